Background: an optimization exercise with open tools, aiming at a short achievable clock period and few clock cycles per item. Do not read the settings as production practice.
In this exercise RTL edits were held to simulation tests only and were not proved equivalent to the original.
Order is by start time. A run may have started before the one above it ended, and the first run may already hold edits.
Some runs may be left out. An edit can pass the tests and still lose a function that they never use.
Power figures rest on the tool's default switching activity, not on a simulated workload.

## flow/config.mk

```make
export PLATFORM = sky130hd
export DESIGN_NAME = core
export DESIGN_NICKNAME = core
export VERILOG_FILES = /design/flow/design.v
export SDC_FILE = /design/flow/constraint.sdc
export NUM_CORES = 4
export LEC_CHECK = 0
export CAP_MARGIN = 20
export CORE_MARGIN = 2
export CORE_UTILIZATION = 40
export SLEW_MARGIN = 20
```

## flow/constraint.sdc

```tcl
create_clock -name core_clock -period 6.5 [get_ports {clk}]
set_input_delay 1.3000 -clock core_clock [delete_from_list [all_inputs] [get_ports {clk}]]
set_output_delay 1.3000 -clock core_clock [all_outputs]
set_load 0.01 [all_outputs]
```

## flow/design.v

```verilog
`timescale 1ns/1ps
module core (
  input  wire        clk,         
  input  wire        rst,         
  output wire [7:0]  imem_addr,   
  input  wire [15:0] imem_rdata,  
  output reg  [7:0]  out_port,    
  output reg         out_valid,   
  output wire        halted       
);
  reg [7:0] data_mem [0:255];
  reg [7:0] pc;      
  reg [7:0] acc;     
  reg [7:0] ir;      
  reg       fetch;   
  reg       halt;    
  wire [7:0] inst_byte = imem_rdata[7:0];
  assign imem_addr = pc;
  assign halted    = halt;
  always @(posedge clk) begin
    if (!halt && !fetch && ir == 8'h12)
      data_mem[inst_byte] <= acc;
  end
  always @(posedge clk or posedge rst) begin
    if (rst) begin
      pc    <= 8'h00;
      acc   <= 8'h00;
      fetch <= 1'b1;
      halt  <= 1'b0;
      out_port  <= 8'h00;
      out_valid <= 1'b0;
    end
    else begin
      out_valid <= 1'b0;
      if (!halt) begin
      if (fetch) begin
        ir    <= inst_byte;
        pc    <= pc + 1;
        fetch <= 1'b0;
      end
      else begin
        case (ir)
          8'h00: begin
          end
          8'h10: begin
            acc <= inst_byte;
            pc  <= pc + 1;
          end
          8'h11: begin
            acc <= data_mem[inst_byte];
            pc  <= pc + 1;
          end
          8'h12: begin
            pc <= pc + 1;
          end
          8'h20: begin
            acc <= acc + inst_byte;
            pc  <= pc + 1;
          end
          8'h21: begin
            acc <= acc + data_mem[inst_byte];
            pc  <= pc + 1;
          end
          8'h22: begin
            acc <= acc - inst_byte;
            pc  <= pc + 1;
          end
          8'h23: begin
            acc <= acc - data_mem[inst_byte];
            pc  <= pc + 1;
          end
          8'h24: begin
            acc <= acc & inst_byte;
            pc  <= pc + 1;
          end
          8'h25: begin
            acc <= acc & data_mem[inst_byte];
            pc  <= pc + 1;
          end
          8'h26: begin
            acc <= acc | inst_byte;
            pc  <= pc + 1;
          end
          8'h27: begin
            acc <= acc | data_mem[inst_byte];
            pc  <= pc + 1;
          end
          8'h30: begin
            pc <= inst_byte;
          end
          8'h31: begin
            if (acc == 8'h00)
              pc <= inst_byte;
            else
              pc <= pc + 1;
          end
          8'h32: begin
            if (acc != 8'h00)
              pc <= inst_byte;
            else
              pc <= pc + 1;
          end
          8'h40: begin
            out_port  <= acc;
            out_valid <= 1'b1;
          end
          8'hFF: begin
            halt <= 1'b1;
          end
          default: begin
          end
        endcase
        fetch <= 1'b1;
      end
      end
    end
  end
endmodule
```

## flow/run.sh

```bash
#!/bin/bash
# synth_recipe.tcl (not shown) runs the flow's synth.tcl, then flattens the netlist and writes it again
# the make line also repeats each setting of config.mk as NAME=value (left out here)
make -C /OpenROAD-flow-scripts/flow DESIGN_CONFIG=/design/flow/config.mk WORK_HOME=/design/flow/orfs CLKGATE_MAP_FILE= SYNTH_SCRIPT=/design/flow/synth_recipe.tcl finish
```

==> results of run 1 <==
==> cell families (layout without fill, tap and decap cells) <==
group | after synthesis | count (layout) | share of synthesized area
buffers and inverters | 273 | 966 | 0.0169
and+or+nand+nor | 630 | 630 | 0.0356
DFF | 2083 | 2083 | 0.759
AOI/OAI and AO/OA | 410 | 410 | 0.0342
xor gates and xnor gates | 11 | 11 | 0.00117
muxes | 638 | 638 | 0.151
other | 0 | 2 | 0
adders and majority gates | 14 | 14 | 0.00222
==> per-layer routing <==
layer	GRT usage	part of all wire
met1	0.314	0.40
met4	0.0888	0.042
met3	0.0495	0.096
met5	0	0.000034
met2	0.340	0.46
==> power breakdown <==
part / internal [mW] / switching, mW
sequential: 16.7 / 0.464
clock: 6.69 / 5.25
combinational: 0.972 / 2.67
total: 24.4 / 8.39
==> cells in the mapped netlist, types with 6 or more instances <==
| cell type | n |
|---|---|
| and3_1 | 7 |
| buf_2 | 61 |
| nor4b_1 | 6 |
| mux2_2 | 11 |
| a22o_1 | 15 |
| buf_1 | 27 |
| a221oi_1 | 10 |
| nand4b_1 | 8 |
| and4b_1 | 6 |
| buf_4 | 19 |
| o32ai_1 | 8 |
| o31ai_1 | 6 |
| nor2_1 | 302 |
| a21oi_1 | 88 |
| mux2i_1 | 146 |
| nand2b_1 | 21 |
| buf_6 | 22 |
| o21ai_0 | 51 |
| a32oi_1 | 6 |
| and2_1 | 7 |
| nor4bb_1 | 6 |
| dfrtp_1 | 26 |
| clkbuf_1 | 120 |
| inv_1 | 19 |
| nor2b_1 | 15 |
| nor4_1 | 12 |
| o22ai_1 | 17 |
| ha_1 | 13 |
| a31oi_1 | 9 |
| nor3_1 | 21 |
| edfxtp_1 | 2056 |
| or3_1 | 6 |
| a211oi_1 | 14 |
| nand3_1 | 47 |
| nand2_1 | 124 |
| o2111ai_1 | 7 |
| nand4_1 | 19 |
| o211ai_1 | 17 |
| xnor2_1 | 7 |
| mux4_2 | 480 |
| a22oi_1 | 127 |
==> repair_timing <==
action / CTS / global route
endpoints found under the setup margin: 1 / 1
gates cloned: 0 / 1
pin swaps: 0 / 6
setup buffers: 0 / 14
resized for setup: 6 / 19
==> state kept, by name (all words and copies together) (netlist names) <==
name       count
data_mem    2048
acc            8
ir             8
out_port       8
pc             8
fetch          1
halt           1
out_valid      1
==> stage by stage <==
step           hold slack, ps  utilization  power (mW)  cells
2_1_floorplan             478            -        19.4   4059
3_3_place_gp              463        0.435        20.9   7036
3_5_place_dp              470        0.435        21.0   7036
4_1_cts                   485        0.469        32.8   7423
5_1_grt                   504        0.470        33.7   7440
6_report                  478        0.470        32.7   7442
==> worst paths after layout <==
path,startpoint,endpoint,cells past startpoint
setup / recovery,imem_rdata[0],acc[7],23
hold / removal,out_port[2],out_port[2],2
setup reg to reg,data_mem[114][1],acc[7],25
hold reg to reg,out_port[2],out_port[2],2
max in group asynchronous,rst,acc[2],2
min in group asynchronous,rst,pc[5],2
==> tightest hold or removal path, cell delays in order (launching register included) <==
cell	delay [ps]
dfrtp_1	340
nand2_1	40
o21ai_0	60
==> final cells by class <==
class	instances	area, um^2
clock buffer	245	5430
fill	16885	108000
sequential	2083	62400
timing repair buffer	559	4940
multi-input combinational	1703	18600
clock inverter	142	1380
antenna	2	5.00
tap	2688	3360
inverter	20	75.1
==> layout by cell type (no fill, tap or decap), types with 10 or more instances in the layout <==
master,instances
clkbuf_1,32
edfxtp_1,2056
a22o_1,15
buf_12,45
nor4_1,11
nor3_1,20
o22ai_1,17
clkdlybuf4s50_1,19
bufinv_16,17
buf_4,479
inv_1,18
clkinv_1,54
mux2i_1,146
a211oi_1,14
nor2_1,300
mux2_2,11
dfrtp_1,18
a22oi_1,126
o211ai_1,17
nand2b_1,21
nor2b_1,12
mux4_2,480
a21oi_1,87
nand2_1,124
nand3_1,46
clkbuf_16,212
clkinv_2,42
nand4_1,19
o21ai_0,47
a221oi_1,10
ha_1,13
==> results.py, run 1 <==
metrics = {
    "outcome": {
        "status": "finished clean",
    },
    "floorplanning": {
        "start_util": 0.402,
        "die-height_um": 457,
        "fp.coreArea_mm2": 0.205,
        "dieArea_mm2": 0.209,
        "io_pins": 36,
        "num_rows": 166,
        "die_w_um": 457,
    },
    "global_route": {
        "antenna_found_initial": 4,
        "grt_overflow": 0,
        "grt_max_degree": 218,
        "grt_pass1_wl_um": 333000,
        "track_usage": 0.224,
        "grt_pass1_vias": 43460,
    },
    "clock_tree": {
        "tritoncts": "built",
        "cts_inserted_buffers": 209,
        "clockBufferDepth": 3,
        "cts_sinks": 2083,
        "cts_root_buf": "clkbuf_16",
        "cts_hold_buffers": 0,
        "htreeDepth": 4,
        "cts.clk_slew.worst_paths_ps": 70,
        "insertion_delay_ps": 860,
    },
    "setup_path": {
        "crit_type": "primary input to flop",
        "crit_slowest_cell": "or4_1",
        "crit_family": "compound AO/OA/AOI/OAI gates",
        "max_stage_delay_ps": 600,
        "cp-end-kind": "flop",
        "worst-path-buf-inv": 4,
        "path_cells": "buf_16, buf_4, buf_6, mux4_2, mux2_2, a211oi_1, o221ai_2, buf_4, or4_1, nand3_1, a21oi_1, o21ai_0, o31ai_1, ha_1, a21boi_1, o21ai_1, a21oi_1, o21ai_2, and4b_1, nor3b_1, or3b_1, a311o_1, mux2_4",
        "r2r_slack_ps": 860,
        "critPathRequiredTime_ps": 7250,
        "critPathLaunchType": "primary input",
        "crit_fanout": 19,
        "crit_arrival_ps": 7090,
    },
    "finish": {
        "finalInstanceArea_mm2": 0.0962,
        "drive_gt1_frac": 0.290,
        "area_delta_synth_final_pct": 17.0,
        "final_nets": 4608,
    },
    "synth": {
        "postSynthAreaPerCell_um2": 20.3,
        "syn_area_mm2": 0.0822,
        "async_flop_share": 0.0130,
        "synth_cells": 4059,
        "synth_edf_count": 2056,
        "synth_top_cell_by_area": "edfxtp_1",
        "ys_ff_latch": 2083,
        "yosys_warnings": 1,
        "ys_types": 82,
        "synth_ff_type": "edfxtp_1",
        "synth.top_cells.by_area": "edfxtp_1 (75%), mux4_2 (13%), mux2i_1 (1.8%)",
        "yosysTopAreaCellShare": 0.751,
        "syn_nets": 4091,
        "seq_area_frac_synth": 0.759,
    },
    "sta": {
        "worst_pin_slew_ps": 1090,
        "drv_slew": 0,
        "setup_violations": 0,
        "tns_ps": 0,
        "fin_skew_ps": 32.0,
        "layout_setup_ws_ps": 159,
        "finalHoldViolCount": 0,
        "fmax_ghz": 0.158,
        "period_share": 0.976,
        "period_needed_ps": 6340,
        "slew_headroom": 0.272,
    },
    "routing": {
        "viasPerCell": 5.89,
        "drc": 0,
        "drt_iter0_markers": 5797,
        "ant_nets": 0,
        "wirelength_um": 235000,
        "vias": 43863,
        "routedWlPerCell_um": 31.6,
        "dr.pass1.iters": 7,
    },
    "placed_design": {
        "place_ws_ps": -1290,
        "place_hpwl_um": 154000,
        "gp_congestion": 0.945,
        "port_buffers": 27,
        "place_area_mm2": 0.0891,
    },
    "pwr": {
        "ir_worst_vdd_mv": 0.255,
        "power.leakage_nw": 30.8,
        "power_density_mw_per_mm2": 340,
    },
    "run": {
        "cap_violations": 0,
    },
    "worst_hold_path": {
        "hp-class": "flop to flop",
    },
}
Testbench counts, summed over its fixed seeds: cycles 173,938, instructions 86,873.
==> inputs of run 2 (changes only) <==
==> flow/design.v (replaced) <==
`timescale 1ns/1ps
module core (
  input  wire        clk,         
  input  wire        rst,         
  output wire [7:0]  imem_addr,   
  input  wire [15:0] imem_rdata,  
  output reg  [7:0]  out_port,    
  output reg         out_valid,   
  output wire        halted       
);
  reg [7:0] data_mem [0:255];
  reg [7:0] pc;        
  reg [7:0] acc;
  reg       halt;
  reg       m_valid;
  reg [7:0] m_op;
  reg [7:0] m_arg;
  reg [7:0] m_pc2;     
  reg       x_valid;
  reg [7:0] x_arg;
  reg [7:0] x_b;       
  reg [7:0] x_pc2;
  reg       x_ld, x_add, x_sub, x_and, x_or, x_st, x_out, x_hlt, x_jz, x_jnz;
  assign imem_addr = pc;
  assign halted    = halt;
  wire [7:0] f_op  = imem_rdata[7:0];
  wire [7:0] f_arg = imem_rdata[15:8];
  wire f_two = (f_op == 8'h10) | (f_op == 8'h11) | (f_op == 8'h12) |
               (f_op[7:3] == 5'b00100) |
               (f_op == 8'h30) | (f_op == 8'h31) | (f_op == 8'h32);
  wire f_jump = (f_op == 8'h30) | (f_op == 8'h32);    
  wire [7:0] pc1 = pc + 8'd1;
  wire [7:0] pc2 = pc + 8'd2;
  wire [7:0] f_npc = f_jump ? f_arg : (f_two ? pc2 : pc1);
  wire x_run  = x_valid & ~halt;
  wire acc_z  = (acc == 8'h00);
  wire x_miss = x_run & ((x_jz & acc_z) | (x_jnz & acc_z));
  wire [7:0] x_tgt = x_jz ? x_arg : x_pc2;
  wire m_mem = (m_op == 8'h11) | (m_op == 8'h21) | (m_op == 8'h23) |
               (m_op == 8'h25) | (m_op == 8'h27);
  wire m_fwd = x_run & x_st & (x_arg == m_arg);
  wire [7:0] m_rd = m_fwd ? acc : data_mem[m_arg];
  wire [7:0] m_b  = m_mem ? m_rd : m_arg;
  always @(posedge clk) begin
    if (x_run && x_st)
      data_mem[x_arg] <= acc;
  end
  always @(posedge clk) begin
    m_op  <= f_op;
    m_arg <= f_arg;
    m_pc2 <= pc2;
    x_arg <= m_arg;
    x_b   <= m_b;
    x_pc2 <= m_pc2;
    x_ld  <= (m_op == 8'h10) | (m_op == 8'h11);
    x_add <= (m_op == 8'h20) | (m_op == 8'h21);
    x_sub <= (m_op == 8'h22) | (m_op == 8'h23);
    x_and <= (m_op == 8'h24) | (m_op == 8'h25);
    x_or  <= (m_op == 8'h26) | (m_op == 8'h27);
    x_st  <= (m_op == 8'h12);
    x_out <= (m_op == 8'h40);
    x_hlt <= (m_op == 8'hFF);
    x_jz  <= (m_op == 8'h31);
    x_jnz <= (m_op == 8'h32);
  end
  always @(posedge clk or posedge rst) begin
    if (rst) begin
      pc        <= 8'h00;
      acc       <= 8'h00;
      halt      <= 1'b0;
      m_valid   <= 1'b0;
      x_valid   <= 1'b0;
      out_port  <= 8'h00;
      out_valid <= 1'b0;
    end
    else begin
      out_valid <= 1'b0;
      if (x_miss) begin
        pc      <= x_tgt;
        m_valid <= 1'b0;
        x_valid <= 1'b0;
      end
      else begin
        pc      <= f_npc;
        m_valid <= 1'b1;
        x_valid <= m_valid;
      end
      if (x_run) begin
        if (x_ld)  acc <= x_b;
        if (x_add) acc <= acc + x_b;
        if (x_sub) acc <= acc - x_b;
        if (x_and) acc <= acc & x_b;
        if (x_or)  acc <= acc | x_b;
        if (x_out) begin
          out_port  <= acc;
          out_valid <= 1'b1;
        end
        if (x_hlt) halt <= 1'b1;
      end
    end
  end
endmodule
==> run 2 against run 1 <==
Synthesized area is 1.9% higher. Wire length fell by 11%. Critical endpoint is now x_b[0]. Count of clock-buffer cells in the layout increased by 18. Register-to-register slack better by 1300 ps.
==> results.py, run 2 <==
metrics = {
    "floorplanning": {
        "die-height_um": 462,
        "start_util": 0.401,
        "dieArea_mm2": 0.213,
        "fp.coreArea_mm2": 0.209,
        "die_w_um": 462,
        "num_rows": 168,
        "io_pins": 36,
    },
    "setup_path": {
        "crit_arrival_ps": 4980,
        "crit_slowest_cell": "dfxtp_4",
        "r2r-end": "x_b[0]",
        "r2r_slack_ps": 2200,
        "path_cells": "buf_12, mux4_2, mux2i_1, o22a_1, a21oi_1, nor3_1, a31o_2, o21ai_0",
        "crit_fanout": 85,
        "reg2reg_depth": 8,
        "critPathLaunch": "m_arg[1]",
        "max_stage_delay_ps": 980,
        "critPathLaunchType": "flop",
        "critPathRequiredTime_ps": 7180,
        "rr_startpoint": "m_arg[1]",
        "crit_type": "flop to flop",
        "cp-end-kind": "flop",
    },
    "routing": {
        "drc": 0,
        "routedWlPerCell_um": 29.3,
        "drt-met1-wl_um": 88100,
        "viasPerCell": 5.74,
        "drt_iter0_markers": 5280,
        "wirelength_um": 209000,
        "wl_met2_um": 101000,
        "highest_layer": "met5",
        "dr.pass1.iters": 8,
        "vias": 40838,
        "wl_met3_um": 14100,
        "ant_nets": 0,
    },
    "finish": {
        "finish.utilization": 0.451,
        "nFillCells": 17647,
        "finalInstanceArea_mm2": 0.0943,
        "largest_reg_flops": 2048,
        "drive_gt1_frac": 0.228,
        "stdcell_count": 7115,
        "layout_commonest_cell": "edfxtp_1",
        "multi_input_area_mm2": 0.0190,
        "regMostFlops": "data_mem",
        "regArea_mm2": 0.0634,
        "layout_common_cells": "edfxtp_1 (2,048), mux4_2 (539), nor2_1 (280), clkbuf_16 (212), mux2i_1 (134)",
        "final_nets": 4174,
        "area_delta_synth_final_pct": 12.5,
    },
    "clock_tree": {
        "htreeDepth": 4,
        "cts_sinks": 2134,
        "cts_inserted_buffers": 211,
        "tritoncts": "built",
        "cts_root_buf": "clkbuf_16",
        "postCtsSetupRepairBufs": 0,
        "insertion_delay_ps": 840,
        "cts_hold_buffers": 0,
        "clockBufferDepth": 3,
        "postCtsResizedCells": 0,
        "cts.clk_slew.worst_paths_ps": 60,
    },
    "outcome": {
        "status": "finished clean",
    },
    "synth": {
        "syn_nets": 4079,
        "seq_area_frac_synth": 0.756,
        "synth_top_cell_by_area": "edfxtp_1",
        "synth_edf_count": 2048,
        "yosys_warnings": 1,
        "yosys-top-cells-count": "edfxtp_1 (2,048), mux4_2 (539), nor2_1 (288)",
        "synth_ff_type": "edfxtp_1",
        "postSynthAreaPerCell_um2": 20.8,
        "synth_cells": 4034,
        "syn_area_mm2": 0.0838,
        "synth.top_cells.by_area": "edfxtp_1 (73%), mux4_2 (14%), mux2i_1 (1.6%)",
        "async_flop_share": 0.0131,
        "synth_most_common_cell": "edfxtp_1",
        "ys_ff_latch": 2134,
        "yosysTopAreaCellShare": 0.734,
        "ys_types": 75,
    },
    "global_route": {
        "grt_pass1_wl_um": 301000,
        "grt_pass1_vias": 40830,
        "grt_max_degree": 221,
        "track_usage": 0.195,
        "grt_overflow": 0,
        "antenna_found_initial": 6,
    },
    "sta": {
        "fmax_ghz": 0.233,
        "fin_skew_ps": 38.3,
        "drv_slew": 0,
        "rsz0062_at_grt": "no",
        "worst_pin_slew_ps": 1270,
        "period_share": 0.662,
        "tns_ps": 0,
        "period_needed_ps": 4300,
        "finalHoldViolCount": 0,
        "slew_headroom": 0.154,
        "setup_violations": 0,
    },
    "worst_hold_path": {
        "min_path_cells": 0,
        "holdPathEnd": "x_pc2[1]",
        "hp-class": "flop to flop",
        "hp-start": "m_pc2[1]",
    },
    "placed_design": {
        "gp_congestion": 0.825,
        "port_buffers": 35,
        "dp_cells": 6717,
        "place_hpwl_um": 125000,
        "place_area_mm2": 0.0872,
    },
    "pwr": {
        "power_density_mw_per_mm2": 335,
        "ir_worst_vdd_mv": 0.269,
        "power.leakage_nw": 29.3,
    },
    "run": {
        "cap_violations": 0,
    },
}
[run 2: cell types whose count changed in the layout (fill, tap and decap cells not counted), moves of 23 or more]
cell / previous run / this run
nor2b_1: 12 / 35
buf_12: 45 / 15
o22ai_1: 17 / 40
buf_4: 479 / 59
mux4_2: 480 / 539
dfxtp_1: 0 / 51
nand2_1: 124 / 93
a22oi_1: 126 / 13
a211oi_1: 14 / 37
a21oi_1: 87 / 28
[run 2: worst max-delay path: cells and delay by family, from the launching register on]
kind / cells / cell delay (ps)
buffers and inverters: 1 / 550
DFF: 1 / 980
and+or+nand+nor: 1 / 890
AOI/OAI and AO/OA: 4 / 650
muxes: 2 / 900
[run 2: power breakdown]
part	internal [mW]	switching, mW	total [mW]
Clock	6.96	5.25	12.2
Sequential	16.4	0.444	16.8
Combinational	0.733	1.80	2.54
[run 2: area by class of cell]
| class | instances | area share |
|---|---|---|
| flip-flops and latches | 2134 | 0.673 |
| well taps | 2805 | 0.0372 |
| inverters | 37 | 0.00147 |
| diodes | 3 | 0.0000797 |
| clock inverters | 128 | 0.0149 |
| multi-input cells | 1629 | 0.202 |
| clock buffers | 263 | 0.0589 |
| repair buffers | 116 | 0.0129 |
[run 2: cell families (layout without fill, tap and decap cells)]
logic type / Yosys count / in the layout / synth area share
AND/OR/NAND/NOR: 598 / 598 / 0.0327
XOR/XNOR: 22 / 22 / 0.00230
AO/OA/AOI/OAI: 289 / 289 / 0.0232
multiplexers: 693 / 693 / 0.164
flip-flops: 2134 / 2134 / 0.756
other: 0 / 3 / 0
buffers and inverters: 271 / 544 / 0.0178
adder cells (fa/ha/maj): 27 / 27 / 0.00421
[run 2: layer usage]
metal	vias to the layer above	GRT usage
li1	16932	-
met2	1569	0.313
met5	-	0
met1	22057	0.278
met3	278	0.0318
met4	2	0.0536
[run 2: through the flow]
step	power [mW]	setup WS, ps	hold slack (ps)
final	31.6	2200	326
after global routing	32.5	2050	336
after CTS	31.8	2010	327
after detailed placement	19.7	2020	312
after global placement	19.6	1970	310
after floorplan	18.6	578	310
[run 2: worst max path at each step]
stage / slack [ps] / end
6_report: 2200 / x_b[0]
5_1_grt: 2050 / x_b[0]
4_1_cts: 2010 / x_b[4]
3_5_place_dp: 2020 / x_b[4]
3_3_place_gp: 1970 / x_b[4]
2_1_floorplan: 580 / acc[7]
Testbench counts for the RTL of run 2, summed over its fixed seeds: cycles 92,013, instructions 86,873.
==> inputs of run 3 (changes only) <==
--- a/flow/config.mk
+++ b/flow/config.mk
@@ -6,6 +6,9 @@
 export NUM_CORES = 4
 export LEC_CHECK = 0
+export ABC_CLOCK_PERIOD_IN_PS = 2500
 export CAP_MARGIN = 20
 export CORE_MARGIN = 2
-export CORE_UTILIZATION = 40
+export CORE_UTILIZATION = 50
+export SETUP_SLACK_MARGIN = 4.0
 export SLEW_MARGIN = 20
+export TNS_END_PERCENT = 100
==> run 3 against run 2 <==
Still clean on timing, DRC and antenna. Power is 2.4% higher. Die area fell by 20%. Sequential share of layout area shrank 3.1 points.
==> results.py, run 3 <==
metrics = {
    "routing": {
        "dr.pass1.iters": 5,
        "routedWlPerCell_um": 33.7,
        "ant_nets": 0,
        "viasPerCell": 6.32,
        "wirelength_um": 226000,
        "drt_iter0_markers": 5292,
        "vias": 42508,
        "drc": 0,
    },
    "clock_tree": {
        "cts_root_buf": "clkbuf_16",
        "cts_sinks": 2134,
        "cts_inserted_buffers": 215,
        "cts.clk_slew.worst_paths_ps": 60,
        "tritoncts": "built",
        "insertion_delay_ps": 860,
        "clockBufferDepth": 3,
        "htreeDepth": 4,
    },
    "finish": {
        "nFillCells": 11865,
        "layout_common_cells": "edfxtp_1 (2,048), mux4_2 (539), clkbuf_16 (223), nor2_4 (202), buf_4 (144)",
        "layout_commonest_cell": "edfxtp_1",
        "drive_gt1_frac": 0.349,
        "finalInstanceArea_mm2": 0.0988,
        "largest_reg_flops": 2048,
        "stdcell_count": 6723,
        "final_nets": 4376,
        "regMostFlops": "data_mem",
        "area_delta_synth_final_pct": 17.9,
    },
    "setup_path": {
        "rr_startpoint": "m_arg[0]",
        "crit_family": "compound AO/OA/AOI/OAI gates",
        "crit_fanout": 5,
        "crit_type": "flop to flop",
        "cp-end-kind": "flop",
        "critPathRequiredTime_ps": 7220,
        "crit_arrival_ps": 3940,
        "critPathLaunchType": "flop",
        "path_cells": "buf_12, buf_6, buf_6, buf_12, buf_4, buf_8, mux4_2, mux4_2, o211ai_1, a31o_2, o21ai_1",
        "crit_slowest_cell": "o211ai_1",
        "worst-path-buf-inv": 6,
        "max_stage_delay_ps": 670,
        "critPathLaunch": "m_arg[0]",
    },
    "pwr": {
        "p_int_mw": 24.4,
        "switching_share": 0.246,
        "power.leakage_nw": 31.1,
        "power_frac_comb": 0.111,
        "p_total_mw": 32.3,
        "switchingPower_mw": 7.94,
        "ir_worst_vdd_mv": 0.250,
        "power_density_mw_per_mm2": 327,
        "clockPowerShare": 0.376,
        "power_frac_seq": 0.513,
    },
    "floorplanning": {
        "start_util": 0.502,
        "dieArea_mm2": 0.171,
        "fp.coreArea_mm2": 0.167,
        "num_rows": 150,
        "die_w_um": 413,
        "io_pins": 36,
        "die-height_um": 413,
    },
    "synth": {
        "ys_ff_latch": 2134,
        "yosys_warnings": 1,
        "yosysTopAreaCellShare": 0.734,
        "synth.top_cells.by_area": "edfxtp_1 (73%), mux4_2 (14%), mux2i_1 (1.6%)",
        "syn_nets": 4079,
        "syn_area_mm2": 0.0838,
        "ys_types": 75,
        "synth_edf_count": 2048,
        "synth_ff_type": "edfxtp_1",
        "seq_area_frac_synth": 0.756,
        "synth_cells": 4034,
        "async_flop_share": 0.0131,
        "synth_most_common_cell": "edfxtp_1",
        "yosys-top-cells-count": "edfxtp_1 (2,048), mux4_2 (539), nor2_1 (288)",
        "postSynthAreaPerCell_um2": 20.8,
        "synth_top_cell_by_area": "edfxtp_1",
    },
    "sta": {
        "holdWs_ps": 329,
        "setup_violations": 0,
        "fin_skew_ps": 42.2,
        "finalHoldViolCount": 0,
        "tns_ps": 0,
        "fmax_ghz": 0.310,
        "drv_slew": 0,
        "slew_headroom": 0.233,
        "period_share": 0.496,
        "rsz0062_at_grt": "yes",
        "worst_pin_slew_ps": 1150,
        "period_needed_ps": 3220,
    },
    "global_route": {
        "use_met2": 0.413,
        "grt_pass1_wl_um": 318000,
        "use_met3": 0.0476,
        "antenna_found_initial": 7,
        "grt_pass1_vias": 41986,
        "met1_usage": 0.383,
        "track_usage": 0.265,
        "grt_max_degree": 195,
        "grt_overflow": 0,
        "busiest_layer": "met2",
    },
    "placed_design": {
        "gp_congestion": 0.835,
        "place_area_mm2": 0.0867,
        "place_hpwl_um": 126000,
        "dp_cells": 6132,
        "port_buffers": 35,
    },
    "worst_hold_path": {
        "hp-class": "flop to flop",
        "hp-start": "m_pc2[4]",
    },
    "outcome": {
        "status": "finished clean",
    },
    "run": {
        "cap_violations": 0,
    },
}
==> run 3: routing by layer <==
layer	vias up	part of all wire
met5	-	0.000035
li1	17394	-
met1	22848	0.41
met2	1911	0.48
met4	2	0.033
met3	353	0.080
==> run 3: final cells by class <==
class / count / area [um^2] / share of cell area
flip-flops and latches: 2134 / 63400 / 0.642
multi-input cells: 1629 / 21400 / 0.217
clock buffers: 264 / 5680 / 0.0575
repair buffers: 314 / 4130 / 0.0418
well taps: 2204 / 2760 / 0.0279
clock inverters: 139 / 1230 / 0.0124
inverters: 37 / 146 / 0.00148
diodes: 2 / 5.00 / 0.0000507
==> run 3: metrics by stage <==
| stage | setup WS [ps] | utilization |
|---|---|---|
| after CTS | 3220 | 0.584 |
| after detailed placement | 2290 | 0.519 |
| after global placement | 1850 | 0.519 |
| after global routing | 3280 | 0.592 |
| after floorplan | 3430 | - |
| final | 3280 | 0.592 |
==> run 3: kinds of logic (layout without fill, tap and decap cells) <==
logic type | after synthesis | count (layout) | synth area share
fa+ha+maj | 27 | 27 | 0.00421
simple gates | 598 | 598 | 0.0327
mux | 693 | 693 | 0.164
buf+inv | 271 | 754 | 0.0178
flops | 2134 | 2134 | 0.756
other cells | 0 | 2 | 0
xor+xnor | 22 | 22 | 0.00230
compound gates | 289 | 289 | 0.0232
==> run 3: final timing paths <==
| kind | slack, ps | cells after the start | to |
|---|---|---|---|
| max | 3280 | 11 | x_b[0] |
| min | 330 | 0 | x_pc2[4] |
| max reg2reg | 3280 | 11 | x_b[0] |
| min reg2reg | 330 | 0 | x_pc2[4] |
| max in group asynchronous | 5040 | 3 | acc[4] |
| min in group asynchronous | 770 | 2 | m_valid |
==> run 3: power groups by stage <==
stage	registers [mW]	logic (mW)	clock network, mW
2_1_floorplan	17.4	1.04	0
3_3_place_gp	17.1	2.51	0
3_5_place_dp	17.2	2.56	0
4_1_cts	16.6	3.34	12.3
5_1_grt	16.6	3.80	12.8
6_report	16.6	3.59	12.1
==> run 3: repair_timing <==
action / 4_1_cts / 5_1_grt
resized for setup: 659 / 151
setup endpoints to repair: 2394 / 1905
endpoints found under the hold margin: 0 / 0
pin swaps: 36 / 40
buffers inserted: 113 / 51
hold buffers: 0 / 0
gates cloned: 16 / 5
==> inputs of run 4 (changes only) <==
--- a/flow/design.v
+++ b/flow/design.v
@@ -13,15 +13,24 @@
   reg [7:0] acc;
   reg       halt;
-  reg       m_valid;
-  reg [7:0] m_op;
-  reg [7:0] m_arg;
-  reg [7:0] m_pc2;     
+  reg         m_valid;
+  reg [7:0]   m_op;
+  reg [7:0]   m_arg;
+  reg [127:0] m_part;  
+  reg [15:0]  m_hi;    
+  reg         m_fw;    
+  reg [7:0]   m_fwd;   
+  reg [7:0]   m_pc2;   
   reg       x_valid;
   reg [7:0] x_arg;
   reg [7:0] x_b;       
+  reg       x_fx;      
   reg [7:0] x_pc2;
   reg       x_ld, x_add, x_sub, x_and, x_or, x_st, x_out, x_hlt, x_jz, x_jnz;
+  reg         w_en;
+  reg [7:0]   w_addr, w_data;
+  reg [255:0] w_oh;    
   assign imem_addr = pc;
   assign halted    = halt;
+  integer k;
   wire [7:0] f_op  = imem_rdata[7:0];
   wire [7:0] f_arg = imem_rdata[15:8];
@@ -35,21 +44,43 @@
   wire x_run  = x_valid & ~halt;
   wire acc_z  = (acc == 8'h00);
-  wire x_miss = x_run & ((x_jz & acc_z) | (x_jnz & acc_z));
+  wire x_miss = x_run & (x_jz | x_jnz) & acc_z;
   wire [7:0] x_tgt = x_jz ? x_arg : x_pc2;
+  wire [7:0] x_opnd = x_fx ? w_data : x_b;
   wire m_mem = (m_op == 8'h11) | (m_op == 8'h21) | (m_op == 8'h23) |
                (m_op == 8'h25) | (m_op == 8'h27);
-  wire m_fwd = x_run & x_st & (x_arg == m_arg);
-  wire [7:0] m_rd = m_fwd ? acc : data_mem[m_arg];
-  wire [7:0] m_b  = m_mem ? m_rd : m_arg;
+  reg [7:0] m_rd;
+  always @* begin
+    m_rd = 8'h00;
+    for (k = 0; k < 16; k = k + 1)
+      m_rd = m_rd | ({8{m_hi[k]}} & m_part[8*k +: 8]);
+  end
+  wire [7:0] m_b = ~m_mem ? m_arg :
+                   (w_en && w_addr == m_arg) ? w_data :
+                   m_fw ? m_fwd : m_rd;
+  wire [15:0] f_lo = 16'd1 << f_arg[3:0];
+  reg [127:0] f_part;
+  integer g, l;
+  always @* begin
+    f_part = 128'd0;
+    for (g = 0; g < 16; g = g + 1)
+      for (l = 0; l < 16; l = l + 1)
+        f_part[8*g +: 8] = f_part[8*g +: 8] | ({8{f_lo[l]}} & data_mem[16*g + l]);
+  end
   always @(posedge clk) begin
-    if (x_run && x_st)
-      data_mem[x_arg] <= acc;
+    for (k = 0; k < 256; k = k + 1)
+      if (w_oh[k])
+        data_mem[k] <= w_data;
   end
   always @(posedge clk) begin
     m_op  <= f_op;
     m_arg <= f_arg;
+    m_part <= f_part;
+    m_hi  <= 16'd1 << f_arg[7:4];
+    m_fw  <= w_en & (w_addr == f_arg);
+    m_fwd <= w_data;
     m_pc2 <= pc2;
     x_arg <= m_arg;
     x_b   <= m_b;
+    x_fx  <= m_mem & x_run & x_st & (x_arg == m_arg);
     x_pc2 <= m_pc2;
     x_ld  <= (m_op == 8'h10) | (m_op == 8'h11);
@@ -63,4 +94,6 @@
     x_jz  <= (m_op == 8'h31);
     x_jnz <= (m_op == 8'h32);
+    w_addr <= x_arg;
+    w_data <= acc;
   end
   always @(posedge clk or posedge rst) begin
@@ -71,4 +104,6 @@
       m_valid   <= 1'b0;
       x_valid   <= 1'b0;
+      w_en      <= 1'b0;
+      w_oh      <= 256'd0;
       out_port  <= 8'h00;
       out_valid <= 1'b0;
@@ -86,10 +121,12 @@
         x_valid <= m_valid;
       end
+      w_en <= x_run & x_st;
+      w_oh <= (x_run & x_st) ? (256'd1 << x_arg) : 256'd0;
       if (x_run) begin
-        if (x_ld)  acc <= x_b;
-        if (x_add) acc <= acc + x_b;
-        if (x_sub) acc <= acc - x_b;
-        if (x_and) acc <= acc & x_b;
-        if (x_or)  acc <= acc | x_b;
+        if (x_ld)  acc <= x_opnd;
+        if (x_add) acc <= acc + x_opnd;
+        if (x_sub) acc <= acc - x_opnd;
+        if (x_and) acc <= acc & x_opnd;
+        if (x_or)  acc <= acc | x_opnd;
         if (x_out) begin
           out_port  <= acc;
--- a/flow/config.mk
+++ b/flow/config.mk
@@ -9,5 +9,5 @@
 export CAP_MARGIN = 20
 export CORE_MARGIN = 2
-export CORE_UTILIZATION = 50
+export CORE_UTILIZATION = 45
 export SETUP_SLACK_MARGIN = 4.0
 export SLEW_MARGIN = 20
==> run 4 against run 3 <==
Sequential cell count up 427. Non-clock buffer count down 35. Synthesized area up 8.2%. Global-route usage up 5.1 points. Sequential share of layout area up 5.5 points. Cell count up 24%. Wire length up 47%. Critical path type is now flop to output port. Highest routed layer unchanged.
==> results.py, run 4 <==
metrics = {
    "routing": {
        "vias": 56224,
        "drt_iter0_markers": 10437,
        "wirelength_um": 333000,
        "drc": 0,
        "dr.pass1.iters": 8,
        "ant_nets": 0,
        "viasPerCell": 6.76,
        "routedWlPerCell_um": 40.1,
    },
    "sta": {
        "finalHoldViolCount": 0,
        "rsz0062_at_grt": "yes",
        "fin_skew_ps": 42.2,
        "slew_headroom": 0.262,
        "worst_pin_slew_ps": 1110,
        "tns_ps": 0,
        "period_share": 0.425,
        "fmax_ghz": 0.362,
        "setup_violations": 0,
        "drv_slew": 0,
        "period_needed_ps": 2760,
    },
    "finish": {
        "regArea_mm2": 0.0732,
        "largest_reg_flops": 2048,
        "stdcell_count": 8315,
        "layout_commonest_cell": "edfxtp_1",
        "final_nets": 5459,
        "nFillCells": 15788,
        "area_delta_synth_final_pct": 15.8,
        "drive_gt1_frac": 0.149,
        "largest_registers": "data_mem x2048, w_oh x256, m_part x128",
        "regMostFlops": "data_mem",
        "layout_common_cells": "edfxtp_1 (2,048), a22oi_1 (556), nor2_1 (322), dfrtp_1 (277), clkbuf_16 (252)",
        "multi_input_area_mm2": 0.0166,
    },
    "global_route": {
        "antenna_found_initial": 20,
        "grt_overflow": 0,
        "met1_usage": 0.433,
        "busiest_layer": "met2",
        "grt_pass1_wl_um": 442000,
        "grt_max_degree": 136,
        "track_usage": 0.315,
        "use_met2": 0.442,
        "grt_pass1_vias": 51178,
        "use_met3": 0.100,
    },
    "setup_path": {
        "crit_family": "flip-flops",
        "r2r_slack_ps": 3820,
        "max_stage_delay_ps": 400,
        "critPathRequiredTime_ps": 5200,
        "worst-path-buf-inv": 1,
        "crit_fanout": 3,
        "path_cells": "buf_2",
        "crit_slowest_cell": "dfrtp_1",
        "crit_arrival_ps": 1460,
        "cp-end-kind": "output port",
        "crit_type": "flop to output port",
        "critPathLaunchType": "flop",
    },
    "clock_tree": {
        "clockBufferDepth": 3,
        "tritoncts": "built",
        "insertion_delay_ps": 930,
        "cts_sinks": 2561,
        "cts.clk_slew.worst_paths_ps": 70,
        "cts_inserted_buffers": 241,
        "htreeDepth": 4,
        "cts_root_buf": "clkbuf_16",
        "cts_hold_buffers": 0,
    },
    "synth": {
        "syn_nets": 5229,
        "yosysTopAreaCellShare": 0.678,
        "yosys_warnings": 2,
        "synth_cells": 5184,
        "postSynthAreaPerCell_um2": 17.5,
        "async_flop_share": 0.111,
        "yosys-top-cells-count": "edfxtp_1 (2,048), a22oi_1 (557), nor2_1 (326)",
        "seq_area_frac_synth": 0.807,
        "ys_ff_latch": 2561,
        "synth_top_cell_by_area": "edfxtp_1",
        "synth.top_cells.by_area": "edfxtp_1 (68%), dfrtp_1 (7.9%), dfxtp_1 (5.0%)",
        "ys_types": 82,
        "synth_edf_count": 2048,
        "synth_most_common_cell": "edfxtp_1",
        "syn_area_mm2": 0.0907,
        "synth_ff_type": "edfxtp_1",
    },
    "outcome": {
        "status": "finished clean",
    },
    "placed_design": {
        "place_hpwl_um": 184000,
        "dp_cells": 7695,
        "gp_congestion": 0.985,
        "port_buffers": 35,
    },
    "floorplanning": {
        "start_util": 0.453,
        "die-height_um": 453,
        "dieArea_mm2": 0.205,
        "die_w_um": 453,
        "io_pins": 36,
        "fp.coreArea_mm2": 0.200,
        "num_rows": 164,
    },
    "pwr": {
        "power.leakage_nw": 34.8,
        "power_density_mw_per_mm2": 355,
        "ir_worst_vdd_mv": 0.247,
        "p_total_mw": 37.3,
    },
    "worst_hold_path": {
        "hp-class": "flop to flop",
    },
    "run": {
        "cap_violations": 0,
    },
}
[run 4: cell types whose count changed after synthesis, sizes merged, moves of 119 or more]
| cell | change |
|---|---|
| a22oi | +544 |
| mux4 | -540 |
| dfrtp | +257 |
| a22o | +199 |
| dfxtp | +170 |
| a221oi | +155 |
| nand4 | +119 |
[run 4: kinds of logic after synthesis]
family / synth area share
buf+inv: 0.0171
flops: 0.807
xor+xnor: 0.00328
mux: 0.0104
compound gates: 0.109
simple gates: 0.0488
fa+ha+maj: 0.00389
[run 4: final cells by class]
type | instances | area share
Antenna cell | 24 | 0.000572
Clock buffer | 326 | 0.0638
Clock inverter | 138 | 0.0138
Inverter | 32 | 0.00120
Multi-Input combinational cell | 2299 | 0.159
Sequential cell | 2561 | 0.698
Tap cell | 2656 | 0.0317
Timing Repair Buffer | 279 | 0.0328
[run 4: final timing paths]
check,from,to,cells after the start
setup / recovery,pc[7],imem_addr[7],1
setup reg to reg,m_hi[12],x_b[4],5
hold / removal,m_pc2[7],x_pc2[7],0
hold reg to reg,m_pc2[7],x_pc2[7],0
max in group asynchronous,rst,w_oh[253],3
min in group asynchronous,rst,pc[1],2
[run 4: worst register-to-register path, delay by kind of cell (launching register included)]
kind	cells	cell delay, ps
AOI/OAI and AO/OA	3	1150
DFF	1	490
muxes	1	350
and+or+nand+nor	1	550
[run 4: where the power goes]
group          total, mW  internal, mW  switching (mW)
Clock               14.4          8.04            6.34
Combinational       3.26         0.800            2.46
Sequential          19.7          19.2           0.469
[run 4: layer usage]
metal  wire length, um  vias to the layer above
met5               322                        -
met4             22700                       14
met3             49300                      968
met2            140000                     4834
met1            121000                    28869
li1                  -                    21539
[run 4: metrics by stage]
step | hold WS, ps | area, um^2 | util | setup WS, ps
global route | 328 | 105000 | 0.524 | 3710
detailed placement | 314 | 94400 | 0.472 | 2100
global placement | 312 | 94400 | 0.472 | 2120
CTS | 329 | 104000 | 0.521 | 3680
floorplan | 310 | 90800 | - | 1420
finish | 324 | 105000 | 0.525 | 3740
[run 4: what timing repair did]
item	in CTS	in global routing
endpoints found under the setup margin	761	561
gates resized for setup	195	46
pin swaps	15	13
setup buffers	66	34
gates cloned	22	10
Testbench counts for the RTL of run 4, summed over its fixed seeds: cycles 92,013, instructions 86,873.
==> inputs of run 5 (changes only) <==
--- a/flow/design.v
+++ b/flow/design.v
@@ -25,6 +25,5 @@
   reg [7:0] x_b;       
   reg       x_fx;      
-  reg [7:0] x_pc2;
-  reg       x_ld, x_add, x_sub, x_and, x_or, x_st, x_out, x_hlt, x_jz, x_jnz;
+  reg       x_ld, x_add, x_sub, x_and, x_or, x_st, x_out, x_hlt;
   reg         w_en;
   reg [7:0]   w_addr, w_data;
@@ -43,8 +42,18 @@
   wire [7:0] f_npc = f_jump ? f_arg : (f_two ? pc2 : pc1);
   wire x_run  = x_valid & ~halt;
-  wire acc_z  = (acc == 8'h00);
-  wire x_miss = x_run & (x_jz | x_jnz) & acc_z;
-  wire [7:0] x_tgt = x_jz ? x_arg : x_pc2;
   wire [7:0] x_opnd = x_fx ? w_data : x_b;
+  wire [7:0] sxor = acc ^ x_opnd;
+  wire [7:0] sor  = acc | x_opnd;
+  wire add_z = ~sxor[0] & (sxor[7:1] == sor[6:0]);
+  wire x_z = ~x_run ? (acc == 8'h00) :
+             x_ld  ? (x_opnd == 8'h00) :
+             x_add ? add_z :
+             x_sub ? (acc == x_opnd) :
+             x_and ? ((acc & x_opnd) == 8'h00) :
+             x_or  ? (sor == 8'h00) :
+                     (acc == 8'h00);
+  wire m_jz   = (m_op == 8'h31);
+  wire m_miss = m_valid & (m_jz | (m_op == 8'h32)) & x_z;
+  wire [7:0] m_tgt = m_jz ? m_arg : m_pc2;
   wire m_mem = (m_op == 8'h11) | (m_op == 8'h21) | (m_op == 8'h23) |
                (m_op == 8'h25) | (m_op == 8'h27);
@@ -83,5 +92,4 @@
     x_b   <= m_b;
     x_fx  <= m_mem & x_run & x_st & (x_arg == m_arg);
-    x_pc2 <= m_pc2;
     x_ld  <= (m_op == 8'h10) | (m_op == 8'h11);
     x_add <= (m_op == 8'h20) | (m_op == 8'h21);
@@ -92,6 +100,4 @@
     x_out <= (m_op == 8'h40);
     x_hlt <= (m_op == 8'hFF);
-    x_jz  <= (m_op == 8'h31);
-    x_jnz <= (m_op == 8'h32);
     w_addr <= x_arg;
     w_data <= acc;
@@ -111,13 +117,12 @@
     else begin
       out_valid <= 1'b0;
-      if (x_miss) begin
-        pc      <= x_tgt;
+      x_valid <= m_valid;
+      if (m_miss) begin
+        pc      <= m_tgt;
         m_valid <= 1'b0;
-        x_valid <= 1'b0;
       end
       else begin
         pc      <= f_npc;
         m_valid <= 1'b1;
-        x_valid <= m_valid;
       end
       w_en <= x_run & x_st;
==> run 5 against run 4 <==
Via count shrank 2.4%. Sequential power shrank 2%. Cell count grew 0.30%. Largest power group unchanged. Highest routed layer unchanged. Clock skew shrank 9.6 ps. Critical path depth grew 10. Maximum frequency shrank 7.1%. Setup slack lost 210 ps. Power shrank 1.3%. Count of clock-buffer cells in the layout grew 30. Worst hold slack gained 100 ps. First-iteration DRC count shrank 15%.
==> results.py, run 5 <==
metrics = {
    "outcome": {
        "status": "finished clean",
    },
    "synth": {
        "yosys-top-cells-count": "edfxtp_1 (2,048), a22oi_1 (503), nor2_1 (374)",
        "ys_types": 69,
        "synth_ff_type": "edfxtp_1",
        "syn_area_mm2": 0.0902,
        "synth_edf_count": 2048,
        "synth_most_common_cell": "edfxtp_1",
        "synth.top_cells.by_area": "edfxtp_1 (68%), dfrtp_1 (7.9%), dfxtp_1 (4.8%)",
        "postSynthAreaPerCell_um2": 17.2,
        "synth_top_cell_by_area": "edfxtp_1",
        "syn_nets": 5281,
        "seq_area_frac_synth": 0.809,
        "synth_cells": 5235,
        "yosys_warnings": 2,
        "async_flop_share": 0.112,
        "ys_ff_latch": 2551,
        "yosysTopAreaCellShare": 0.682,
    },
    "routing": {
        "wl_met3_um": 42200,
        "viasPerCell": 6.58,
        "wl_met2_um": 142000,
        "drt_iter0_markers": 8845,
        "vias": 54898,
        "dr.pass1.iters": 6,
        "routedWlPerCell_um": 38.4,
        "drc": 0,
        "ant_nets": 0,
        "highest_layer": "met5",
        "drt-met1-wl_um": 116000,
        "wirelength_um": 320000,
    },
    "finish": {
        "finish.utilization": 0.528,
        "largest_reg_flops": 2048,
        "final_nets": 5506,
        "regMostFlops": "data_mem",
        "drive_gt1_frac": 0.155,
        "multi_input_area_mm2": 0.0170,
        "finalInstanceArea_mm2": 0.105,
        "area_delta_synth_final_pct": 16.6,
        "layout_commonest_cell": "edfxtp_1",
        "regArea_mm2": 0.0730,
        "nFillCells": 15756,
        "largest_registers": "data_mem x2048, w_oh x256, m_part x128",
        "layout_common_cells": "edfxtp_1 (2,048), a22oi_1 (501), nor2_1 (345), dfrtp_1 (282), clkbuf_16 (250)",
    },
    "setup_path": {
        "cp-end-kind": "flop",
        "crit_slowest_cell": "or4_4",
        "crit_fanout": 8,
        "critPathRequiredTime_ps": 7310,
        "r2r-end": "pc[4]",
        "worst-path-buf-inv": 2,
        "crit_family": "simple AND/OR/NAND/NOR gates",
        "path_cells": "buf_12, mux2_4, inv_4, ha_4, nor4_4, a41oi_2, a311oi_4, a311oi_4, or4_4, nor2_1, a21o_1",
        "crit_type": "flop to flop",
        "reg2reg_depth": 11,
        "critPathLaunchType": "flop",
        "max_stage_delay_ps": 610,
        "worst_path_most_repeated_cell": "a311oi_4",
        "crit_arrival_ps": 3780,
        "r2r_slack_ps": 3530,
        "rr_startpoint": "x_fx",
    },
    "floorplanning": {
        "start_util": 0.452,
        "io_pins": 36,
        "dieArea_mm2": 0.204,
        "die-height_um": 452,
        "die_w_um": 452,
        "num_rows": 164,
        "fp.coreArea_mm2": 0.199,
    },
    "placed_design": {
        "port_buffers": 35,
        "place_hpwl_um": 178000,
        "place_area_mm2": 0.0942,
        "gp_congestion": 0.935,
    },
    "sta": {
        "finalHoldViolCount": 0,
        "period_share": 0.457,
        "worst_pin_slew_ps": 1180,
        "fmax_ghz": 0.337,
        "slew_headroom": 0.217,
        "period_needed_ps": 2970,
        "drv_slew": 0,
        "tns_ps": 0,
        "rsz0062_at_grt": "yes",
        "fin_skew_ps": 32.6,
        "setup_violations": 0,
        "holdWs_ps": 426,
    },
    "clock_tree": {
        "htreeDepth": 4,
        "insertion_delay_ps": 900,
        "cts_hold_buffers": 0,
        "cts.clk_slew.worst_paths_ps": 60,
        "tritoncts": "built",
        "cts_sinks": 2551,
        "cts_root_buf": "clkbuf_16",
        "clockBufferDepth": 3,
        "cts_inserted_buffers": 240,
    },
    "pwr": {
        "power_density_mw_per_mm2": 350,
        "power.leakage_nw": 35.0,
        "ir_worst_vdd_mv": 0.284,
    },
    "global_route": {
        "grt_overflow": 0,
        "antenna_found_initial": 20,
        "grt_max_degree": 130,
        "track_usage": 0.307,
        "grt_pass1_wl_um": 432000,
        "grt_pass1_vias": 51724,
    },
    "run": {
        "cap_violations": 0,
    },
    "worst_hold_path": {
        "min_path_cells": 0,
        "hp-start": "m_valid",
        "hp-class": "flop to flop",
        "holdPathEnd": "x_valid",
    },
}
==> run 5: logic make-up after synthesis <==
| family | count (synthesis) | share of synthesized area |
|---|---|---|
| simple gates | 882 | 0.0446 |
| fa+ha+maj | 28 | 0.00405 |
| xor+xnor | 48 | 0.00466 |
| flops | 2551 | 0.809 |
| compound gates | 1251 | 0.108 |
| mux | 130 | 0.0152 |
| buf+inv | 345 | 0.0146 |
==> run 5: area by class of cell <==
class                   count  share of cell area
diodes                      5            0.000119
clock buffers             356              0.0668
clock inverters           105              0.0110
inverters                  31             0.00119
multi-input cells        2344               0.162
flip-flops and latches   2551               0.694
well taps                2656              0.0316
repair buffers            292              0.0334
==> run 5: worst max-delay path by stage <==
stage	startpoint	end	cells past startpoint
3_3_place_gp	imem_rdata[8]	m_part[118]	8
3_5_place_dp	imem_rdata[8]	m_part[118]	8
4_1_cts	x_fx	pc[1]	10
6_report	x_fx	pc[4]	11
2_1_floorplan	rst	acc[0]	1
5_1_grt	x_fx	pc[1]	11
==> run 5: layer usage <==
layer | up-vias | global-route usage
met5 | - | 0.000466
met4 | 16 | 0.163
met3 | 841 | 0.0806
met2 | 4165 | 0.461
met1 | 28345 | 0.412
li1 | 21531 | -
==> run 5: where the power goes <==
part | internal [mW] | switching (mW)
clock network | 8.18 | 6.21
registers | 18.8 | 0.419
logic | 0.846 | 2.31
==> run 5: what timing repair did <==
| action | CTS | global route |
|---|---|---|
| buffers inserted | 88 | 27 |
| cloned | 21 | 4 |
| setup endpoints to repair | 650 | 476 |
| pin swaps | 37 | 29 |
| gates resized for setup | 222 | 90 |
| hold endpoints to repair | 0 | 0 |
==> run 5: per-stage QoR <==
step | setup slack, ps | total power, mW | cells
after detailed placement | 1570 | 22.2 | 7733
after CTS | 3560 | 36.7 | 8303
final | 3530 | 36.8 | 8340
after floorplan | 1420 | 20.7 | 5235
after global placement | 1550 | 22.2 | 7733
after global routing | 3460 | 37.6 | 8335
Testbench counts for the RTL of run 5, summed over its fixed seeds: cycles 89,731, instructions 86,873.
==> inputs of run 6 (changes only) <==
==> flow/design.v (replaced) <==
`timescale 1ns/1ps
module core (
  input  wire        clk,         
  input  wire        rst,         
  output wire [7:0]  imem_addr,   
  input  wire [15:0] imem_rdata,  
  output reg  [7:0]  out_port,    
  output reg         out_valid,   
  output wire        halted       
);
  function automatic f_len2(input [7:0] op);      
    f_len2 = (op == 8'h10) | (op == 8'h11) | (op == 8'h12) |
             (op[7:3] == 5'b00100) |
             (op == 8'h30) | (op == 8'h31) | (op == 8'h32);
  endfunction
  function automatic f_ctl(input [7:0] op);       
    f_ctl = (op == 8'h30) | (op == 8'h31) | (op == 8'h32);
  endfunction
  function automatic f_take(input [7:0] op);      
    f_take = (op == 8'h30) | (op == 8'h32);
  endfunction
  function automatic f_alu(input [7:0] op);       
    f_alu = (op[7:3] == 5'b00100);
  endfunction
  function automatic f_mem(input [7:0] op);       
    f_mem = (op == 8'h11) | (op == 8'h21) | (op == 8'h23) |
            (op == 8'h25) | (op == 8'h27);
  endfunction
  reg [7:0]   data_mem [0:255];
  reg [7:0]   c_d [0:63];
  reg [1:0]   c_t [0:63];
  reg [63:0]  c_v;
  reg [7:0]   pc;                  
  reg [7:0]   ia;                  
  reg [7:0]   q2, q3;              
  reg         qv2, qv3;            
  reg [7:0]   acc;
  reg         halt;
  assign imem_addr = ia;
  assign halted    = halt;
  integer k, g, l;
  reg         mA_v, mB_v;
  reg [7:0]   mA_op, mA_arg, mB_op, mB_arg, m_alt;
  reg [127:0] mA_part, mB_part;    
  reg [15:0]  mA_hi, mB_hi;        
  reg         mA_fw, mB_fw;        
  reg [7:0]   m_fwd;               
  reg       xA_v, xB_v;
  reg [7:0] xA_arg, xB_arg, xA_b, xB_b, x_alt;
  reg       xA_fx, xB_fx, xB_fp;
  reg       xA_ld, xA_add, xA_sub, xA_and, xA_or, xA_st, xA_out, xA_hlt, xA_br;
  reg       xB_ld, xB_add, xB_sub, xB_and, xB_or, xB_st, xB_out, xB_br;
  reg         w_en;
  reg [7:0]   w_addr, w_data;
  reg [255:0] w_oh;                
  wire runA = xA_v & ~halt;
  wire runB = xB_v & ~halt;
  wire [7:0] opndA = xA_fx ? w_data : xA_b;
  reg  [7:0] accA;
  always @* begin
    accA = acc;
    if (runA) begin
      if (xA_ld)  accA = opndA;
      if (xA_add) accA = acc + opndA;
      if (xA_sub) accA = acc - opndA;
      if (xA_and) accA = acc & opndA;
      if (xA_or)  accA = acc | opndA;
    end
  end
  wire [7:0] sxor = acc ^ opndA;
  wire [7:0] sor  = acc | opndA;
  wire add_z = ~sxor[0] & (sxor[7:1] == sor[6:0]);
  wire zA = ~runA ? (acc == 8'h00) :
            xA_ld  ? (opndA == 8'h00) :
            xA_add ? add_z :
            xA_sub ? (acc == opndA) :
            xA_and ? ((acc & opndA) == 8'h00) :
            xA_or  ? (sor == 8'h00) :
                     (acc == 8'h00);
  wire [7:0] opndB = xB_fp ? acc : (xB_fx ? w_data : xB_b);
  wire [7:0] baseB = (runA & xA_ld) ? opndA : acc;
  reg  [7:0] accB;
  always @* begin
    accB = accA;
    if (runB) begin
      if (xB_ld)  accB = opndB;
      if (xB_add) accB = baseB + opndB;
      if (xB_sub) accB = baseB - opndB;
      if (xB_and) accB = baseB & opndB;
      if (xB_or)  accB = baseB | opndB;
    end
  end
  wire x_miss = (runA & xA_br & (acc == 8'h00)) | (runB & xB_br & zA);
  wire       x_st     = (runA & xA_st) | (runB & xB_st);
  wire [7:0] x_staddr = xA_st ? xA_arg : xB_arg;
  wire [7:0] b0 = imem_rdata[7:0];
  wire [7:0] b1 = imem_rdata[15:8];
  wire a_two = f_len2(b0);
  wire [7:0] opB  = a_two ? q2 : b1;
  wire [7:0] argB = a_two ? q3 : q2;
  wire b_two  = a_two ? f_len2(q2) : f_len2(b1);
  wire b_take = a_two ? f_take(q2) : f_take(b1);
  wire b_alu  = a_two ? f_alu(q2)  : f_alu(b1);
  wire b_ok   = a_two ? (qv2 & (~b_two | qv3)) : (~b_two | qv2);
  wire pair = b_ok & ~f_ctl(b0) & (b0 != 8'hFF) & (opB != 8'hFF) &
              ~((b0 == 8'h40) & (opB == 8'h40)) &
              ~((b0 == 8'h12) & (opB == 8'h12)) &
              ~(f_alu(b0) & b_alu);
  wire [7:0] pc1 = pc + 8'd1;
  wire [7:0] pc2 = pc + 8'd2;
  wire [7:0] pc3 = pc + 8'd3;
  wire [7:0] pc4 = pc + 8'd4;
  wire a_take = f_take(b0);
  wire s_b1   = ~pair & a_take;
  wire s_q2   = pair & b_take & ~a_two;
  wire s_q3   = pair & b_take & a_two;
  wire s_seq1 = ~pair & ~a_take & ~a_two;
  wire s_seq2 = (~pair & ~a_take & a_two) | (pair & ~b_take & ~a_two & ~b_two);
  wire s_seq3 = pair & ~b_take & (a_two ^ b_two);
  wire s_seq4 = pair & ~b_take & a_two & b_two;
  function automatic [8:0] c_rdo(input [7:0] a, input integer off);
    reg [10:0] w;
    reg [1:0]  et;
    integer    i;
    begin
      w = 11'd0;
      for (i = 0; i < 64; i = i + 1)
        w = w | ({11{a[5:0] == i}} &
                 {c_v[(i + off) % 64], c_t[(i + off) % 64], c_d[(i + off) % 64]});
      et = a[7:6] + (({26'd0, a[5:0]} + off) > 63);
      c_rdo = {w[10] & (w[9:8] == et), w[7:0]};
    end
  endfunction
  wire [8:0] p3 = c_rdo(pc, 3);
  wire [8:0] p4 = c_rdo(pc, 4);
  wire [8:0] p5 = c_rdo(pc, 5);
  wire [8:0] p6 = c_rdo(pc, 6);
  wire [8:0] p7 = c_rdo(pc, 7);
  wire [8:0] tb_2 = c_rdo(b1, 2);
  wire [8:0] tb_3 = c_rdo(b1, 3);
  wire [8:0] t2_2 = c_rdo(q2, 2);
  wire [8:0] t2_3 = c_rdo(q2, 3);
  wire [8:0] t3_2 = c_rdo(q3, 2);
  wire [8:0] t3_3 = c_rdo(q3, 3);
  reg [7:0]  n_pc;
  reg [17:0] n_q;                  
  always @* begin
    n_pc = pc; n_q = 18'd0;
    if (x_miss) begin
      n_pc = x_alt;                
    end else begin
      case (1'b1)
        s_b1:   begin n_pc = b1;  n_q = {tb_3, tb_2}; end
        s_q2:   begin n_pc = q2;  n_q = {t2_3, t2_2}; end
        s_q3:   begin n_pc = q3;  n_q = {t3_3, t3_2}; end
        s_seq1: begin n_pc = pc1; n_q = {p4, p3}; end
        s_seq2: begin n_pc = pc2; n_q = {p5, p4}; end
        s_seq3: begin n_pc = pc3; n_q = {p6, p5}; end
        s_seq4: begin n_pc = pc4; n_q = {p7, p6}; end
        default: ;
      endcase
    end
  end
  wire [7:0] f_alt = pair ? ((opB == 8'h31) ? argB : (a_two ? pc4 : pc3))
                          : ((b0 == 8'h31) ? b1 : pc2);
  always @(posedge clk) begin
    c_d[pc[5:0]]  <= b0;
    c_t[pc[5:0]]  <= pc[7:6];
    c_d[pc1[5:0]] <= b1;
    c_t[pc1[5:0]] <= pc1[7:6];
  end
  always @(posedge clk) begin
    if (rst) ia <= 8'h00;
    else     ia <= n_pc;
  end
  wire mA_mem = f_mem(mA_op);
  wire mB_mem = f_mem(mB_op);
  reg [7:0] memA, memB;
  always @* begin
    memA = 8'h00; memB = 8'h00;
    for (k = 0; k < 16; k = k + 1) begin
      memA = memA | ({8{mA_hi[k]}} & mA_part[8*k +: 8]);
      memB = memB | ({8{mB_hi[k]}} & mB_part[8*k +: 8]);
    end
  end
  wire [7:0] rdA = (w_en && w_addr == mA_arg) ? w_data : mA_fw ? m_fwd : memA;
  wire [7:0] rdB = (w_en && w_addr == mB_arg) ? w_data : mB_fw ? m_fwd : memB;
  wire [15:0] loA = 16'd1 << b1[3:0];
  wire [15:0] loB = 16'd1 << argB[3:0];
  reg [127:0] partA, partB;
  always @* begin
    partA = 128'd0; partB = 128'd0;
    for (g = 0; g < 16; g = g + 1)
      for (l = 0; l < 16; l = l + 1) begin
        partA[8*g +: 8] = partA[8*g +: 8] | ({8{loA[l]}} & data_mem[16*g + l]);
        partB[8*g +: 8] = partB[8*g +: 8] | ({8{loB[l]}} & data_mem[16*g + l]);
      end
  end
  always @(posedge clk) begin
    for (k = 0; k < 256; k = k + 1)
      if (w_oh[k])
        data_mem[k] <= w_data;
  end
  always @(posedge clk) begin
    q2      <= n_q[7:0];
    q3      <= n_q[16:9];
    mA_op   <= b0;
    mA_arg  <= b1;
    mA_part <= partA;
    mA_hi   <= 16'd1 << b1[7:4];
    mA_fw   <= w_en & (w_addr == b1);
    m_fwd   <= w_data;
    mB_op   <= opB;
    mB_arg  <= argB;
    mB_part <= partB;
    mB_hi   <= 16'd1 << argB[7:4];
    mB_fw   <= w_en & (w_addr == argB);
    m_alt   <= f_alt;
    xA_arg <= mA_arg;
    xB_arg <= mB_arg;
    xA_b   <= mA_mem ? rdA : mA_arg;
    xB_b   <= mB_mem ? rdB : mB_arg;
    xA_fx  <= mA_mem & x_st & (x_staddr == mA_arg);
    xB_fx  <= mB_mem & x_st & (x_staddr == mB_arg);
    xB_fp  <= mB_mem & (mA_op == 8'h12) & (mA_arg == mB_arg);
    x_alt  <= m_alt;
    xA_ld  <= (mA_op == 8'h10) | (mA_op == 8'h11);
    xA_add <= (mA_op == 8'h20) | (mA_op == 8'h21);
    xA_sub <= (mA_op == 8'h22) | (mA_op == 8'h23);
    xA_and <= (mA_op == 8'h24) | (mA_op == 8'h25);
    xA_or  <= (mA_op == 8'h26) | (mA_op == 8'h27);
    xA_st  <= (mA_op == 8'h12);
    xA_out <= (mA_op == 8'h40);
    xA_hlt <= (mA_op == 8'hFF);
    xA_br  <= (mA_op == 8'h31) | (mA_op == 8'h32);
    xB_ld  <= (mB_op == 8'h10) | (mB_op == 8'h11);
    xB_add <= (mB_op == 8'h20) | (mB_op == 8'h21);
    xB_sub <= (mB_op == 8'h22) | (mB_op == 8'h23);
    xB_and <= (mB_op == 8'h24) | (mB_op == 8'h25);
    xB_or  <= (mB_op == 8'h26) | (mB_op == 8'h27);
    xB_st  <= (mB_op == 8'h12);
    xB_out <= (mB_op == 8'h40);
    xB_br  <= (mB_op == 8'h31) | (mB_op == 8'h32);
    w_addr <= x_staddr;
    w_data <= xA_st ? acc : accA;
  end
  always @(posedge clk or posedge rst) begin
    if (rst) begin
      pc        <= 8'h00;
      qv2       <= 1'b0;
      qv3       <= 1'b0;
      c_v       <= 64'd0;
      acc       <= 8'h00;
      halt      <= 1'b0;
      mA_v      <= 1'b0;
      mB_v      <= 1'b0;
      xA_v      <= 1'b0;
      xB_v      <= 1'b0;
      w_en      <= 1'b0;
      w_oh      <= 256'd0;
      out_port  <= 8'h00;
      out_valid <= 1'b0;
    end
    else begin
      c_v[pc[5:0]]  <= 1'b1;
      c_v[pc1[5:0]] <= 1'b1;
      pc   <= n_pc;
      qv2  <= n_q[8];
      qv3  <= n_q[17];
      if (x_miss) begin
        mA_v <= 1'b0;
        mB_v <= 1'b0;
        xA_v <= 1'b0;
        xB_v <= 1'b0;
      end
      else begin
        mA_v <= 1'b1;
        mB_v <= pair;
        xA_v <= mA_v;
        xB_v <= mB_v;
      end
      acc       <= accB;
      w_en      <= x_st;
      w_oh      <= x_st ? (256'd1 << x_staddr) : 256'd0;
      out_valid <= 1'b0;
      if (runA & xA_out) begin
        out_port  <= acc;
        out_valid <= 1'b1;
      end
      if (runB & xB_out) begin
        out_port  <= accA;
        out_valid <= 1'b1;
      end
      if (runA & xA_hlt) halt <= 1'b1;
    end
  end
endmodule
--- a/flow/config.mk
+++ b/flow/config.mk
@@ -10,5 +10,5 @@
 export CORE_MARGIN = 2
 export CORE_UTILIZATION = 45
-export SETUP_SLACK_MARGIN = 4.0
+export SETUP_SLACK_MARGIN = 3.3
 export SLEW_MARGIN = 20
-export TNS_END_PERCENT = 100
+export TNS_END_PERCENT = 20
==> run 6 against run 5 <==
The run now fails in global routing (5_1_grt). Synthesized cell count rose to 3.3 times the previous value. Synthesized area increased by 110%.
==> results.py, run 6 <==
metrics = {
    "floorplanning": {
        "die-height_um": 652,
        "num_rows": 237,
        "io_pins": 36,
        "die_w_um": 652,
        "start_util": 0.453,
    },
    "clock_tree": {
        "cts_sinks": 3479,
        "cts_inserted_buffers": 362,
        "cts_hold_buffers": 0,
        "htreeDepth": 5,
        "clockBufferDepth": 4,
        "cts_root_buf": "clkbuf_16",
    },
    "outcome": {
        "status": "stopped before the end",
        "error_line": "[ERROR GRT-0116] Global routing finished with congestion. Check the congestion regions in the DRC Viewer.",
        "lastStage": "global routing (5_1_grt)",
    },
    "synth": {
        "async_flop_share": 0.101,
        "synth_cells": 17113,
        "yosys_warnings": 2,
        "syn_nets": 17231,
        "synth_ff_type": "edfxtp_1",
        "syn_area_mm2": 0.189,
        "seq_area_frac_synth": 0.521,
        "synth.top_cells.by_area": "edfxtp_1 (43%), a221oi_1 (8.6%), a22o_1 (8.5%)",
        "ys_types": 100,
        "synth_simple_gate_area_frac": 0.102,
        "ys_ff_latch": 3479,
        "synth-adder-area-share": 0.00689,
        "synth_top_cell_by_area": "edfxtp_1",
        "synth_edf_count": 2688,
        "yosysTopAreaCellShare": 0.428,
        "synth_most_common_cell": "edfxtp_1",
        "postSynthAreaPerCell_um2": 11.0,
        "yosys-top-cells-count": "edfxtp_1 (2,688), clkbuf_1 (2,083), a22oi_1 (2,041)",
        "synth_xor_area_frac": 0.00858,
        "synth_compound_area_frac": 0.282,
        "synth.area.mux_share": 0.0277,
        "synth_top_family_by_area": "compound AO/OA/AOI/OAI gates",
    },
    "global_route": {
        "grt_pass1_wl_um": 2470000,
        "grt_max_degree": 208,
        "grt_pass1_vias": 226970,
        "track_usage": 0.859,
        "grt_overflow": 4149,
    },
    "placed_design": {
        "place_area_mm2": 0.201,
        "gp_congestion": 1.25,
        "dp_cells": 21476,
        "place_hpwl_um": 974000,
        "port_buffers": 35,
    },
}
[run 6: cell types whose count changed after synthesis, sizes merged, moves of 640 or more]
cell    delta
clkbuf  +1821
nand2    +799
edfxtp   +640
a22oi   +1538
a22o    +1632
a221oi  +1712
[run 6: logic make-up after synthesis]
group,count (synthesis)
buf+inv,2531
compound gates,6565
simple gates,3779
fa+ha+maj,102
mux,472
xor+xnor,185
flops,3479
[run 6: per-layer routing]
layer  GRT usage  GRT overflow
met1       0.877           804
met2       0.946          1499
met3       0.784           884
met4       0.796           831
met5       0.641           131
[run 6: through the flow]
| stage | setup slack, ps | hold slack [ps] | power [mW] |
|---|---|---|---|
| 4_1_cts | 2420 | 322 | 94.7 |
| 3_5_place_dp | 717 | 312 | 68.7 |
| 3_3_place_gp | 623 | 311 | 68.8 |
| 2_1_floorplan | -870 | 310 | 46.6 |
[run 6: repair_timing]
| action | in CTS |
|---|---|
| setup buffers | 435 |
| gates cloned | 40 |
| setup endpoints to repair | 1919 |
| resized for setup | 745 |
| pin swaps | 200 |
[run 6: power by group through the flow]
stage / Clock, mW / Combinational (mW) / Sequential [mW]
4_1_cts: 22.4 / 39.3 / 33.0
3_5_place_dp: 0 / 35.1 / 33.7
3_3_place_gp: 0 / 35.1 / 33.7
2_1_floorplan: 0 / 16.6 / 30.0
[run 6: how the worst max path moves through the flow]
stage	from	endpoint	slack [ps]	cells after the start
after detailed placement	q3[1]	qv3	720	14
after CTS	q3[0]	qv3	2420	13
after global placement	q3[1]	qv2	620	13
after floorplan	rst	ia[2]	-870	3
Testbench counts for the RTL of run 6, summed over its fixed seeds: cycles 62,744, instructions 86,873.
==> inputs of run 7 (changes only) <==
--- a/flow/design.v
+++ b/flow/design.v
@@ -120,14 +120,18 @@
   wire s_seq4 = pair & ~b_take & a_two & b_two;
   function automatic [8:0] c_rdo(input [7:0] a, input integer off);
-    reg [10:0] w;
-    reg [1:0]  et;
-    integer    i;
+    reg [8:0] w;
+    reg [1:0] t0, t1;
+    reg       hit;
+    integer   i, e;
     begin
-      w = 11'd0;
-      for (i = 0; i < 64; i = i + 1)
-        w = w | ({11{a[5:0] == i}} &
-                 {c_v[(i + off) % 64], c_t[(i + off) % 64], c_d[(i + off) % 64]});
-      et = a[7:6] + (({26'd0, a[5:0]} + off) > 63);
-      c_rdo = {w[10] & (w[9:8] == et), w[7:0]};
+      w = 9'd0;
+      t0 = a[7:6];
+      t1 = a[7:6] + 2'd1;
+      for (i = 0; i < 64; i = i + 1) begin
+        e = (i + off) % 64;
+        hit = c_v[e] & (c_t[e] == ((i + off >= 64) ? t1 : t0));
+        w = w | ({9{a[5:0] == i}} & {hit, c_d[e]});
+      end
+      c_rdo = w;
     end
   endfunction
@@ -187,14 +191,17 @@
   wire [7:0] rdB = (w_en && w_addr == mB_arg) ? w_data : mB_fw ? m_fwd : memB;
   wire [15:0] loA = 16'd1 << b1[3:0];
-  wire [15:0] loB = 16'd1 << argB[3:0];
-  reg [127:0] partA, partB;
+  wire [15:0] lo2 = 16'd1 << q2[3:0];
+  wire [15:0] lo3 = 16'd1 << q3[3:0];
+  reg [127:0] partA, part2, part3;
   always @* begin
-    partA = 128'd0; partB = 128'd0;
+    partA = 128'd0; part2 = 128'd0; part3 = 128'd0;
     for (g = 0; g < 16; g = g + 1)
       for (l = 0; l < 16; l = l + 1) begin
         partA[8*g +: 8] = partA[8*g +: 8] | ({8{loA[l]}} & data_mem[16*g + l]);
-        partB[8*g +: 8] = partB[8*g +: 8] | ({8{loB[l]}} & data_mem[16*g + l]);
+        part2[8*g +: 8] = part2[8*g +: 8] | ({8{lo2[l]}} & data_mem[16*g + l]);
+        part3[8*g +: 8] = part3[8*g +: 8] | ({8{lo3[l]}} & data_mem[16*g + l]);
       end
   end
+  wire [127:0] partB = a_two ? part3 : part2;
   always @(posedge clk) begin
     for (k = 0; k < 256; k = k + 1)
--- a/flow/config.mk
+++ b/flow/config.mk
@@ -9,5 +9,5 @@
 export CAP_MARGIN = 20
 export CORE_MARGIN = 2
-export CORE_UTILIZATION = 45
+export CORE_UTILIZATION = 30
 export SETUP_SLACK_MARGIN = 3.3
 export SLEW_MARGIN = 20
==> run 7 against run 6 <==
The run again fails in global routing (5_1_grt). Synthesized area grew 4.4%. Synthesized cell count increased by 8.4%.
==> results.py, run 7 <==
metrics = {
    "outcome": {
        "status": "stopped before the end",
        "lastStage": "global routing (5_1_grt)",
        "error_line": "[ERROR GRT-0232] Routing congestion too high. Check the congestion heatmap in the GUI.",
    },
    "synth": {
        "synth_top_cell_by_area": "edfxtp_1",
        "synth_edf_count": 2688,
        "synth_most_common_cell": "a22oi_1",
        "synth.top_cells.by_area": "edfxtp_1 (41%), a22oi_1 (12%), a221oi_1 (6.0%)",
        "syn_nets": 18643,
        "synth_ff_type": "edfxtp_1",
        "syn_area_mm2": 0.197,
        "async_flop_share": 0.101,
        "yosys_warnings": 2,
        "yosys-top-cells-count": "a22oi_1 (3,195), edfxtp_1 (2,688), clkbuf_1 (2,032)",
        "seq_area_frac_synth": 0.499,
        "ys_types": 98,
        "postSynthAreaPerCell_um2": 10.6,
        "yosysTopAreaCellShare": 0.409,
        "synth_cells": 18557,
        "ys_ff_latch": 3479,
    },
    "placed_design": {
        "port_buffers": 35,
        "gp_congestion": 1.20,
        "place_hpwl_um": 1270000,
    },
    "floorplanning": {
        "io_pins": 36,
        "start_util": 0.301,
        "die-height_um": 815,
        "num_rows": 297,
        "die_w_um": 815,
    },
    "clock_tree": {
        "htreeDepth": 5,
        "cts_sinks": 3479,
        "cts_root_buf": "clkbuf_16",
        "cts_hold_buffers": 0,
        "cts_inserted_buffers": 383,
        "clockBufferDepth": 4,
    },
    "global_route": {
        "grt_max_degree": 171,
        "track_usage": 0.601,
        "grt_overflow": 1,
    },
}
-- run 7: cell types whose count changed after synthesis, moves of 153 or more --
cell and delta:
a221oi_1 -505, a22o_1 -520, a22oi_1 +1154, and3_1 -236, nand3_1 +458, nor2_1 +153
nor3_1 +180, o22ai_1 +253, xnor2_1 +470
-- run 7: worst min path at each step --
stage | to | slack [ps]
2_1_floorplan | x_alt[0] | 310
3_3_place_gp | x_alt[6] | 310
3_5_place_dp | x_alt[3] | 310
4_1_cts | x_alt[7] | 320
-- run 7: power groups by stage --
stage / clock network (mW) / registers [mW] / logic [mW]
after global placement: 0 / 33.1 / 47.8
after CTS: 23.4 / 32.1 / 52.5
after detailed placement: 0 / 33.0 / 47.2
after floorplan: 0 / 30.1 / 20.1
-- run 7: logic make-up after synthesis --
group           share of synthesized area
fa+ha+maj                         0.00447
mux                                0.0315
buf+inv                            0.0497
simple gates                        0.109
compound gates                      0.278
xor+xnor                           0.0287
flops                               0.499
-- run 7: per-layer routing --
metal	overflow	global-route usage
met5	0	0.236
met4	0	0.588
met3	0	0.445
met2	1	0.752
met1	0	0.610
-- run 7: timing repair --
item	4_1_cts
setup endpoints to repair	1918
cloned	15
resized for setup	949
setup buffers	537
pin swaps	261
-- run 7: through the flow --
stage               instances  utilization  cell area [um^2]  TNS [ps]  worst slack, ps
CTS                     27735        0.368            241000         0             2810
detailed placement      26469        0.332            217000         0             1080
global placement        26464        0.332            217000         0             1030
floorplan               18557            -            198000     -2740             -706
Testbench counts for the RTL of run 7, summed over its fixed seeds: cycles 62,744, instructions 86,873.
==> inputs of run 8 (changes only) <==
==> flow/design.v (replaced) <==
`timescale 1ns/1ps
module core (
  input  wire        clk,         
  input  wire        rst,         
  output wire [7:0]  imem_addr,   
  input  wire [15:0] imem_rdata,  
  output reg  [7:0]  out_port,    
  output reg         out_valid,   
  output wire        halted       
);
  reg [7:0] data_mem [0:255];
  reg [7:0] pc;        
  reg [7:0] ia;        
  reg [7:0] acc;
  reg       halt;
  reg         m_valid;
  reg [7:0]   m_op;
  reg [7:0]   m_arg;
  reg [127:0] m_part;  
  reg [15:0]  m_hi;    
  reg         m_fw;    
  reg [7:0]   m_fwd;   
  reg [7:0]   m_pc2;   
  reg       x_valid;
  reg [7:0] x_arg;
  reg [7:0] x_b;       
  reg       x_fx;      
  reg [7:0] x_pc2;
  reg       x_ld, x_add, x_sub, x_and, x_or, x_st, x_out, x_hlt, x_jz, x_jnz;
  reg         w_en;
  reg [7:0]   w_addr, w_data;
  reg [255:0] w_oh;    
  assign imem_addr = ia;
  assign halted    = halt;
  integer k;
  wire [7:0] f_op  = imem_rdata[7:0];
  wire [7:0] f_arg = imem_rdata[15:8];
  wire f_two = (f_op == 8'h10) | (f_op == 8'h11) | (f_op == 8'h12) |
               (f_op[7:3] == 5'b00100) |
               (f_op == 8'h30) | (f_op == 8'h31) | (f_op == 8'h32);
  wire f_jump = (f_op == 8'h30) | (f_op == 8'h32);    
  wire [7:0] pc1 = pc + 8'd1;
  wire [7:0] pc2 = pc + 8'd2;
  wire [7:0] f_npc = f_jump ? f_arg : (f_two ? pc2 : pc1);
  wire x_run  = x_valid & ~halt;
  wire acc_z  = (acc == 8'h00);
  wire x_miss = x_run & (x_jz | x_jnz) & acc_z;
  wire [7:0] x_tgt = x_jz ? x_arg : x_pc2;
  wire x_keep = ~x_run | ~(x_ld | x_add | x_sub | x_and | x_or);
  wire m_jz   = (m_op == 8'h31);
  wire m_res  = m_valid & (m_jz | (m_op == 8'h32)) & x_keep;
  wire m_miss = m_res & acc_z;
  wire [7:0] m_tgt = m_jz ? m_arg : m_pc2;
  wire [7:0] x_opnd = x_fx ? w_data : x_b;
  always @(posedge clk) begin
    if (rst)         ia <= 8'h00;
    else if (x_miss) ia <= x_tgt;
    else if (m_miss) ia <= m_tgt;
    else             ia <= f_npc;
  end
  wire m_mem = (m_op == 8'h11) | (m_op == 8'h21) | (m_op == 8'h23) |
               (m_op == 8'h25) | (m_op == 8'h27);
  reg [7:0] m_rd;
  always @* begin
    m_rd = 8'h00;
    for (k = 0; k < 16; k = k + 1)
      m_rd = m_rd | ({8{m_hi[k]}} & m_part[8*k +: 8]);
  end
  wire [7:0] m_b = ~m_mem ? m_arg :
                   (w_en && w_addr == m_arg) ? w_data :
                   m_fw ? m_fwd : m_rd;
  wire [15:0] f_lo = 16'd1 << f_arg[3:0];
  reg [127:0] f_part;
  integer g, l;
  always @* begin
    f_part = 128'd0;
    for (g = 0; g < 16; g = g + 1)
      for (l = 0; l < 16; l = l + 1)
        f_part[8*g +: 8] = f_part[8*g +: 8] | ({8{f_lo[l]}} & data_mem[16*g + l]);
  end
  always @(posedge clk) begin
    for (k = 0; k < 256; k = k + 1)
      if (w_oh[k])
        data_mem[k] <= w_data;
  end
  always @(posedge clk) begin
    m_op  <= f_op;
    m_arg <= f_arg;
    m_part <= f_part;
    m_hi  <= 16'd1 << f_arg[7:4];
    m_fw  <= w_en & (w_addr == f_arg);
    m_fwd <= w_data;
    m_pc2 <= pc2;
    x_arg <= m_arg;
    x_b   <= m_b;
    x_fx  <= m_mem & x_run & x_st & (x_arg == m_arg);
    x_pc2 <= m_pc2;
    x_ld  <= (m_op == 8'h10) | (m_op == 8'h11);
    x_add <= (m_op == 8'h20) | (m_op == 8'h21);
    x_sub <= (m_op == 8'h22) | (m_op == 8'h23);
    x_and <= (m_op == 8'h24) | (m_op == 8'h25);
    x_or  <= (m_op == 8'h26) | (m_op == 8'h27);
    x_st  <= (m_op == 8'h12);
    x_out <= (m_op == 8'h40);
    x_hlt <= (m_op == 8'hFF);
    x_jz  <= (m_op == 8'h31) & ~m_res;
    x_jnz <= (m_op == 8'h32) & ~m_res;
    w_addr <= x_arg;
    w_data <= acc;
  end
  always @(posedge clk or posedge rst) begin
    if (rst) begin
      pc        <= 8'h00;
      acc       <= 8'h00;
      halt      <= 1'b0;
      m_valid   <= 1'b0;
      x_valid   <= 1'b0;
      w_en      <= 1'b0;
      w_oh      <= 256'd0;
      out_port  <= 8'h00;
      out_valid <= 1'b0;
    end
    else begin
      out_valid <= 1'b0;
      if (x_miss) begin
        pc      <= x_tgt;
        m_valid <= 1'b0;
        x_valid <= 1'b0;
      end
      else if (m_miss) begin
        pc      <= m_tgt;
        m_valid <= 1'b0;
        x_valid <= m_valid;
      end
      else begin
        pc      <= f_npc;
        m_valid <= 1'b1;
        x_valid <= m_valid;
      end
      w_en <= x_run & x_st;
      w_oh <= (x_run & x_st) ? (256'd1 << x_arg) : 256'd0;
      if (x_run) begin
        if (x_ld)  acc <= x_opnd;
        if (x_add) acc <= acc + x_opnd;
        if (x_sub) acc <= acc - x_opnd;
        if (x_and) acc <= acc & x_opnd;
        if (x_or)  acc <= acc | x_opnd;
        if (x_out) begin
          out_port  <= acc;
          out_valid <= 1'b1;
        end
        if (x_hlt) halt <= 1'b1;
      end
    end
  end
endmodule
--- a/flow/config.mk
+++ b/flow/config.mk
@@ -9,6 +9,6 @@
 export CAP_MARGIN = 20
 export CORE_MARGIN = 2
-export CORE_UTILIZATION = 30
-export SETUP_SLACK_MARGIN = 3.3
+export CORE_UTILIZATION = 45
+export SETUP_SLACK_MARGIN = 4.0
 export SLEW_MARGIN = 20
-export TNS_END_PERCENT = 20
+export TNS_END_PERCENT = 100
==> run 8 against run 7 <==
The run now finishes clean. Synthesized area fell by 54%. Synthesized cell count fell by 72%.
==> results.py, run 8 <==
metrics = {
    "sta": {
        "rsz0062_at_grt": "yes",
        "fin_skew_ps": 37.3,
        "slew_headroom": 0.102,
        "period_share": 0.415,
        "period_needed_ps": 2690,
        "fmax_ghz": 0.371,
        "worst_pin_slew_ps": 1350,
        "drv_slew": 0,
        "holdWs_ps": 350,
        "finalHoldViolCount": 0,
        "setup_violations": 0,
    },
    "routing": {
        "routedWlPerCell_um": 39.2,
        "viasPerCell": 6.69,
        "dr.pass1.iters": 9,
        "drt_iter0_markers": 10338,
        "drc": 0,
        "vias": 55991,
        "wirelength_um": 328000,
        "ant_nets": 0,
    },
    "clock_tree": {
        "cts_sinks": 2569,
        "clockBufferDepth": 3,
        "cts_root_buf": "clkbuf_16",
        "cts.clk_slew.worst_paths_ps": 60,
        "cts_inserted_buffers": 239,
        "tritoncts": "built",
        "htreeDepth": 4,
        "insertion_delay_ps": 880,
    },
    "floorplanning": {
        "num_rows": 164,
        "die_w_um": 453,
        "fp.coreArea_mm2": 0.200,
        "dieArea_mm2": 0.206,
        "die-height_um": 453,
        "io_pins": 36,
        "start_util": 0.454,
    },
    "finish": {
        "area_delta_synth_final_pct": 17.2,
        "layout_common_cells": "edfxtp_1 (2,048), a22oi_1 (421), nor2_1 (339), dfrtp_1 (285), a22o_1 (274)",
        "finish.utilization": 0.532,
        "nFillCells": 15801,
        "largest_registers": "data_mem x2048, w_oh x256, m_part x128",
        "final_nets": 5533,
        "drive_gt1_frac": 0.169,
        "multi_input_area_mm2": 0.0172,
        "regArea_mm2": 0.0734,
        "finalInstanceArea_mm2": 0.107,
        "layout_commonest_cell": "edfxtp_1",
        "largest_reg_flops": 2048,
        "regMostFlops": "data_mem",
    },
    "setup_path": {
        "crit_arrival_ps": 1390,
        "reg2reg_depth": 6,
        "crit_type": "flop to output port",
        "max_stage_delay_ps": 390,
        "critPathLaunchType": "flop",
        "cp-end-kind": "output port",
        "path_cells": "buf_2",
        "crit_fanout": 3,
        "critPathRequiredTime_ps": 5200,
        "crit_slowest_cell": "dfrtp_1",
        "crit_family": "flip-flops",
        "worst-path-buf-inv": 1,
        "worst-path-stages": 1,
    },
    "synth": {
        "seq_area_frac_synth": 0.807,
        "async_flop_share": 0.111,
        "synth_cells": 5213,
        "yosysTopAreaCellShare": 0.677,
        "yosys_warnings": 2,
        "synth_top_cell_by_area": "edfxtp_1",
        "synth_edf_count": 2048,
        "postSynthAreaPerCell_um2": 17.4,
        "syn_area_mm2": 0.0909,
        "synth.top_cells.by_area": "edfxtp_1 (68%), dfrtp_1 (7.8%), dfxtp_1 (5.2%)",
        "synth_most_common_cell": "edfxtp_1",
        "syn_nets": 5258,
        "synth_ff_type": "edfxtp_1",
        "ys_ff_latch": 2569,
        "ys_types": 77,
        "yosys-top-cells-count": "edfxtp_1 (2,048), a22oi_1 (422), nor2_1 (360)",
    },
    "placed_design": {
        "gp_congestion": 0.925,
        "port_buffers": 35,
        "place_hpwl_um": 183000,
        "place_area_mm2": 0.0951,
    },
    "pwr": {
        "power.leakage_nw": 35.8,
        "power_density_mw_per_mm2": 351,
        "ir_worst_vdd_mv": 0.280,
    },
    "global_route": {
        "grt_max_degree": 191,
        "grt_overflow": 0,
        "grt_pass1_wl_um": 439000,
        "track_usage": 0.311,
        "antenna_found_initial": 22,
        "grt_pass1_vias": 52300,
    },
    "outcome": {
        "status": "finished clean",
    },
    "worst_hold_path": {
        "min_path_cells": 0,
        "hp-class": "flop to flop",
    },
    "run": {
        "cap_violations": 0,
    },
}
[run 8: cell count changes after synthesis, moves of 690 or more]
cell,change
a221oi_1,-1171
a22o_1,-1046
clkbuf_1,-1818
nand2_1,-846
nand3_1,-690
a22oi_1,-2773
[run 8: power breakdown]
part,switching (mW),internal [mW]
logic,2.49,0.861
registers,0.490,19.2
clock network,6.24,8.11
[run 8: routing by layer]
layer / track usage / vias to the layer above / share of wire
li1: - / 21705 / -
met1: 0.423 / 28934 / 0.36
met2: 0.462 / 4478 / 0.44
met3: 0.0894 / 858 / 0.14
met4: 0.147 / 16 / 0.057
met5: 0 / - / 0.00036
[run 8: timing repair]
action | in CTS | in global routing
endpoints found under the setup margin | 671 | 508
setup buffers | 69 | 66
resized for setup | 230 | 109
pin swaps | 33 | 38
gates cloned | 21 | 11
hold buffers | 0 | 0
[run 8: worst reg2reg max path: stages, from the launching register on]
cell	delay [ps]
dfxtp_1	570
a22o_1	330
a221oi_2	430
nand4_1	470
mux2_2	430
mux2i_1	120
o21ai_0	90
[run 8: cell type report]
class | count | share of cell area
inverters | 32 | 0.00120
diodes | 9 | 0.000211
repair buffers | 354 | 0.0407
clock inverters | 119 | 0.0123
multi-input cells | 2291 | 0.162
well taps | 2656 | 0.0312
repair inverters | 1 | 0.0000470
flip-flops and latches | 2569 | 0.689
clock buffers | 336 | 0.0638
[run 8: final timing paths]
path / to / startpoint / slack [ps]
worst max-delay path: halted / halt / 3810
worst min-delay path: x_pc2[3] / m_pc2[3] / 350
worst max register to register: x_b[1] / m_hi[1] / 3900
worst min register to register: x_pc2[3] / m_pc2[3] / 350
max in group asynchronous: w_oh[54] / rst / 4250
min in group asynchronous: w_oh[140] / rst / 1140
[run 8: cells by family after synthesis]
kind of cell,Yosys count,synth area share
multiplexers,121,0.0140
adder cells (fa/ha/maj),27,0.00388
buffers and inverters,354,0.0158
AND/OR/NAND/NOR,794,0.0410
flip-flops,2569,0.807
XOR/XNOR,36,0.00347
AO/OA/AOI/OAI,1312,0.115
[run 8: through the flow]
step	setup WS (ps)	total power, mW	setup TNS, ps	instances
after floorplan	-14.3	21.2	-28.6	5213
after CTS	3760	37.2	0	8281
after global routing	3750	38.2	0	8358
after global placement	1750	22.8	0	7736
after detailed placement	1730	22.9	0	7736
final	3810	37.4	0	8367
Testbench counts for the RTL of run 8, summed over its fixed seeds: cycles 89,939, instructions 86,873.
==> inputs of run 9 (changes only) <==
==> flow/design.v (replaced) <==
`timescale 1ns/1ps
module core (
  input  wire        clk,         
  input  wire        rst,         
  output wire [7:0]  imem_addr,   
  input  wire [15:0] imem_rdata,  
  output reg  [7:0]  out_port,    
  output reg         out_valid,   
  output wire        halted       
);
  function automatic f_len2(input [7:0] op);      
    f_len2 = (op == 8'h10) | (op == 8'h11) | (op == 8'h12) |
             (op[7:3] == 5'b00100) |
             (op == 8'h30) | (op == 8'h31) | (op == 8'h32);
  endfunction
  function automatic f_ctl(input [7:0] op);       
    f_ctl = (op == 8'h30) | (op == 8'h31) | (op == 8'h32);
  endfunction
  function automatic f_take(input [7:0] op);      
    f_take = (op == 8'h30) | (op == 8'h32);
  endfunction
  function automatic f_alu(input [7:0] op);       
    f_alu = (op[7:3] == 5'b00100);
  endfunction
  function automatic f_mem(input [7:0] op);       
    f_mem = (op == 8'h11) | (op == 8'h21) | (op == 8'h23) |
            (op == 8'h25) | (op == 8'h27);
  endfunction
  reg [7:0]   data_mem [0:255];
  reg [7:0]   c_d [0:31];
  reg [2:0]   c_t [0:31];
  reg [31:0]  c_v;
  reg [7:0]   pc;                  
  reg [31:0]  pco;                 
  reg [7:0]   ia;                  
  reg [7:0]   q2, q3;              
  reg         qv2, qv3;            
  reg [7:0]   acc;
  reg         halt;
  assign imem_addr = ia;
  assign halted    = halt;
  integer k, g, l;
  reg         mA_v, mB_v;
  reg [7:0]   mA_op, mA_arg, mB_op, mB_arg, m_alt;
  reg [127:0] mA_part, mB_part;    
  reg [15:0]  mA_hi, mB_hi;        
  reg         mA_fw, mB_fw;        
  reg [7:0]   m_fwd;               
  reg       xA_v, xB_v;
  reg [7:0] xA_arg, xB_arg, xA_b, xB_b, x_alt;
  reg       xA_fx, xB_fx, xB_fp;
  reg       xA_ld, xA_add, xA_sub, xA_and, xA_or, xA_st, xA_out, xA_hlt, xA_br;
  reg       xB_ld, xB_add, xB_sub, xB_and, xB_or, xB_st, xB_out, xB_br;
  reg         w_en;
  reg [7:0]   w_addr, w_data;
  reg [255:0] w_oh;                
  wire runA = xA_v & ~halt;
  wire runB = xB_v & ~halt;
  wire [7:0] opndA = xA_fx ? w_data : xA_b;
  reg  [7:0] accA;
  always @* begin
    accA = acc;
    if (runA) begin
      if (xA_ld)  accA = opndA;
      if (xA_add) accA = acc + opndA;
      if (xA_sub) accA = acc - opndA;
      if (xA_and) accA = acc & opndA;
      if (xA_or)  accA = acc | opndA;
    end
  end
  wire [7:0] sxor = acc ^ opndA;
  wire [7:0] sor  = acc | opndA;
  wire add_z = ~sxor[0] & (sxor[7:1] == sor[6:0]);
  wire zA = ~runA ? (acc == 8'h00) :
            xA_ld  ? (opndA == 8'h00) :
            xA_add ? add_z :
            xA_sub ? (acc == opndA) :
            xA_and ? ((acc & opndA) == 8'h00) :
            xA_or  ? (sor == 8'h00) :
                     (acc == 8'h00);
  wire [7:0] opndB = xB_fp ? acc : (xB_fx ? w_data : xB_b);
  wire [7:0] baseB = (runA & xA_ld) ? opndA : acc;
  reg  [7:0] accB;
  always @* begin
    accB = accA;
    if (runB) begin
      if (xB_ld)  accB = opndB;
      if (xB_add) accB = baseB + opndB;
      if (xB_sub) accB = baseB - opndB;
      if (xB_and) accB = baseB & opndB;
      if (xB_or)  accB = baseB | opndB;
    end
  end
  wire x_miss = (runA & xA_br & (acc == 8'h00)) | (runB & xB_br & zA);
  wire       x_st     = (runA & xA_st) | (runB & xB_st);
  wire [7:0] x_staddr = xA_st ? xA_arg : xB_arg;
  wire [7:0] b0 = imem_rdata[7:0];
  wire [7:0] b1 = imem_rdata[15:8];
  wire a_two = f_len2(b0);
  wire [7:0] opB  = a_two ? q2 : b1;
  wire [7:0] argB = a_two ? q3 : q2;
  wire b_two  = a_two ? f_len2(q2) : f_len2(b1);
  wire b_take = a_two ? f_take(q2) : f_take(b1);
  wire b_alu  = a_two ? f_alu(q2)  : f_alu(b1);
  wire b_ok   = a_two ? (qv2 & (~b_two | qv3)) : (~b_two | qv2);
  wire pair = b_ok & ~f_ctl(b0) & (b0 != 8'hFF) & (opB != 8'hFF) &
              ~((b0 == 8'h40) & (opB == 8'h40)) &
              ~((b0 == 8'h12) & (opB == 8'h12)) &
              ~(f_alu(b0) & b_alu);
  wire [7:0] pc1 = pc + 8'd1;
  wire [7:0] pc2 = pc + 8'd2;
  wire [7:0] pc3 = pc + 8'd3;
  wire [7:0] pc4 = pc + 8'd4;
  wire a_take = f_take(b0);
  wire s_b1   = ~pair & a_take;
  wire s_q2   = pair & b_take & ~a_two;
  wire s_q3   = pair & b_take & a_two;
  wire s_seq1 = ~pair & ~a_take & ~a_two;
  wire s_seq2 = (~pair & ~a_take & a_two) | (pair & ~b_take & ~a_two & ~b_two);
  wire s_seq3 = pair & ~b_take & (a_two ^ b_two);
  wire s_seq4 = pair & ~b_take & a_two & b_two;
  function automatic [8:0] c_rdo(input [7:0] a, input integer off);
    reg [8:0] w;
    reg [2:0] t0, t1;
    reg       hit;
    integer   i, e;
    begin
      w = 9'd0;
      t0 = a[7:5];
      t1 = a[7:5] + 3'd1;
      for (i = 0; i < 32; i = i + 1) begin
        e = (i + off) % 32;
        hit = c_v[e] & (c_t[e] == ((i + off >= 32) ? t1 : t0));
        w = w | ({9{a[4:0] == i}} & {hit, c_d[e]});
      end
      c_rdo = w;
    end
  endfunction
  function automatic [8:0] c_rdp(input integer off);
    reg [8:0] w;
    reg [2:0] t0, t1;
    reg       hit;
    integer   i, e;
    begin
      w = 9'd0;
      t0 = pc[7:5];
      t1 = pc[7:5] + 3'd1;
      for (i = 0; i < 32; i = i + 1) begin
        e = (i + off) % 32;
        hit = c_v[e] & (c_t[e] == ((i + off >= 32) ? t1 : t0));
        w = w | ({9{pco[i]}} & {hit, c_d[e]});
      end
      c_rdp = w;
    end
  endfunction
  wire [8:0] p3 = c_rdp(3);
  wire [8:0] p4 = c_rdp(4);
  wire [8:0] p5 = c_rdp(5);
  wire [8:0] p6 = c_rdp(6);
  wire [8:0] p7 = c_rdp(7);
  wire [8:0] tb_2 = c_rdo(b1, 2);
  wire [8:0] tb_3 = c_rdo(b1, 3);
  wire [8:0] t2_2 = c_rdo(q2, 2);
  wire [8:0] t2_3 = c_rdo(q2, 3);
  wire [8:0] t3_2 = c_rdo(q3, 2);
  wire [8:0] t3_3 = c_rdo(q3, 3);
  reg [31:0] n_pco;
  always @* begin
    n_pco = pco;
    if (x_miss) n_pco = 32'd1 << x_alt[4:0];
    else begin
      case (1'b1)
        s_b1:   n_pco = 32'd1 << b1[4:0];
        s_q2:   n_pco = 32'd1 << q2[4:0];
        s_q3:   n_pco = 32'd1 << q3[4:0];
        s_seq1: n_pco = {pco[30:0], pco[31]};
        s_seq2: n_pco = {pco[29:0], pco[31:30]};
        s_seq3: n_pco = {pco[28:0], pco[31:29]};
        s_seq4: n_pco = {pco[27:0], pco[31:28]};
        default: ;
      endcase
    end
  end
  reg [7:0]  n_pc;
  reg [17:0] n_q;                  
  always @* begin
    n_pc = pc; n_q = 18'd0;
    if (x_miss) begin
      n_pc = x_alt;                
    end else begin
      case (1'b1)
        s_b1:   begin n_pc = b1;  n_q = {tb_3, tb_2}; end
        s_q2:   begin n_pc = q2;  n_q = {t2_3, t2_2}; end
        s_q3:   begin n_pc = q3;  n_q = {t3_3, t3_2}; end
        s_seq1: begin n_pc = pc1; n_q = {p4, p3}; end
        s_seq2: begin n_pc = pc2; n_q = {p5, p4}; end
        s_seq3: begin n_pc = pc3; n_q = {p6, p5}; end
        s_seq4: begin n_pc = pc4; n_q = {p7, p6}; end
        default: ;
      endcase
    end
  end
  wire [7:0] f_alt = pair ? ((opB == 8'h31) ? argB : (a_two ? pc4 : pc3))
                          : ((b0 == 8'h31) ? b1 : pc2);
  always @(posedge clk) begin
    for (k = 0; k < 32; k = k + 1) begin
      if (pco[k]) begin
        c_d[k] <= b0;
        c_t[k] <= pc[7:5];
      end
      if (pco[(k + 31) % 32]) begin
        c_d[k] <= b1;
        c_t[k] <= pc1[7:5];
      end
    end
  end
  always @(posedge clk) begin
    if (rst) ia <= 8'h00;
    else     ia <= n_pc;
  end
  wire mA_mem = f_mem(mA_op);
  wire mB_mem = f_mem(mB_op);
  reg [7:0] memA, memB;
  always @* begin
    memA = 8'h00; memB = 8'h00;
    for (k = 0; k < 16; k = k + 1) begin
      memA = memA | ({8{mA_hi[k]}} & mA_part[8*k +: 8]);
      memB = memB | ({8{mB_hi[k]}} & mB_part[8*k +: 8]);
    end
  end
  wire [7:0] rdA = (w_en && w_addr == mA_arg) ? w_data : mA_fw ? m_fwd : memA;
  wire [7:0] rdB = (w_en && w_addr == mB_arg) ? w_data : mB_fw ? m_fwd : memB;
  wire [15:0] loA = 16'd1 << b1[3:0];
  wire [15:0] loB = 16'd1 << argB[3:0];
  reg [127:0] partA, partB;
  always @* begin
    partA = 128'd0; partB = 128'd0;
    for (g = 0; g < 16; g = g + 1)
      for (l = 0; l < 16; l = l + 1) begin
        partA[8*g +: 8] = partA[8*g +: 8] | ({8{loA[l]}} & data_mem[16*g + l]);
        partB[8*g +: 8] = partB[8*g +: 8] | ({8{loB[l]}} & data_mem[16*g + l]);
      end
  end
  always @(posedge clk) begin
    for (k = 0; k < 256; k = k + 1)
      if (w_oh[k])
        data_mem[k] <= w_data;
  end
  always @(posedge clk) begin
    q2      <= n_q[7:0];
    q3      <= n_q[16:9];
    mA_op   <= b0;
    mA_arg  <= b1;
    mA_part <= partA;
    mA_hi   <= 16'd1 << b1[7:4];
    mA_fw   <= w_en & (w_addr == b1);
    m_fwd   <= w_data;
    mB_op   <= opB;
    mB_arg  <= argB;
    mB_part <= partB;
    mB_hi   <= 16'd1 << argB[7:4];
    mB_fw   <= w_en & (w_addr == argB);
    m_alt   <= f_alt;
    xA_arg <= mA_arg;
    xB_arg <= mB_arg;
    xA_b   <= mA_mem ? rdA : mA_arg;
    xB_b   <= mB_mem ? rdB : mB_arg;
    xA_fx  <= mA_mem & x_st & (x_staddr == mA_arg);
    xB_fx  <= mB_mem & x_st & (x_staddr == mB_arg);
    xB_fp  <= mB_mem & (mA_op == 8'h12) & (mA_arg == mB_arg);
    x_alt  <= m_alt;
    xA_ld  <= (mA_op == 8'h10) | (mA_op == 8'h11);
    xA_add <= (mA_op == 8'h20) | (mA_op == 8'h21);
    xA_sub <= (mA_op == 8'h22) | (mA_op == 8'h23);
    xA_and <= (mA_op == 8'h24) | (mA_op == 8'h25);
    xA_or  <= (mA_op == 8'h26) | (mA_op == 8'h27);
    xA_st  <= (mA_op == 8'h12);
    xA_out <= (mA_op == 8'h40);
    xA_hlt <= (mA_op == 8'hFF);
    xA_br  <= (mA_op == 8'h31) | (mA_op == 8'h32);
    xB_ld  <= (mB_op == 8'h10) | (mB_op == 8'h11);
    xB_add <= (mB_op == 8'h20) | (mB_op == 8'h21);
    xB_sub <= (mB_op == 8'h22) | (mB_op == 8'h23);
    xB_and <= (mB_op == 8'h24) | (mB_op == 8'h25);
    xB_or  <= (mB_op == 8'h26) | (mB_op == 8'h27);
    xB_st  <= (mB_op == 8'h12);
    xB_out <= (mB_op == 8'h40);
    xB_br  <= (mB_op == 8'h31) | (mB_op == 8'h32);
    w_addr <= x_staddr;
    w_data <= xA_st ? acc : accA;
  end
  always @(posedge clk or posedge rst) begin
    if (rst) begin
      pc        <= 8'h00;
      pco       <= 32'd1;
      qv2       <= 1'b0;
      qv3       <= 1'b0;
      c_v       <= 32'd0;
      acc       <= 8'h00;
      halt      <= 1'b0;
      mA_v      <= 1'b0;
      mB_v      <= 1'b0;
      xA_v      <= 1'b0;
      xB_v      <= 1'b0;
      w_en      <= 1'b0;
      w_oh      <= 256'd0;
      out_port  <= 8'h00;
      out_valid <= 1'b0;
    end
    else begin
      c_v  <= c_v | pco | {pco[30:0], pco[31]};
      pc   <= n_pc;
      pco  <= n_pco;
      qv2  <= n_q[8];
      qv3  <= n_q[17];
      if (x_miss) begin
        mA_v <= 1'b0;
        mB_v <= 1'b0;
        xA_v <= 1'b0;
        xB_v <= 1'b0;
      end
      else begin
        mA_v <= 1'b1;
        mB_v <= pair;
        xA_v <= mA_v;
        xB_v <= mB_v;
      end
      acc       <= accB;
      w_en      <= x_st;
      w_oh      <= x_st ? (256'd1 << x_staddr) : 256'd0;
      out_valid <= 1'b0;
      if (runA & xA_out) begin
        out_port  <= acc;
        out_valid <= 1'b1;
      end
      if (runB & xB_out) begin
        out_port  <= accA;
        out_valid <= 1'b1;
      end
      if (runA & xA_hlt) halt <= 1'b1;
    end
  end
endmodule
--- a/flow/config.mk
+++ b/flow/config.mk
@@ -9,6 +9,6 @@
 export CAP_MARGIN = 20
 export CORE_MARGIN = 2
-export CORE_UTILIZATION = 45
-export SETUP_SLACK_MARGIN = 4.0
+export CORE_UTILIZATION = 35
+export SETUP_SLACK_MARGIN = 3.5
 export SLEW_MARGIN = 20
-export TNS_END_PERCENT = 100
+export TNS_END_PERCENT = 50
==> run 9 against run 8 <==
The flow now stops in global routing (5_1_grt). Synthesized area grew 69%. Synthesized cell count rose by 140%.
==> results.py, run 9 <==
metrics = {
    "placed_design": {
        "port_buffers": 35,
        "place_hpwl_um": 508000,
        "gp_congestion": 1.11,
    },
    "clock_tree": {
        "cts_inserted_buffers": 342,
        "cts_hold_buffers": 0,
        "clockBufferDepth": 4,
        "cts_root_buf": "clkbuf_16",
        "cts_sinks": 3191,
        "htreeDepth": 5,
    },
    "synth": {
        "synth_cells": 12724,
        "yosysTopAreaCellShare": 0.469,
        "synth_top_cell_by_area": "edfxtp_1",
        "yosys-top-cells-count": "edfxtp_1 (2,400), a221oi_1 (1,283), a22o_1 (1,266)",
        "syn_area_mm2": 0.154,
        "synth_edf_count": 2400,
        "ys_ff_latch": 3191,
        "seq_area_frac_synth": 0.584,
        "synth_most_common_cell": "edfxtp_1",
        "ys_types": 103,
        "async_flop_share": 0.111,
        "yosys_warnings": 4,
        "synth_ff_type": "edfxtp_1",
        "synth.top_cells.by_area": "edfxtp_1 (47%), a221oi_1 (7.3%), a22o_1 (7.2%)",
        "postSynthAreaPerCell_um2": 12.1,
        "syn_nets": 12804,
    },
    "global_route": {
        "grt_overflow": 1,
        "grt_max_degree": 212,
        "track_usage": 0.383,
    },
    "floorplanning": {
        "num_rows": 243,
        "die_w_um": 666,
        "start_util": 0.351,
        "io_pins": 36,
        "die-height_um": 666,
    },
    "outcome": {
        "status": "stopped before the end",
        "error_line": "[ERROR GRT-0232] Routing congestion too high. Check the congestion heatmap in the GUI.",
        "lastStage": "global routing (5_1_grt)",
    },
}
[run 9: cell types whose count changed after synthesis, moves of 211 or more]
cell	before	now
a221oi_1	182	1283
a22o_1	274	1266
a22oi_1	422	1034
clkbuf_1	214	1210
edfxtp_1	2048	2400
nand2_1	136	685
nand4_1	93	587
nor2_1	360	571
xnor2_1	22	514
[run 9: worst min path at each step]
stage | endpoint | slack [ps] | cells past startpoint
after floorplan | x_alt[0] | 310 | 0
after global placement | x_alt[7] | 310 | 0
after detailed placement | x_alt[4] | 310 | 0
after CTS | x_alt[5] | 290 | 0
[run 9: through the flow]
stage               instance area (um^2)  cells  setup WS, ps  power [mW]
CTS                               180000  18525          3230        78.2
floorplan                         154000  12724          -670        43.6
global placement                  162000  17537           958        56.5
detailed placement                162000  17542           903        56.5
[run 9: metal layers]
metal / overflow / GRT usage
met5: 0 / 0.0341
met4: 0 / 0.299
met3: 0 / 0.196
met2: 1 / 0.523
met1: 0 / 0.447
[run 9: kinds of logic after synthesis]
group,after synthesis,share of synthesized area
AOI/OAI and AO/OA,4390,0.231
xor gates and xnor gates,602,0.0344
adders and majority gates,62,0.00525
buffers and inverters,1585,0.0396
DFF,3191,0.584
muxes,283,0.0201
and+or+nand+nor,2611,0.0850
[run 9: power groups by stage]
stage / clock, mW / sequential (mW) / combinational [mW]
2_1_floorplan: 0 / 28.6 / 15.1
3_3_place_gp: 0 / 34.0 / 22.5
3_5_place_dp: 0 / 33.9 / 22.6
4_1_cts: 20.3 / 33.3 / 24.6
[run 9: what timing repair did]
action / in CTS
resized for setup: 607
cloned: 47
pin swaps: 138
setup buffers: 304
endpoints found under the setup margin: 646
Testbench counts for the RTL of run 9, summed over its fixed seeds: cycles 64,745, instructions 86,873.

## separate check: timing with driven ports
No port has a modelled driver above. Below, the same layouts with a new extraction and two added sets of constraints.
Step 1 sets driving cells, clkbuf_16 on the clock port and buf_2 on the other inputs (assumed; they add their load-dependent delay and slew).
Step 2, shift: input delay + t, output delay - t, t = (earliest + latest rising clock arrival at the registers) / 2. This alone moves slack from input paths to output paths.
Slacks: no drivers / after step 1 / after step 2; pairs: no drivers / after step 1.
run	t, ns	setup slack, ns	worst register clock-pin slew, ns
run 1	0.939	0.159 / 0.155 / -0.783	0.07 / 0.07
run 2	0.916	2.200 / 2.200 / 2.200	0.07 / 0.07
run 3	0.928	3.278 / 3.278 / 3.278	0.07 / 0.07
run 4	0.991	3.740 / 3.646 / 2.698	0.07 / 0.07
run 5	0.974	3.530 / 3.530 / 2.712	0.07 / 0.07
run 8	0.965	3.806 / 3.681 / 2.716	0.07 / 0.07
With both steps, setup timing fails in run 1, where it was met with ideal ports. The setup slack of run 8, which loses most, moves by -0.125 ns with the drivers and by -1.090 ns with both steps.
